What follows belongs to an exercise in optimizing a design on an open flow for a short achievable clock period and few clock cycles per item; a production flow would make more cautious choices. Function was checked by simulation only, so behaviour that the tests miss may differ from the original. Runs are listed by start time; runs that overlapped did not see each other's results, and the first one shown may already differ from the original design. The series may have gaps, and a smaller design here may also do less where the tests do not look. No activity file was given, so power comes from the tool's default toggle rates.

==> design/flow/design.v <==
module selgen(
	input [7:0] ins,       
	input pend,
	output [100:0] sel);
	wire [1:0] op = ins[7:6];
	wire [7:0] xd = 8'b1 << ins[5:3];
	wire [7:0] yd = 8'b1 << ins[2:0];
	wire mv = ~pend & (op == 2'b00);
	wire ad = ~pend & (op == 2'b10);
	wire sb = ~pend & (op == 2'b11);
	assign sel[100] = pend;
	genvar i, j;
	generate
		for (i = 0; i < 8; i = i + 1) begin : d
			assign sel[i] = mv & yd[i];
			assign sel[8 + i] = ad & xd[i] & yd[i];
			for (j = 0; j < 8; j = j + 1) begin : p
				if (i < j)
					assign sel[16 + (i * (15 - i)) / 2 + j - i - 1] = ad & ((xd[i] & yd[j]) | (xd[j] & yd[i]));
				if (i != j)
					assign sel[44 + i * 7 + (j < i ? j : j - 1)] = sb & xd[i] & yd[j];
			end
		end
	endgenerate
endmodule
module bitmux(
	input [100:0] sel,
	input [100:0] dat,
	output out);
	assign out = |(sel & dat);
endmodule
module add16(
	input [15:0] a,
	input [15:0] b,
	input cin,
	output [15:0] s);
	wire [15:0] p0 = a ^ b;
	wire [15:0] g0 = a & b;
	wire [15:0] g1, p1, g2, p2, g3, p3, g4, p4;
	assign g1[0] = g0[0] | (p0[0] & cin);
	assign p1[0] = 1'b0;
	genvar n;
	generate
		for (n = 1; n < 16; n = n + 1) begin : l1
			assign g1[n] = g0[n] | (p0[n] & g0[n-1]);
			assign p1[n] = p0[n] & p0[n-1];
		end
	endgenerate
	wire [15:0] gg0 = {g0[15:1], g1[0]};
	wire [15:0] pp0 = {p0[15:1], 1'b0};
	generate
		for (n = 0; n < 16; n = n + 1) begin : k1
			if (n >= 1) begin
				assign g2[n] = gg0[n] | (pp0[n] & gg0[n-1]);
				assign p2[n] = pp0[n] & pp0[n-1];
			end else begin
				assign g2[n] = gg0[n];
				assign p2[n] = pp0[n];
			end
		end
		for (n = 0; n < 16; n = n + 1) begin : k2
			if (n >= 2) begin
				assign g3[n] = g2[n] | (p2[n] & g2[n-2]);
				assign p3[n] = p2[n] & p2[n-2];
			end else begin
				assign g3[n] = g2[n];
				assign p3[n] = p2[n];
			end
		end
		for (n = 0; n < 16; n = n + 1) begin : k3
			if (n >= 4) begin
				assign g4[n] = g3[n] | (p3[n] & g3[n-4]);
				assign p4[n] = p3[n] & p3[n-4];
			end else begin
				assign g4[n] = g3[n];
				assign p4[n] = p3[n];
			end
		end
	endgenerate
	wire [15:0] g5;
	generate
		for (n = 0; n < 16; n = n + 1) begin : k4
			if (n >= 8)
				assign g5[n] = g4[n] | (p4[n] & g4[n-8]);
			else
				assign g5[n] = g4[n];
		end
	endgenerate
	assign s = p0 ^ {g5[14:0], cin};
endmodule
module cute_processor(
	input [15:0] DIN,
	input Resetn, Clock, Run,
	output reg Done,
	output reg [15:0] BusWires);
	parameter mvi = 2'b01;
	reg [15:0] R [0:7];
	reg [15:0] S [0:7][0:7];    
	reg [15:0] D [0:7][0:7];    
	reg pend;           
	reg [2:0] px;       
	wire [1:0] op = DIN[14:13];
	wire [2:0] x = DIN[12:10];
	wire [100:0] sel, selw;
	selgen u_sel (.ins(DIN[14:7]), .pend(pend), .sel(sel));
	selgen u_selw (.ins(DIN[14:7]), .pend(pend), .sel(selw));
	wire [100:0] dat [0:15];
	genvar gi, gj, gb;
	generate
		for (gb = 0; gb < 16; gb = gb + 1) begin : cand
			assign dat[gb][100] = DIN[gb];
			for (gi = 0; gi < 8; gi = gi + 1) begin : d
				assign dat[gb][gi] = R[gi][gb];
				if (gb == 0)
					assign dat[gb][8 + gi] = 1'b0;
				else
					assign dat[gb][8 + gi] = R[gi][gb - 1];
				for (gj = 0; gj < 8; gj = gj + 1) begin : p
					if (gi < gj)
						assign dat[gb][16 + (gi * (15 - gi)) / 2 + gj - gi - 1] = S[gi][gj][gb];
					if (gi != gj)
						assign dat[gb][44 + gi * 7 + (gj < gi ? gj : gj - 1)] = D[gi][gj][gb];
				end
			end
		end
	endgenerate
	wire [15:0] res, resw;
	generate
		for (gb = 0; gb < 16; gb = gb + 1) begin : mux
			bitmux u_mux (.sel(sel), .dat(dat[gb]), .out(res[gb]));
			bitmux u_muxw (.sel(selw), .dat(dat[gb]), .out(resw[gb]));
		end
	endgenerate
	always @(*) begin
		Done = pend | (Run & (op != mvi));
		BusWires = res;
	end
	always @(posedge Clock, negedge Resetn)
		if (!Resetn)
			pend <= 1'b0;
		else
			pend <= ~pend & Run & (op == mvi);
	always @(posedge Clock)
		if (~pend)
			px <= x;
	wire wr = pend | (Run & (op != mvi));
	wire [2:0] wx = pend ? px : x;
	wire [7:0] wd = {8{wr}} & (8'b1 << wx);
	wire [15:0] T [0:7];    
	wire [15:0] U [0:7];    
	wire [15:0] V [0:7];    
	generate
		for (gb = 0; gb < 8; gb = gb + 1) begin : upd
			add16 u_t (.a(resw), .b(R[gb]), .cin(1'b0), .s(T[gb]));
			add16 u_u (.a(resw), .b(~R[gb]), .cin(1'b1), .s(U[gb]));
			add16 u_v (.a(R[gb]), .b(~resw), .cin(1'b1), .s(V[gb]));
		end
	endgenerate
	generate
		for (gi = 0; gi < 8; gi = gi + 1) begin : wr_r
			always @(posedge Clock)
				if (wd[gi])
					R[gi] <= resw;
			for (gj = 0; gj < 8; gj = gj + 1) begin : wr_p
				if (gi < gj)
					always @(posedge Clock)
						if (wd[gi] | wd[gj])
							S[gi][gj] <= wd[gi] ? T[gj] : T[gi];
				if (gi != gj)
					always @(posedge Clock)
						if (wd[gi] | wd[gj])
							D[gi][gj] <= wd[gi] ? U[gj] : V[gi];
			end
		end
	endgenerate
endmodule
==> design/flow/run.sh <==
#!/bin/bash
# synth_recipe.tcl (not shown) runs the flow's synth.tcl, then flattens the netlist and writes it again
# the make line also repeats each setting of config.mk as NAME=value (left out here)
make -C /OpenROAD-flow-scripts/flow DESIGN_CONFIG=/design/flow/config.mk WORK_HOME=/design/flow/orfs CLKGATE_MAP_FILE= SYNTH_SCRIPT=/design/flow/synth_recipe.tcl finish
==> design/flow/config.mk <==
export PLATFORM = sky130hd
export DESIGN_NAME = cute_processor
export DESIGN_NICKNAME = cute_processor
export VERILOG_FILES = /design/flow/design.v
export SDC_FILE = /design/flow/constraint.sdc
export NUM_CORES = 4
export LEC_CHECK = 0
export CAP_MARGIN = 20
export CORE_MARGIN = 2
export CORE_UTILIZATION = 40
export SETUP_SLACK_MARGIN = 2
export SLEW_MARGIN = 20
export SYNTH_HIERARCHICAL = 1
export SYNTH_MINIMUM_KEEP_SIZE = 0
==> design/flow/constraint.sdc <==
create_clock -name core_clock -period 6.0 [get_ports {Clock}]
set_input_delay 1.2000 -clock core_clock [delete_from_list [all_inputs] [get_ports {Clock}]]
set_output_delay 1.2000 -clock core_clock [all_outputs]
set_load 0.01 [all_outputs]
==> results.sh, run 1 <==
export IMPL_status="did not finish"
export IMPL_stop_stage="global routing (5_1_grt)"
export IMPL_error="[ERROR GRT-0232] Routing congestion too high. Check the congestion heatmap in the GUI."
export IMPL_synthTopCellsByArea="edfxtp_1, a21o_1, a221oi_2, a22o_1, ha_1"
export IMPL_async_flop_share_pct=0.0678
export IMPL_synth_seq_area_share_pct=45.7
export IMPL_syn_area_sq_um=96900
export IMPL_cts_buffers=172
export IMPL_yosys_area_top_type="edfxtp_1"
export IMPL_synth_edf_count=1472
export IMPL_ios=36
export IMPL_grt_use_total_pct=70.2
export IMPL_cts_max_path_buffers=3
export IMPL_clock_sinks=1476
export IMPL_grt_ovfl_total=1
export IMPL_dp_cells=14000
export IMPL_yosysWarnings=13
export IMPL_num_rows=180
export IMPL_port_buffers=35
export IMPL_yosysTopAreaCellShare_pct=45.6
export IMPL_initial_core_util_pct=40.3
export IMPL_ys_seq_elements=1476
export IMPL_synth_cells=8508
export IMPL_grt_max_degree=100
export IMPL_pre_cts_slack_ns=-1.53
export IMPL_synth_main_ff_cell="edfxtp_1"
export IMPL_h_tree_depth=4
export IMPL_die_w_um=496
export IMPL_hpwl_um=629000
export IMPL_ys_types=80
export IMPL_place_area_sq_um=128000
export IMPL_cts_root_buf="clkbuf_16"
export IMPL_synth_avg_cell_area_sq_um=11.4
export IMPL_die_height_um=496
export IMPL_gp_congestion=1.27
-- power by group through the flow --
stage                     clock [mW]  combinational [mW]  sequential (mW)
after detailed placement           0                25.3             14.6
after floorplan                    0                9.44             14.3
after global placement             0                25.0             14.6
after CTS                       10.9                26.4             14.4
-- Yosys stat by module, one instance, submodules excluded --
module,flip-flops and latches,cells,times used
add16,0,97,24
bitmux,0,61,32
cute_processor,1476,3848,1
selgen,0,190,2
-- timing repair --
| action | CTS |
|---|---|
| setup buffers | 123 |
| pin swaps | 224 |
| resized for setup | 762 |
| endpoints found under the setup margin | 1490 |
| hold buffers | 0 |
| gates cloned | 6 |
-- routing by layer --
layer | GRT overflow | track usage [%]
met5 | 0 | 39.5
met4 | 0 | 64.6
met3 | 0 | 59.6
met2 | 1 | 81.0
met1 | 0 | 72.7
-- through the flow --
| stage | hold slack (ns) | TNS (ns) |
|---|---|---|
| global placement | 0.610 | -1187.96 |
| CTS | 0.460 | 0 |
| floorplan | 0.581 | 0 |
| detailed placement | 0.619 | -1032.60 |
-- synthesized netlist by cell type, types with 52 or more instances --
cell      count
a22oi_1     378
nor2_1      268
buf_2       119
a221oi_1    184
clkbuf_1    161
inv_1       344
a21oi_1     268
o21ai_0      97
nor4_1       64
nand3_1      97
nand2_1     814
a31oi_1      52
a22o_1      608
a221oi_2    472
nor2b_1      61
ha_1        336
and2_1      142
a21o_1     1096
edfxtp_1   1472
and3_1       81
nand4_1     227
xnor2_1     216
xor2_1      102
nor3_1       52
-- logic make-up after synthesis --
group	share of synthesized area, %
and+or+nand+nor	11.1
DFF	45.7
muxes	0.485
AOI/OAI and AO/OA	31.4
other	0.00775
buffers and inverters	3.12
adders and majority gates	5.33
xor gates and xnor gates	2.87
-- how the worst max path moves through the flow --
stage / startpoint / endpoint / slack [ns] / depth (start not counted)
CTS: DIN[8] / BusWires[14] / 0.60 / 17
detailed placement: DIN[13] / D[12][14] / -1.53 / 26
global placement: DIN[13] / S[46][12] / -1.70 / 20
floorplan: DIN[11] / S[55][12] / 0.53 / 17
Testbench counts, summed over its fixed seeds: cycles 4,148, instructions 3,264.
==> run 2: changes to the inputs <==
==> design/flow/design.v (replaced) <==
module g_nor2(input a, b, output y); assign y = ~(a | b); endmodule
module g_nand4(input a, b, c, d, output y); assign y = ~(a & b & c & d); endmodule
module g_a22oi(input a, b, c, d, output y); assign y = ~((a & b) | (c & d)); endmodule
module g_a222oi(input a, b, c, d, e, f, output y); assign y = ~((a & b) | (c & d) | (e & f)); endmodule
module ydec(
	input [2:0] y,
	input busy,
	output [7:0] sel);
	assign sel = {8{~busy}} & (8'b1 << y);
endmodule
module busbit(
	input [7:0] sel,
	input [7:0] r,
	input sg, g, si, din,
	output out,
	output outw);
	wire n0, n1, n2, n3;
	g_a222oi u0 (.a(sel[0]), .b(r[0]), .c(sel[1]), .d(r[1]), .e(sg), .f(g), .y(n0));
	g_a222oi u1 (.a(sel[2]), .b(r[2]), .c(sel[3]), .d(r[3]), .e(si), .f(din), .y(n1));
	g_a22oi u2 (.a(sel[4]), .b(r[4]), .c(sel[5]), .d(r[5]), .y(n2));
	g_a22oi u3 (.a(sel[6]), .b(r[6]), .c(sel[7]), .d(r[7]), .y(n3));
	g_nand4 u4 (.a(n0), .b(n1), .c(n2), .d(n3), .y(out));
	g_nand4 u5 (.a(n0), .b(n1), .c(n2), .d(n3), .y(outw));
endmodule
module cute_processor(
	input [15:0] DIN,
	input Resetn, Clock, Run,
	output reg Done,
	output reg [15:0] BusWires);
	parameter mv = 2'b00, mvi = 2'b01;
	reg [15:0] R [0:7];
	reg [15:0] G;       
	reg sg;             
	reg si;             
	reg [2:0] px;       
	wire [1:0] op = DIN[14:13];
	wire [2:0] x = DIN[12:10];
	wire [2:0] y = DIN[9:7];
	wire busy = sg | si;
	wire idle = ~busy;
	wire acc = idle & Run;
	wire [7:0] sel;
	ydec u_ydec (.y(y), .busy(busy), .sel(sel));
	wire [15:0] bus, busw;    
	genvar b;
	generate
		for (b = 0; b < 16; b = b + 1) begin : bits
			busbit u_bit (.sel(sel),
				.r({R[7][b], R[6][b], R[5][b], R[4][b], R[3][b], R[2][b], R[1][b], R[0][b]}),
				.sg(sg), .g(G[b]), .si(si), .din(DIN[b]), .out(bus[b]), .outw(busw[b]));
		end
	endgenerate
	always @(*) begin
		Done = sg | si | (acc & (op == mv));
		BusWires = bus;
	end
	always @(posedge Clock, negedge Resetn)
		if (!Resetn) begin
			sg <= 1'b0;
			si <= 1'b0;
		end else begin
			sg <= acc & op[1];
			si <= acc & (op == mvi);
		end
	always @(posedge Clock)
		if (idle) begin
			px <= x;
			G <= op[0] ? R[x] - R[y] : R[x] + R[y];
		end
	integer k;
	always @(posedge Clock)
		for (k = 0; k < 8; k = k + 1)
			if ((busy & (px == k)) | (acc & (op == mv) & (x == k)))
				R[k] <= busw;
endmodule
--- a/design/flow/config.mk
+++ b/design/flow/config.mk
@@ -8,7 +8,7 @@
 export CAP_MARGIN = 20
 export CORE_MARGIN = 2
 export CORE_UTILIZATION = 40
-export SETUP_SLACK_MARGIN = 2
+export SETUP_SLACK_MARGIN = 3
 export SLEW_MARGIN = 20
 export SYNTH_HIERARCHICAL = 1
 export SYNTH_MINIMUM_KEEP_SIZE = 0
==> results.sh, run 2 <==
export IMPL_async_flop_share_pct=1.34
export IMPL_setup_viol=0
export IMPL_critPathKind="in2reg"
export IMPL_yosys_top_cells_count="edfxtp_1, nor2_1, mux2i_1"
export IMPL_status="finished clean"
export IMPL_tns_ns=0
export IMPL_worstSetupStartpointType="input port"
export IMPL_worst_hold_path_type="reg2reg"
export IMPL_grt_ovfl_total=0
export IMPL_antenna_left=0
export IMPL_min_from="R[4][12]"
export IMPL_grt_max_degree=29
export IMPL_maxUsedRoutingLayer="met5"
export IMPL_cts_tree="yes"
export IMPL_synth_cells=724
export IMPL_power_switching_mw=1.03
export IMPL_synth_avg_cell_area_sq_um=12.2
export IMPL_yosys_area_share_simple_pct=11.8
export IMPL_ys_types=73
export IMPL_synthToLayoutAreaGrowth_pct=41.2
export IMPL_worst_pin_slew_ns=1.12
export IMPL_grt_use_total_pct=29.3
export IMPL_worstPathArrival_ns=4.40
export IMPL_final_common_cell="edfxtp_1"
export IMPL_met2WireLength_um=16100
export IMPL_synth_main_ff_cell="edfxtp_1"
export IMPL_largest_register="R"
export IMPL_num_vias=8079
export IMPL_syn_area_sq_um=8860
export IMPL_die_w_um=153
export IMPL_dp_cells=1030
export IMPL_clockPowerShare_pct=31.8
export IMPL_synth_compound_area_share_pct=20.3
export IMPL_r2r_start="sg"
export IMPL_critPathCaptureType="register"
export IMPL_hold_violations=0
export IMPL_final_nets=976
export IMPL_yosys_area_top_type="edfxtp_1"
export IMPL_internal_power_mw=2.37
export IMPL_synth_edf_count=147
export IMPL_n_antenna_cell=0
export IMPL_switching_share_pct=30.2
export IMPL_grt_pass1_vias=8177
export IMPL_p_seq_share_pct=39.7
export IMPL_cts_max_path_buffers=2
export IMPL_ios=36
export IMPL_drv_cap=0
export IMPL_rsz0062_at_grt="yes"
export IMPL_initial_core_util_pct=40.7
export IMPL_synth_most_common_cell="edfxtp_1"
export IMPL_antenna_found_initial=1
export IMPL_num_rows=54
export IMPL_post_drt_via_cell_ratio=6.56
export IMPL_total_power_mw=3.40
export IMPL_h_tree_depth=4
export IMPL_layout_common_cells="edfxtp_1, buf_4, mux2i_1, nor2_1, buf_6"
export IMPL_dr_wl_met3_um=3570
export IMPL_yosysWarnings=8
export IMPL_top_regs="R (128), G (16), px (3)"
export IMPL_fin_crit_sh_pct=70.1
export IMPL_synth_adder_area_share_pct=2.63
export IMPL_clock_sinks=149
export IMPL_fp_coreArea_sq_um=21800
export IMPL_hpwl_um=20300
export IMPL_n_fill_cell=1697
export IMPL_grt_pass1_wl_um=50900
export IMPL_die_height_um=153
export IMPL_dr_pass1_iters=6
export IMPL_gp_congestion=0.979
export IMPL_synth_top_family_by_area="compound AO/OA/AOI/OAI gates"
export IMPL_synth_seq_area_share_pct=50.4
export IMPL_yosysTopAreaCellShare_pct=49.8
export IMPL_slew_headroom_pct=25.0
export IMPL_stdcell_count=1232
export IMPL_ys_seq_elements=149
export IMPL_holdBufCountCts=0
export IMPL_crit_path_start="DIN[9]"
export IMPL_synthTopCellsByArea="edfxtp_1, mux2i_1, a22oi_2, a222oi_1, mux4_2"
export IMPL_cts_buffers=17
export IMPL_wl_um=35500
export IMPL_slew_violations=0
export IMPL_power_leakage_nw=4.62
export IMPL_port_buffers=35
export IMPL_muxShareOfSynthArea_pct=8.97
export IMPL_drt_met1_wl_um=13600
export IMPL_wl_per_cell_um=28.8
export IMPL_clk_pin_slew_worst_paths_ns=0.07
export IMPL_drcViolationCount=0
export IMPL_crit_fanout=7
export IMPL_clk_latency_ns=0.44
export IMPL_vdd_drop_max_mv=0.173
export IMPL_largest_register_ffs=128
export IMPL_fmax_mhz=238
export IMPL_cp_required_ns=6.19
export IMPL_period_minus_slack_ns=4.21
export IMPL_synth_xor_area_share_pct=2.67
export IMPL_p_per_area_nw_per_um2=272
export IMPL_power_frac_comb_pct=28.5
export IMPL_die_area_sq_um=23300
export IMPL_clock_skew_ns=0.00992
export IMPL_cts_root_buf="clkbuf_16"
export IMPL_drtIter0Drc=1116
export IMPL_final_util_pct=57.5
export IMPL_drive_above_1_share_pct=42.0
run 2: changes by cell type after synthesis, sizes merged, moves of 210 or more:
cell	delta
edfxtp	-1325
a21o	-1117
nand2	-784
a221oi	-649
a22o	-606
a22oi	-337
inv	-332
ha	-319
a21oi	-258
nor2	-210
run 2: critical path, stage by stage:
cell      delay [ns]
buf_12          0.12
buf_12          0.13
or3_4           0.41
buf_12          0.17
o22ai_4         0.21
ha_4            0.18
nor2_2          0.04
xor2_1          0.14
ha_1            0.33
a21o_1          0.19
a21oi_2         0.17
o21bai_2        0.12
a2111o_1        0.46
a31o_2          0.25
a21o_1          0.16
xor2_1          0.14
run 2: worst paths after layout:
kind | cells after the start | endpoint | slack, ns
min in group asynchronous | 1 | si | 0.94
max in group asynchronous | 1 | sg | 4.91
setup / recovery | 16 | G[10] | 1.79
setup reg to reg | 23 | R[0][12] | 2.18
hold reg to reg | 3 | R[7][12] | 0.81
hold / removal | 3 | R[7][12] | 0.81
run 2: layer usage:
layer | vias to the layer above | GRT usage (%)
met2 | 553 | 46.7
met4 | 2 | 16.9
li1 | 3430 | -
met3 | 136 | 5.12
met1 | 3958 | 37.8
met5 | - | 0
run 2: stage by stage:
| step | hold WS, ns | setup WS [ns] | instance area (sq um) |
|---|---|---|---|
| final | 0.808 | 1.79 | 12500 |
| after global routing | 0.846 | 1.72 | 12500 |
| after CTS | 0.783 | 1.84 | 12000 |
| after detailed placement | 0.821 | 0.775 | 9780 |
| after global placement | 0.794 | 0.818 | 9770 |
| after floorplan | 0.704 | 1.73 | 9130 |
run 2: repair_timing:
action | in CTS | in global routing
setup endpoints to repair | 289 | 57
gates resized for setup | 173 | 79
pin swaps | 63 | 58
setup buffers | 129 | 32
cloned | 6 | 3
run 2: power groups by stage:
stage               clock [mW]  combinational, mW  sequential [mW]
floorplan                    0              0.457             1.34
global placement             0              0.653             1.37
detailed placement           0              0.666             1.37
CTS                       1.08              0.839             1.35
global route              1.12               1.03             1.36
finish                    1.08              0.971             1.35
run 2: kinds of logic (layout without fill, tap and decap cells):
| family | after synthesis | after routing |
|---|---|---|
| multiplexers | 64 | 64 |
| flip-flops | 149 | 149 |
| AO/OA/AOI/OAI | 217 | 217 |
| adder cells (fa/ha/maj) | 18 | 18 |
| AND/OR/NAND/NOR | 195 | 195 |
| buffers and inverters | 54 | 282 |
| XOR/XNOR | 27 | 27 |
run 2: final cells by class:
class,count,area [sq um],share of cell area (%)
clock buffer,19,433,3.46
clock inverter,13,146,1.17
timing repair buffer,231,2360,18.8
multi-input combinational,521,4670,37.3
inverter,19,81.3,0.650
sequential,149,4470,35.8
tap,280,350,2.80
run 2: modules after synthesis (local to each module, per instance), excerpt:
module / times used / cell area [sq um]
g_nand4: 32 / 6.26
g_a22oi: 32 / 12.5
g_a222oi: 32 / 10.0
cute_processor: 1 / 7860
ydec: 1 / 81.3
Testbench counts for the RTL of run 2, summed over its fixed seeds: cycles 5,717, instructions 3,264.
==> run 3: changes to the inputs <==
==> design/flow/design.v (replaced) <==
module g_nand4(input a, b, c, d, output y); assign y = ~(a & b & c & d); endmodule
module g_a22oi(input a, b, c, d, output y); assign y = ~((a & b) | (c & d)); endmodule
module g_a22o(input a, b, c, d, output y); assign y = (a & b) | (c & d); endmodule
module g_a221oi(input a, b, c, d, e, output y); assign y = ~((a & b) | (c & d) | e); endmodule
module rdec(
	input [2:0] n,
	input off,
	output [7:0] sel);
	assign sel = {8{~off}} & (8'b1 << n);
endmodule
module busbit(
	input [7:0] sel,
	input [7:0] r,
	input e,
	output out,
	output outw);
	wire n0, n1, n2, n3;
	g_a22oi u0 (.a(sel[0]), .b(r[0]), .c(sel[1]), .d(r[1]), .y(n0));
	g_a22oi u1 (.a(sel[2]), .b(r[2]), .c(sel[3]), .d(r[3]), .y(n1));
	g_a22oi u2 (.a(sel[4]), .b(r[4]), .c(sel[5]), .d(r[5]), .y(n2));
	g_a221oi u3 (.a(sel[6]), .b(r[6]), .c(sel[7]), .d(r[7]), .e(e), .y(n3));
	g_nand4 u4 (.a(n0), .b(n1), .c(n2), .d(n3), .y(out));
	g_nand4 u5 (.a(n0), .b(n1), .c(n2), .d(n3), .y(outw));
endmodule
module rbit(
	input [7:0] sel,
	input [7:0] r,
	output out);
	wire n0, n1, n2, n3;
	g_a22oi u0 (.a(sel[0]), .b(r[0]), .c(sel[1]), .d(r[1]), .y(n0));
	g_a22oi u1 (.a(sel[2]), .b(r[2]), .c(sel[3]), .d(r[3]), .y(n1));
	g_a22oi u2 (.a(sel[4]), .b(r[4]), .c(sel[5]), .d(r[5]), .y(n2));
	g_a22oi u3 (.a(sel[6]), .b(r[6]), .c(sel[7]), .d(r[7]), .y(n3));
	g_nand4 u4 (.a(n0), .b(n1), .c(n2), .d(n3), .y(out));
endmodule
module add16(
	input [15:0] a,
	input [15:0] b,
	output [15:0] s);
	wire [15:0] p0 = a ^ b;
	wire [15:0] g0 = a & b;
	wire [15:0] g1, p1, g2, p2, g3, p3, g4;
	genvar n;
	generate
		for (n = 0; n < 16; n = n + 1) begin : k
			if (n >= 1) begin
				assign g1[n] = g0[n] | (p0[n] & g0[n-1]);
				assign p1[n] = p0[n] & p0[n-1];
			end else begin
				assign g1[n] = g0[n];
				assign p1[n] = p0[n];
			end
			if (n >= 2) begin
				assign g2[n] = g1[n] | (p1[n] & g1[n-2]);
				assign p2[n] = p1[n] & p1[n-2];
			end else begin
				assign g2[n] = g1[n];
				assign p2[n] = p1[n];
			end
			if (n >= 4) begin
				assign g3[n] = g2[n] | (p2[n] & g2[n-4]);
				assign p3[n] = p2[n] & p2[n-4];
			end else begin
				assign g3[n] = g2[n];
				assign p3[n] = p2[n];
			end
			if (n >= 8)
				assign g4[n] = g3[n] | (p3[n] & g3[n-8]);
			else
				assign g4[n] = g3[n];
		end
	endgenerate
	assign s = p0 ^ {g4[14:0], 1'b0};
endmodule
module cute_processor(
	input [15:0] DIN,
	input Resetn, Clock, Run,
	output reg Done,
	output reg [15:0] BusWires);
	parameter mv = 2'b00, mvi = 2'b01;
	reg [15:0] R [0:7];
	reg [15:0] G;       
	reg sg;             
	reg si;             
	reg [2:0] px;       
	wire [1:0] op = DIN[14:13];
	wire [2:0] x = DIN[12:10];
	wire [2:0] y = DIN[9:7];
	wire busy = sg | si;
	wire idle = ~busy;
	wire acc = idle & Run;
	wire [7:0] sel_lo, sel_hi, selx;
	rdec u_ylo (.n(y), .off(busy), .sel(sel_lo));
	rdec u_yhi (.n(y), .off(busy), .sel(sel_hi));
	rdec u_x (.n(x), .off(1'b0), .sel(selx));
	wire [15:0] bus, busw;    
	wire [15:0] rx;           
	wire [15:0] e;
	genvar b;
	generate
		for (b = 0; b < 16; b = b + 1) begin : bits
			wire [7:0] rb = {R[7][b], R[6][b], R[5][b], R[4][b], R[3][b], R[2][b], R[1][b], R[0][b]};
			g_a22o u_e (.a(sg), .b(G[b]), .c(si), .d(DIN[b]), .y(e[b]));
			busbit u_bit (.sel(b < 8 ? sel_lo : sel_hi), .r(rb), .e(e[b]), .out(bus[b]), .outw(busw[b]));
			rbit u_rx (.sel(selx), .r(rb), .out(rx[b]));
		end
	endgenerate
	always @(*) begin
		Done = sg | si | (acc & (op == mv));
		BusWires = bus;
	end
	always @(posedge Clock, negedge Resetn)
		if (!Resetn) begin
			sg <= 1'b0;
			si <= 1'b0;
		end else begin
			sg <= acc & op[1];
			si <= acc & (op == mvi);
		end
	wire [15:0] sum, nsum;
	add16 u_add (.a(rx), .b(busw), .s(sum));
	add16 u_sub (.a(~rx), .b(busw), .s(nsum));
	always @(posedge Clock) begin
		px <= x;
		G <= op[0] ? ~nsum : sum;
	end
	integer k;
	always @(posedge Clock)
		for (k = 0; k < 8; k = k + 1)
			if ((busy & (px == k)) | (acc & (op == mv) & (x == k)))
				R[k] <= busw;
endmodule
==> results.sh, run 3 <==
export IMPL_status="finished clean"
export IMPL_synthTopCellsByArea="edfxtp_1, a22oi_2, dfxtp_1, ha_1, nand4_1"
export IMPL_die_height_um=150
export IMPL_largest_register="R"
export IMPL_num_rows=53
export IMPL_p_seq_share_pct=33.8
export IMPL_synth_seq_area_share_pct=50.0
export IMPL_vdd_drop_max_mv=0.240
export IMPL_synth_most_common_cell="edfxtp_1"
export IMPL_synth_edf_count=128
export IMPL_final_nets=940
export IMPL_antenna_found_initial=0
export IMPL_yosys_top_cells_count="edfxtp_1, a22oi_2, nand4_1"
export IMPL_min_from="R[7][9]"
export IMPL_initial_core_util_pct=40.6
export IMPL_die_area_sq_um=22500
export IMPL_grt_use_total_pct=27.1
export IMPL_synthToLayoutAreaGrowth_pct=48.3
export IMPL_regArea_sq_um=4280
export IMPL_drive_above_1_share_pct=54.8
export IMPL_r2r_end="G[15]"
export IMPL_multi_input_area_sq_um=5070
export IMPL_grt_pass1_vias=7260
export IMPL_n_antenna_cell=0
export IMPL_rsz0062_at_grt="yes"
export IMPL_internal_power_mw=2.65
export IMPL_grt_ovfl_total=0
export IMPL_async_flop_share_pct=1.34
export IMPL_largest_register_ffs=128
export IMPL_ys_types=53
export IMPL_n_fill_cell=1573
export IMPL_stdcell_area_sq_um=12700
export IMPL_ios=36
export IMPL_synth_cells=641
export IMPL_worstPathArrival_ns=2.58
export IMPL_cts_max_path_buffers=2
export IMPL_slew_violations=0
export IMPL_cts_tree="yes"
export IMPL_grt_pass1_wl_um=44500
export IMPL_port_buffers=35
export IMPL_fmax_mhz=264
export IMPL_ys_seq_elements=149
export IMPL_drcViolationCount=0
export IMPL_antenna_left=0
export IMPL_fin_crit_sh_pct=63.0
export IMPL_setup_viol=0
export IMPL_syn_area_sq_um=8540
export IMPL_r2r_start="si"
export IMPL_synth_avg_cell_area_sq_um=13.3
export IMPL_clock_skew_ns=0.00942
export IMPL_top_regs="R (128), G (16), px (3)"
export IMPL_power_leakage_nw=4.57
export IMPL_wl_um=30400
export IMPL_clk_pin_slew_worst_paths_ns=0.06
export IMPL_critPathKind="reg2out"
export IMPL_switching_share_pct=31.1
export IMPL_layout_common_cells="edfxtp_1, buf_4, a22oi_2, nand4_1, buf_6"
export IMPL_clock_sinks=149
export IMPL_worstSetupStartpointType="register"
export IMPL_p_per_area_nw_per_um2=304
export IMPL_crit_fanout=6
export IMPL_place_area_sq_um=9780
export IMPL_clockPowerShare_pct=30.5
export IMPL_grt_max_degree=17
export IMPL_gp_congestion=0.919
export IMPL_clk_latency_ns=0.44
export IMPL_synth_main_ff_cell="edfxtp_1"
export IMPL_dr_pass1_iters=5
export IMPL_slew_headroom_pct=44.5
export IMPL_yosysTopAreaCellShare_pct=45.0
export IMPL_r2r_cells=18
export IMPL_wl_per_cell_um=25.9
export IMPL_total_power_mw=3.85
export IMPL_die_w_um=150
export IMPL_tns_ns=0
export IMPL_hold_depth=3
export IMPL_critPathCaptureType="primary output"
export IMPL_num_vias=7314
export IMPL_cts_buffers=17
export IMPL_final_common_cell="edfxtp_1"
export IMPL_fp_coreArea_sq_um=21000
export IMPL_dp_cells=985
export IMPL_stdcell_count=1177
export IMPL_power_frac_comb_pct=35.8
export IMPL_period_minus_slack_ns=3.78
export IMPL_yosys_area_top_type="edfxtp_1"
export IMPL_drtIter0Drc=838
export IMPL_worst_pin_slew_ns=0.824
export IMPL_h_tree_depth=4
export IMPL_hpwl_um=17700
export IMPL_post_drt_via_cell_ratio=6.21
export IMPL_cp_required_ns=4.80
export IMPL_worst_hold_path_type="reg2reg"
export IMPL_regToRegSetupSlack_ns=2.35
export IMPL_cts_root_buf="clkbuf_16"
export IMPL_hold_violations=0
export IMPL_power_switching_mw=1.20
export IMPL_hold_end="R[1][9]"
export IMPL_yosysWarnings=8
export IMPL_drv_cap=0
[run 3: cell count changes in the layout (fill, tap and decap cells not counted), sizes merged, moves of 13 or more]
cell | before | now
a222oi | 32 | 0
a22o | 2 | 16
a22oi | 41 | 112
dfxtp | 0 | 19
edfxtp | 147 | 128
ha | 17 | 30
inv | 21 | 43
mux2i | 49 | 16
nand4 | 33 | 48
nor2 | 58 | 7
o22ai | 24 | 6
[run 3: per-module statistics from Yosys (local to each module, per instance), excerpt]
module / flip-flops and latches / copies in the design / cells / cell area (sq um)
rdec: 0 / 3 / 8 / 81.3
add16: 0 / 2 / 100 / 731
g_a221oi: 0 / 16 / 1 / 15.0
g_nand4: 0 / 48 / 1 / 6.26
cute_processor: 149 / 1 / 225 / 4750
g_a22o: 0 / 16 / 1 / 8.76
g_a22oi: 0 / 112 / 1 / 12.5
[run 3: how the worst max path moves through the flow]
stage,startpoint,to,slack [ns]
CTS,sg,BusWires[12],2.24
global route,si,BusWires[5],2.16
detailed placement,DIN[9],G[15],0.68
finish,si,BusWires[5],2.22
floorplan,DIN[12],G[14],2.10
global placement,DIN[8],G[15],0.79
[run 3: timing repair]
item,4_1_cts,5_1_grt
pin swaps,78,62
buffers inserted,132,23
setup endpoints to repair,289,32
gates resized for setup,244,54
gates cloned,5,0
hold buffers,0,0
[run 3: metal layers]
metal	share of wire [%]	wire, um	up-vias	track usage [%]
met2	47	14400	376	43.5
met5	0	0	-	0
met1	41	12500	3676	36.3
met4	3.5	1050	0	9.81
met3	8.1	2470	70	5.58
li1	-	-	3192	-
[run 3: power by group through the flow]
stage / clock network, mW / logic (mW) / registers [mW]
global route: 1.22 / 1.46 / 1.31
detailed placement: 0 / 0.919 / 1.33
CTS: 1.18 / 1.20 / 1.30
floorplan: 0 / 0.642 / 1.30
global placement: 0 / 0.904 / 1.33
finish: 1.17 / 1.38 / 1.30
[run 3: cell type report]
class	instances	share of cell area [%]
Clock inverter	13	1.63
Tap cell	275	2.72
Inverter	43	1.30
Sequential cell	149	33.8
Timing Repair Buffer	224	17.1
Clock buffer	19	3.42
Multi-Input combinational cell	454	40.0
[run 3: cells by family (layout without fill, tap and decap cells)]
kind of cell    after synthesis  after routing  share of synthesized area, %
mux                          16             16                          1.87
flops                       149            149                          50.0
other cells                   1              8                        0.0439
compound gates              221            221                          27.0
buf+inv                      45            299                          2.08
fa+ha+maj                    32             32                          4.86
simple gates                151            151                          11.5
xor+xnor                     26             26                          2.67
[run 3: metrics by stage]
stage / util (%) / hold WS [ns] / setup slack, ns
after floorplan: - / 0.640 / 2.10
after global placement: 46.5 / 0.891 / 0.794
after detailed placement: 46.5 / 0.891 / 0.677
after CTS: 58.0 / 0.758 / 2.24
after global routing: 60.2 / 0.835 / 2.16
final: 60.2 / 0.800 / 2.22
[run 3: critical path: stages (launching register included)]
cell and delay, ns:
dfrtp_4 0.49, nor2_4 0.21, clkinvlp_4 0.15, buf_12 0.15
buf_6 0.11, nor4b_4 0.30, buf_4 0.18, buf_6 0.10
buf_6 0.09, a22oi_2 0.07, nand4_1 0.13, buf_2 0.16
Testbench counts for the RTL of run 3, summed over its fixed seeds: cycles 5,717, instructions 3,264.
==> run 4: changes to the inputs <==
==> design/flow/design.v (replaced) <==
module g_nand4(input a, b, c, d, output y); assign y = ~(a & b & c & d); endmodule
module g_a22oi(input a, b, c, d, output y); assign y = ~((a & b) | (c & d)); endmodule
module g_a22o(input a, b, c, d, output y); assign y = (a & b) | (c & d); endmodule
module g_inv(input a, output y); assign y = ~a; endmodule
module g_and2(input a, b, output y); assign y = a & b; endmodule
module g_and4(input a, b, c, d, output y); assign y = a & b & c & d; endmodule
module g_nand2(input a, b, output y); assign y = ~(a & b); endmodule
module g_nor2(input a, b, output y); assign y = ~(a | b); endmodule
module g_xor2(input a, b, output y); assign y = a ^ b; endmodule
module g_a21oi(input a1, a2, b1, output y); assign y = ~((a1 & a2) | b1); endmodule
module g_o21ai(input a1, a2, b1, output y); assign y = ~((a1 | a2) & b1); endmodule
module g_a221oi(input a, b, c, d, e, output y); assign y = ~((a & b) | (c & d) | e); endmodule
module rdec(
	input [2:0] n,
	input on,
	output [7:0] sel);
	assign sel = {8{on}} & (8'b1 << n);
endmodule
module busbit(
	input [7:0] sel,
	input [7:0] r,
	input e,
	output out,
	output outw);
	wire n0, n1, n2, n3;
	g_a22oi u0 (.a(sel[0]), .b(r[0]), .c(sel[1]), .d(r[1]), .y(n0));
	g_a22oi u1 (.a(sel[2]), .b(r[2]), .c(sel[3]), .d(r[3]), .y(n1));
	g_a22oi u2 (.a(sel[4]), .b(r[4]), .c(sel[5]), .d(r[5]), .y(n2));
	g_a221oi u3 (.a(sel[6]), .b(r[6]), .c(sel[7]), .d(r[7]), .e(e), .y(n3));
	g_nand4 u4 (.a(n0), .b(n1), .c(n2), .d(n3), .y(out));
	g_nand4 u5 (.a(n0), .b(n1), .c(n2), .d(n3), .y(outw));
endmodule
module rbit(
	input [7:0] sel,
	input [7:0] r,
	output out,
	output outn);
	wire n0, n1, n2, n3;
	g_a22oi u0 (.a(sel[0]), .b(r[0]), .c(sel[1]), .d(r[1]), .y(n0));
	g_a22oi u1 (.a(sel[2]), .b(r[2]), .c(sel[3]), .d(r[3]), .y(n1));
	g_a22oi u2 (.a(sel[4]), .b(r[4]), .c(sel[5]), .d(r[5]), .y(n2));
	g_a22oi u3 (.a(sel[6]), .b(r[6]), .c(sel[7]), .d(r[7]), .y(n3));
	g_nand4 u4 (.a(n0), .b(n1), .c(n2), .d(n3), .y(out));
	g_and4 u5 (.a(n0), .b(n1), .c(n2), .d(n3), .y(outn));
endmodule
module add16(
	input [15:0] a,
	input [15:0] b,
	output [15:0] s);
	wire [15:0] p0, g0, g1n, p1n, g2, p2, g3n, p3n, g4;
	genvar n;
	generate
		for (n = 0; n < 16; n = n + 1) begin : k
			g_xor2 u_p (.a(a[n]), .b(b[n]), .y(p0[n]));
			g_and2 u_g (.a(a[n]), .b(b[n]), .y(g0[n]));
			if (n >= 1) begin : l1
				g_a21oi u_g1 (.a1(p0[n]), .a2(g0[n-1]), .b1(g0[n]), .y(g1n[n]));
				g_nand2 u_p1 (.a(p0[n]), .b(p0[n-1]), .y(p1n[n]));
			end else begin : l1p
				g_inv u_g1 (.a(g0[n]), .y(g1n[n]));
				g_inv u_p1 (.a(p0[n]), .y(p1n[n]));
			end
			if (n >= 2) begin : l2
				g_o21ai u_g2 (.a1(p1n[n]), .a2(g1n[n-2]), .b1(g1n[n]), .y(g2[n]));
				g_nor2 u_p2 (.a(p1n[n]), .b(p1n[n-2]), .y(p2[n]));
			end else begin : l2p
				g_inv u_g2 (.a(g1n[n]), .y(g2[n]));
				g_inv u_p2 (.a(p1n[n]), .y(p2[n]));
			end
			if (n >= 4) begin : l3
				g_a21oi u_g3 (.a1(p2[n]), .a2(g2[n-4]), .b1(g2[n]), .y(g3n[n]));
				g_nand2 u_p3 (.a(p2[n]), .b(p2[n-4]), .y(p3n[n]));
			end else begin : l3p
				g_inv u_g3 (.a(g2[n]), .y(g3n[n]));
				g_inv u_p3 (.a(p2[n]), .y(p3n[n]));
			end
			if (n >= 8) begin : l4
				g_o21ai u_g4 (.a1(p3n[n]), .a2(g3n[n-8]), .b1(g3n[n]), .y(g4[n]));
			end else begin : l4p
				g_inv u_g4 (.a(g3n[n]), .y(g4[n]));
			end
			if (n >= 1) begin : sm
				g_xor2 u_s (.a(p0[n]), .b(g4[n-1]), .y(s[n]));
			end else begin : s0
				assign s[n] = p0[n];
			end
		end
	endgenerate
endmodule
module cute_processor(
	input [15:0] DIN,
	input Resetn, Clock, Run,
	output reg Done,
	output reg [15:0] BusWires);
	parameter mv = 2'b00, mvi = 2'b01;
	reg [15:0] R [0:7];
	reg [15:0] G;       
	reg sg;             
	reg si;             
	reg [2:0] px;       
	reg idle;           
	wire [1:0] op = DIN[14:13];
	wire [2:0] x = DIN[12:10];
	wire [2:0] y = DIN[9:7];
	wire busy = ~idle;
	wire acc = idle & Run;
	wire [7:0] sel_lo, sel_hi, selx;
	rdec u_ylo (.n(y), .on(idle), .sel(sel_lo));
	rdec u_yhi (.n(y), .on(idle), .sel(sel_hi));
	rdec u_x (.n(x), .on(1'b1), .sel(selx));
	wire [15:0] bus, busw;    
	wire [15:0] rx, rxn;      
	wire [15:0] e;
	genvar b;
	generate
		for (b = 0; b < 16; b = b + 1) begin : bits
			wire [7:0] rb = {R[7][b], R[6][b], R[5][b], R[4][b], R[3][b], R[2][b], R[1][b], R[0][b]};
			g_a22o u_e (.a(sg), .b(G[b]), .c(si), .d(DIN[b]), .y(e[b]));
			busbit u_bit (.sel(b < 8 ? sel_lo : sel_hi), .r(rb), .e(e[b]), .out(bus[b]), .outw(busw[b]));
			rbit u_rx (.sel(selx), .r(rb), .out(rx[b]), .outn(rxn[b]));
		end
	endgenerate
	always @(*) begin
		Done = sg | si | (acc & (op == mv));
		BusWires = bus;
	end
	always @(posedge Clock, negedge Resetn)
		if (!Resetn) begin
			sg <= 1'b0;
			si <= 1'b0;
			idle <= 1'b1;
		end else begin
			sg <= acc & op[1];
			si <= acc & (op == mvi);
			idle <= ~(acc & (op != mv));
		end
	wire [15:0] sum, nsum;
	add16 u_add (.a(rx), .b(busw), .s(sum));
	add16 u_sub (.a(rxn), .b(busw), .s(nsum));
	always @(posedge Clock) begin
		px <= x;
		G <= op[0] ? ~nsum : sum;
	end
	integer k;
	always @(posedge Clock)
		for (k = 0; k < 8; k = k + 1)
			if ((busy & (px == k)) | (acc & (op == mv) & (x == k)))
				R[k] <= busw;
endmodule
==> results.sh, run 4 <==
export IMPL_hold_violations=0
export IMPL_n_fill_cell=1734
export IMPL_tns_ns=0
export IMPL_pre_cts_slack_ns=0.917
export IMPL_hold_depth=1
export IMPL_fmax_mhz=281
export IMPL_stdcell_count=1206
export IMPL_dr_pass1_iters=5
export IMPL_worst_pin_slew_ns=0.925
export IMPL_critPathCaptureType="primary output"
export IMPL_fp_coreArea_sq_um=22000
export IMPL_setup_viol=0
export IMPL_grt_pass1_vias=7714
export IMPL_slew_violations=0
export IMPL_async_flop_share_pct=2.00
export IMPL_cp_required_ns=4.80
export IMPL_yosysTopAreaCellShare_pct=42.8
export IMPL_die_area_sq_um=23700
export IMPL_syn_area_sq_um=8990
export IMPL_drcViolationCount=0
export IMPL_multi_input_area_sq_um=5640
export IMPL_largest_register="R"
export IMPL_ys_seq_elements=150
export IMPL_hpwl_um=18900
export IMPL_drv_cap=0
export IMPL_grt_use_total_pct=26.1
export IMPL_largest_register_ffs=128
export IMPL_yosys_top_cells_count="edfxtp_1, a22oi_2, xor2_1"
export IMPL_worstPathArrival_ns=2.36
export IMPL_num_rows=54
export IMPL_worstSetupStartpointType="input port"
export IMPL_final_util_pct=58.0
export IMPL_holdBufCountCts=0
export IMPL_clock_sinks=150
export IMPL_drive_above_1_share_pct=57.3
export IMPL_slew_headroom_pct=38.4
export IMPL_r2r_cells=16
export IMPL_final_nets=932
export IMPL_die_w_um=154
export IMPL_antenna_left=0
export IMPL_ios=36
export IMPL_cts_root_buf="clkbuf_16"
export IMPL_initial_core_util_pct=40.9
export IMPL_synth_most_common_cell="edfxtp_1"
export IMPL_yosys_area_top_type="edfxtp_1"
export IMPL_port_buffers=35
export IMPL_cts_tree="yes"
export IMPL_regArea_sq_um=4300
export IMPL_period_minus_slack_ns=3.56
export IMPL_ys_types=37
export IMPL_die_height_um=154
export IMPL_rsz0062_at_grt="yes"
export IMPL_status="finished clean"
export IMPL_synthToLayoutAreaGrowth_pct=41.6
export IMPL_dp_cells=1056
export IMPL_clock_skew_ns=0.00689
export IMPL_synth_seq_area_share_pct=47.8
export IMPL_clk_latency_ns=0.43
export IMPL_p_per_area_nw_per_um2=302
export IMPL_crit_fanout=6
export IMPL_synth_avg_cell_area_sq_um=12.5
export IMPL_grt_ovfl_total=0
export IMPL_worst_hold_path_type="reg2reg"
export IMPL_n_antenna_cell=0
export IMPL_synth_cells=721
export IMPL_power_leakage_nw=4.46
export IMPL_gp_congestion=0.969
export IMPL_wl_per_cell_um=25.6
export IMPL_yosysWarnings=8
export IMPL_wl_um=30800
export IMPL_drtIter0Drc=506
export IMPL_synthTopCellsByArea="edfxtp_1, a22oi_2, xor2_1, a21oi_2, dfxtp_1"
export IMPL_cts_buffers=17
export IMPL_grt_pass1_wl_um=46000
export IMPL_top_regs="R (128), G (16), px (3)"
export IMPL_num_vias=7448
export IMPL_synth_edf_count=128
export IMPL_post_drt_via_cell_ratio=6.18
export IMPL_layout_common_cells="edfxtp_1, a22oi_2, buf_4, nand4_1, a21oi_2"
export IMPL_h_tree_depth=4
export IMPL_fin_crit_sh_pct=59.3
export IMPL_grt_max_degree=23
export IMPL_clk_pin_slew_worst_paths_ns=0.06
export IMPL_critPathKind="in2out"
export IMPL_finalWorstSetupSlack_ns=2.44
export IMPL_synth_main_ff_cell="edfxtp_1"
export IMPL_vdd_drop_max_mv=0.211
export IMPL_antenna_found_initial=0
export IMPL_final_common_cell="edfxtp_1"
export IMPL_cts_max_path_buffers=2
## run 4: repair_timing
item | in CTS | in global routing
pin swaps | 97 | 33
cloned | 5 | 0
buffers inserted | 100 | 13
setup endpoints to repair | 161 | 32
gates resized for setup | 284 | 35
## run 4: power by group
part	switching, mW	internal (mW)	total (mW)
clock	0.439	0.740	1.18
combinational	0.797	0.568	1.36
sequential	0.0467	1.26	1.30
## run 4: worst max-delay path: stages
cell      delay (ns)
buf_12          0.11
and4b_4         0.26
buf_6           0.15
a221oi_4        0.29
nand4_1         0.17
buf_2           0.17
## run 4: final timing paths
check,start,end,slack (ns)
max,DIN[8],BusWires[3],2.44
min,idle,idle,0.68
max reg2reg,idle,G[15],2.71
min reg2reg,idle,idle,0.68
max in group asynchronous,Resetn,idle,4.84
min in group asynchronous,Resetn,si,0.94
## run 4: logic make-up after synthesis
kind of cell,Yosys count,share of synthesized area [%]
AO/OA/AOI/OAI,243,27.7
other,1,0.0417
multiplexers,16,1.78
flip-flops,150,47.8
XOR/XNOR,62,6.04
buffers and inverters,52,2.44
AND/OR/NAND/NOR,197,14.2
## run 4: through the flow
step	hold slack [ns]	instance area (sq um)	total power [mW]
finish	0.679	12700	3.85
detailed placement	0.634	10200	2.31
global route	0.718	12700	4.01
CTS	0.676	12400	3.76
floorplan	0.564	9360	2.03
global placement	0.613	10200	2.30
## run 4: modules after synthesis (local to each module, per instance), excerpt
module / flip-flops and latches / area, sq um / cells
cute_processor: 150 / 4750 / 213
g_xor2: 0 / 8.76 / 1
g_a22oi: 0 / 12.5 / 1
g_nand4: 0 / 6.26 / 1
rdec: 0 / 95.1 / 8
g_a221oi: 0 / 15.0 / 1
g_nand2: 0 / 3.75 / 1
g_a22o: 0 / 8.76 / 1
g_inv: 0 / 3.75 / 1
add16: 0 / 7.51 / 1
g_and2: 0 / 6.26 / 1
g_o21ai: 0 / 5.00 / 1
g_nor2: 0 / 3.75 / 1
g_a21oi: 0 / 8.76 / 1
## run 4: per-layer routing
metal	track usage, %	part of all wire, %
met1	32.6	41
met2	43.7	49
met3	5.27	6.2
met5	0	0
met4	12.1	4.3
## run 4: area by class of cell
class,instances,area share [%]
Tap cell,280,2.75
Clock inverter,12,1.56
Clock buffer,20,3.43
Inverter,47,1.39
Multi-Input combinational cell,526,44.3
Sequential cell,150,33.8
Timing Repair Buffer,171,12.8
Testbench counts for the RTL of run 4, summed over its fixed seeds: cycles 5,717, instructions 3,264.
==> run 5: changes to the inputs <==
--- a/design/flow/design.v
+++ b/design/flow/design.v
@@ -14,7 +14,24 @@
 	input [2:0] n,
 	input on,
 	output [7:0] sel);
-	assign sel = {8{on}} & (8'b1 << n);
+	wire [2:0] nn;
+	wire [3:0] lo_n;
+	wire [1:0] hi_n;
+	g_inv i0 (.a(n[0]), .y(nn[0]));
+	g_inv i1 (.a(n[1]), .y(nn[1]));
+	g_inv i2 (.a(n[2]), .y(nn[2]));
+	g_nand2 l0 (.a(nn[1]), .b(nn[0]), .y(lo_n[0]));
+	g_nand2 l1 (.a(nn[1]), .b(n[0]), .y(lo_n[1]));
+	g_nand2 l2 (.a(n[1]), .b(nn[0]), .y(lo_n[2]));
+	g_nand2 l3 (.a(n[1]), .b(n[0]), .y(lo_n[3]));
+	g_nand2 h0 (.a(nn[2]), .b(on), .y(hi_n[0]));
+	g_nand2 h1 (.a(n[2]), .b(on), .y(hi_n[1]));
+	genvar j;
+	generate
+		for (j = 0; j < 8; j = j + 1) begin : s
+			g_nor2 u (.a(lo_n[j % 4]), .b(hi_n[j / 4]), .y(sel[j]));
+		end
+	endgenerate
 endmodule
 module busbit(
 	input [7:0] sel,
==> results.sh, run 5 <==
export IMPL_status="finished clean"
export IMPL_die_area_sq_um=23400
export IMPL_grt_pass1_wl_um=45900
export IMPL_yosysTopAreaCellShare_pct=43.2
export IMPL_synth_cells=748
export IMPL_worstPathArrival_ns=2.26
export IMPL_async_flop_share_pct=2.00
export IMPL_post_drt_via_cell_ratio=5.90
export IMPL_fin_crit_sh_pct=57.6
export IMPL_crit_fanout=7
export IMPL_grt_busiest_layer="met2"
export IMPL_cts_buffers=17
export IMPL_initial_core_util_pct=40.8
export IMPL_stdcell_area_sq_um=12900
export IMPL_use_met1_pct=32.7
export IMPL_synth_most_common_cell="edfxtp_1"
export IMPL_critPathKind="in2out"
export IMPL_slew_headroom_pct=54.2
export IMPL_yosysWarnings=8
export IMPL_antenna_found_initial=0
export IMPL_die_height_um=153
export IMPL_wl_um=30200
export IMPL_synth_seq_area_share_pct=48.4
export IMPL_grt_pass1_vias=7632
export IMPL_worst_pin_slew_ns=0.687
export IMPL_yosys_area_top_type="edfxtp_1"
export IMPL_dp_cells=1066
export IMPL_cp_required_ns=4.80
export IMPL_grt_max_degree=19
export IMPL_fp_coreArea_sq_um=21800
export IMPL_grt_ovfl_total=0
export IMPL_synthToLayoutAreaGrowth_pct=45.0
export IMPL_pre_cts_slack_ns=1.10
export IMPL_port_buffers=35
export IMPL_synth_avg_cell_area_sq_um=11.9
export IMPL_final_nets=957
export IMPL_largest_register="R"
export IMPL_cts_root_buf="clkbuf_16"
export IMPL_synth_edf_count=128
export IMPL_wl_per_cell_um=24.5
export IMPL_period_minus_slack_ns=3.46
export IMPL_synthTopCellsByArea="edfxtp_1, a22oi_2, xor2_1, a21oi_2, dfxtp_1"
export IMPL_num_rows=54
export IMPL_vdd_drop_max_mv=0.222
export IMPL_layout_common_cells="edfxtp_1, a22oi_2, buf_4, nand4_1, inv_1"
export IMPL_tns_ns=0
export IMPL_holdBufCountCts=0
export IMPL_ys_types=32
export IMPL_n_antenna_cell=0
export IMPL_drtIter0Drc=470
export IMPL_stdcell_count=1231
export IMPL_cts_tree="yes"
export IMPL_largest_register_ffs=128
export IMPL_p_per_area_nw_per_um2=294
export IMPL_place_area_sq_um=10000
export IMPL_dr_pass1_iters=5
export IMPL_syn_area_sq_um=8890
export IMPL_final_common_cell="edfxtp_1"
export IMPL_grt_use_total_pct=25.8
export IMPL_synth_main_ff_cell="edfxtp_1"
export IMPL_hpwl_um=18700
export IMPL_met3_usage_pct=4.05
export IMPL_h_tree_depth=4
export IMPL_regArea_sq_um=4300
export IMPL_cts_max_path_buffers=2
export IMPL_slew_violations=0
export IMPL_met2_usage_pct=44.9
export IMPL_antenna_left=0
export IMPL_critPathCaptureType="primary output"
export IMPL_hold_slack_ns=0.693
export IMPL_yosys_top_cells_count="edfxtp_1, a22oi_2, xor2_1"
export IMPL_gp_congestion=0.953
export IMPL_clock_sinks=150
export IMPL_num_vias=7267
export IMPL_drive_above_1_share_pct=57.6
export IMPL_n_fill_cell=1677
export IMPL_multi_input_area_sq_um=5690
export IMPL_power_leakage_nw=4.50
export IMPL_clock_skew_ns=0.0132
export IMPL_die_w_um=153
export IMPL_setup_viol=0
export IMPL_worst_hold_path_type="reg2reg"
export IMPL_ios=36
export IMPL_drcViolationCount=0
export IMPL_clk_pin_slew_worst_paths_ns=0.07
export IMPL_worstSetupStartpointType="input port"
export IMPL_hold_violations=0
export IMPL_clk_latency_ns=0.43
export IMPL_rsz0062_at_grt="yes"
export IMPL_ys_seq_elements=150
export IMPL_top_regs="R (128), G (16), px (3)"
export IMPL_drv_cap=0
export IMPL_finalWorstSetupSlack_ns=2.54
export IMPL_fmax_mhz=289
## run 5: layout make-up
cell class / instances / share of cell area [%]
Multi-Input combinational cell: 538 / 44.1
Sequential cell: 150 / 33.4
Timing Repair Buffer: 175 / 13.4
Clock buffer: 19 / 3.51
Tap cell: 280 / 2.72
Inverter: 56 / 1.73
Clock inverter: 13 / 1.12
## run 5: logic make-up (layout without fill, tap and decap cells)
group	after synthesis	count (layout)	synth area share [%]
muxes	16	16	1.80
AOI/OAI and AO/OA	243	243	28.0
xor gates and xnor gates	62	62	6.11
DFF	150	150	48.4
buffers and inverters	61	263	2.84
other	1	2	0.0422
and+or+nand+nor	215	215	12.9
## run 5: per-stage QoR
| step | utilization [%] | power (mW) |
|---|---|---|
| finish | 59.1 | 3.79 |
| CTS | 57.3 | 3.66 |
| global placement | 46.0 | 2.26 |
| floorplan | - | 2.00 |
| global route | 59.1 | 3.94 |
| detailed placement | 46.0 | 2.27 |
## run 5: power by group
part           switching [mW]  internal (mW)
clock                   0.454          0.639
sequential             0.0482           1.26
combinational           0.808          0.582
total                    1.31           2.48
## run 5: final timing paths
kind | startpoint | endpoint | slack, ns | cells after the start
max | DIN[7] | BusWires[9] | 2.54 | 8
min | idle | idle | 0.69 | 1
max reg2reg | idle | G[15] | 2.75 | 18
min reg2reg | idle | idle | 0.69 | 1
max in group asynchronous | Resetn | idle | 4.84 | 1
min in group asynchronous | Resetn | si | 0.94 | 1
## run 5: modules after synthesis, one instance, submodules excluded, excerpt
module | area, sq um | cells
cute_processor | 4750 | 213
g_a221oi | 15.0 | 1
g_and4 | 8.76 | 1
g_a21oi | 8.76 | 1
g_xor2 | 8.76 | 1
g_a22o | 8.76 | 1
add16 | 7.51 | 1
g_nand2 | 3.75 | 1
g_inv | 3.75 | 1
g_nor2 | 3.75 | 1
## run 5: worst max-delay path, stage by stage
cell      delay [ns]
buf_12          0.12
inv_4           0.05
nand2_4         0.08
nor2_4          0.05
buf_12          0.15
a221oi_4        0.30
nand4_1         0.13
buf_2           0.17
## run 5: what timing repair did
item                                    CTS  global route
buffers inserted                        115            16
gates resized for setup                 283            55
endpoints found under the setup margin  185            31
gates cloned                              0             0
pin swaps                               146            47
## run 5: routing by layer
| metal | wire length [um] | part of all wire, % |
|---|---|---|
| met4 | 852 | 2.8 |
| met3 | 1480 | 4.9 |
| met2 | 15500 | 51 |
| met1 | 12300 | 41 |
| met5 | 0 | 0 |
Testbench counts for the RTL of run 5, summed over its fixed seeds: cycles 5,717, instructions 3,264.
==> run 6: changes to the inputs <==
--- a/design/flow/design.v
+++ b/design/flow/design.v
@@ -121,9 +121,11 @@
 	wire [2:0] y = DIN[9:7];
 	wire busy = ~idle;
 	wire acc = idle & Run;
-	wire [7:0] sel_lo, sel_hi, selx;
-	rdec u_ylo (.n(y), .on(idle), .sel(sel_lo));
-	rdec u_yhi (.n(y), .on(idle), .sel(sel_hi));
+	wire [7:0] sel0, sel1, sel2, sel3, selx;    
+	rdec u_y0 (.n(y), .on(idle), .sel(sel0));
+	rdec u_y1 (.n(y), .on(idle), .sel(sel1));
+	rdec u_y2 (.n(y), .on(idle), .sel(sel2));
+	rdec u_y3 (.n(y), .on(idle), .sel(sel3));
 	rdec u_x (.n(x), .on(1'b1), .sel(selx));
 	wire [15:0] bus, busw;    
 	wire [15:0] rx, rxn;      
@@ -133,7 +135,7 @@
 		for (b = 0; b < 16; b = b + 1) begin : bits
 			wire [7:0] rb = {R[7][b], R[6][b], R[5][b], R[4][b], R[3][b], R[2][b], R[1][b], R[0][b]};
 			g_a22o u_e (.a(sg), .b(G[b]), .c(si), .d(DIN[b]), .y(e[b]));
-			busbit u_bit (.sel(b < 8 ? sel_lo : sel_hi), .r(rb), .e(e[b]), .out(bus[b]), .outw(busw[b]));
+			busbit u_bit (.sel(b < 4 ? sel0 : b < 8 ? sel1 : b < 12 ? sel2 : sel3), .r(rb), .e(e[b]), .out(bus[b]), .outw(busw[b]));
 			rbit u_rx (.sel(selx), .r(rb), .out(rx[b]), .outn(rxn[b]));
 		end
 	endgenerate
==> results.sh, run 6 <==
export IMPL_status="finished clean"
export IMPL_crit_fanout=7
export IMPL_cts_buffers=17
export IMPL_grt_pass1_wl_um=47300
export IMPL_place_area_sq_um=10400
export IMPL_r2r_start="sg"
export IMPL_tns_ns=0
export IMPL_largest_register_ffs=128
export IMPL_ios=36
export IMPL_grt_max_degree=18
export IMPL_yosys_area_top_type="edfxtp_1"
export IMPL_drive_above_1_share_pct=58.9
export IMPL_period_minus_slack_ns=3.42
export IMPL_synth_seq_area_share_pct=47.7
export IMPL_hold_violations=0
export IMPL_p_seq_share_pct=33.9
export IMPL_grt_use_total_pct=26.7
export IMPL_setup_viol=0
export IMPL_largest_register="R"
export IMPL_dr_pass1_iters=5
export IMPL_drtIter0Drc=530
export IMPL_h_tree_depth=4
export IMPL_post_drt_via_cell_ratio=6.05
export IMPL_die_height_um=154
export IMPL_antenna_found_initial=0
export IMPL_cts_max_path_buffers=2
export IMPL_synth_edf_count=128
export IMPL_synth_avg_cell_area_sq_um=11.5
export IMPL_slew_headroom_pct=40.3
export IMPL_yosysTopAreaCellShare_pct=42.6
export IMPL_syn_area_sq_um=9020
export IMPL_total_power_mw=3.85
export IMPL_worstSetupStartpointType="input port"
export IMPL_finalWorstSetupSlack_ns=2.58
export IMPL_yosys_top_cells_count="edfxtp_1, a22oi_2, nand2_1"
export IMPL_wl_per_cell_um=25.1
export IMPL_grt_pass1_vias=7787
export IMPL_r2r_cells=14
export IMPL_die_area_sq_um=23800
export IMPL_fmax_mhz=292
export IMPL_worst_pin_slew_ns=0.895
export IMPL_cp_required_ns=4.80
export IMPL_num_rows=54
export IMPL_n_fill_cell=1700
export IMPL_wl_um=31300
export IMPL_critPathCaptureType="primary output"
export IMPL_regArea_sq_um=4300
export IMPL_gp_congestion=1.00
export IMPL_worst_hold_path_type="reg2reg"
export IMPL_crit_chain="buf_16 -> inv_8 -> nand2_4 -> buf_6 -> nor2_4 -> a22oi_2 -> nand4_1 -> buf_2"
export IMPL_power_leakage_nw=4.58
export IMPL_top_regs="R (128), G (16), px (3)"
export IMPL_synthToLayoutAreaGrowth_pct=45.1
export IMPL_hold_depth=2
export IMPL_clockPowerShare_pct=30.2
export IMPL_clk_pin_slew_worst_paths_ns=0.07
export IMPL_vdd_drop_max_mv=0.225
export IMPL_hpwl_um=19700
export IMPL_p_per_area_nw_per_um2=294
export IMPL_drv_cap=0
export IMPL_grt_ovfl_total=0
export IMPL_cts_root_buf="clkbuf_16"
export IMPL_final_util_pct=59.6
export IMPL_synth_main_ff_cell="edfxtp_1"
export IMPL_initial_core_util_pct=41.1
export IMPL_yosysWarnings=8
export IMPL_n_antenna_cell=0
export IMPL_layout_common_cells="edfxtp_1, a22oi_2, buf_4, nor2_4, nand4_1"
export IMPL_fin_crit_sh_pct=57.1
export IMPL_synthTopCellsByArea="edfxtp_1, a22oi_2, xor2_1, a21oi_2, dfxtp_1"
export IMPL_clock_skew_ns=0.00822
export IMPL_slew_violations=0
export IMPL_fp_coreArea_sq_um=22000
export IMPL_switching_share_pct=34.7
export IMPL_clock_sinks=150
export IMPL_power_switching_mw=1.34
export IMPL_final_nets=973
export IMPL_synth_most_common_cell="edfxtp_1"
export IMPL_ys_seq_elements=150
export IMPL_num_vias=7548
export IMPL_critical_path_slowest_cell="nor2_4"
export IMPL_pre_cts_slack_ns=1.03
export IMPL_r2r_end="G[14]"
export IMPL_clk_latency_ns=0.43
export IMPL_ys_types=32
export IMPL_die_w_um=154
export IMPL_multi_input_area_sq_um=5970
export IMPL_min_from="R[3][0]"
export IMPL_final_common_cell="edfxtp_1"
export IMPL_antenna_left=0
export IMPL_port_buffers=35
export IMPL_regToRegSetupSlack_ns=2.70
export IMPL_worstPathArrival_ns=2.22
export IMPL_power_frac_comb_pct=35.9
export IMPL_drcViolationCount=0
export IMPL_stdcell_area_sq_um=13100
export IMPL_slowest_delay_ns=0.22
export IMPL_internal_power_mw=2.51
export IMPL_hold_end="R[2][0]"
export IMPL_async_flop_share_pct=2.00
export IMPL_rsz0062_at_grt="yes"
export IMPL_cts_tree="yes"
export IMPL_synth_cells=782
export IMPL_critPathKind="in2out"
## run 6: logic make-up (layout without fill, tap and decap cells)
family	after synthesis	after routing	share of synthesized area (%)
xor gates and xnor gates	62	62	6.02
AOI/OAI and AO/OA	243	243	27.6
and+or+nand+nor	243	243	13.9
buffers and inverters	67	251	3.05
DFF	150	150	47.7
other	1	2	0.0416
muxes	16	16	1.78
## run 6: critical path, delay by kind of cell
kind / cells / cell delay, ns
simple gates: 3 / 0.40
compound gates: 1 / 0.13
buf+inv: 4 / 0.47
## run 6: cell type report
type	instances	share of cell area (%)
timing repair buffer	157	11.9
inverter	62	2.06
clock buffer	17	3.25
sequential	150	32.9
clock inverter	15	1.55
multi-input combinational	566	45.6
tap	280	2.68
## run 6: how the worst max path moves through the flow
| stage | cells past startpoint | slack (ns) | end | startpoint |
|---|---|---|---|---|
| after floorplan | 4 | 2.58 | R[4][0] | DIN[13] |
| after global placement | 13 | 1.10 | G[14] | DIN[7] |
| after detailed placement | 13 | 1.03 | G[14] | DIN[7] |
| after CTS | 9 | 2.61 | BusWires[13] | DIN[9] |
| after global routing | 18 | 2.53 | G[12] | DIN[7] |
| final | 8 | 2.58 | BusWires[2] | DIN[7] |
## run 6: metal layers
metal / global-route usage, % / routed length (um) / share of wire (%)
met5: 0 / 0 / 0
met4: 10.5 / 1040 / 3.3
met3: 3.70 / 1420 / 4.5
met2: 45.9 / 15400 / 49
met1: 34.2 / 13400 / 43
## run 6: timing repair
action,4_1_cts,5_1_grt
endpoints found under the setup margin,288,31
pin swaps,133,52
hold buffers,0,0
resized for setup,337,52
cloned,3,0
setup buffers,93,16
## run 6: stage by stage
| stage | instances | hold WS, ns |
|---|---|---|
| after floorplan | 783 | 0.545 |
| after global placement | 1101 | 0.665 |
| after detailed placement | 1102 | 0.695 |
| after CTS | 1230 | 0.722 |
| after global routing | 1247 | 0.767 |
| final | 1247 | 0.736 |
## run 6: power groups by stage
| stage | combinational, mW | sequential [mW] | clock, mW |
|---|---|---|---|
| after detailed placement | 1.02 | 1.33 | 0 |
| after global placement | 1.01 | 1.33 | 0 |
| after global routing | 1.47 | 1.31 | 1.22 |
| final | 1.38 | 1.31 | 1.16 |
| after CTS | 1.28 | 1.31 | 1.17 |
| after floorplan | 0.753 | 1.31 | 0 |
## run 6: Yosys stat by module, one instance, submodules excluded, a selection
module          flops+latches  times used  cell area, sq um
g_and2                      0          30              6.26
g_a221oi                    0          16              15.0
g_and4                      0          16              8.76
g_xor2                      0          62              8.76
g_o21ai                     0          40              5.00
g_nand2                     0          70              3.75
add16                       0           2              7.51
g_a22o                      0          16              8.76
g_a22oi                     0         112              12.5
cute_processor            150           1              4750
g_nor2                      0          62              3.75
g_nand4                     0          48              6.26
g_inv                       0          45              3.75
g_a21oi                     0          50              8.76
Testbench counts for the RTL of run 6, summed over its fixed seeds: cycles 5,717, instructions 3,264.
==> run 7: changes to the inputs <==
--- a/design/flow/design.v
+++ b/design/flow/design.v
@@ -1,6 +1,7 @@
 module g_nand4(input a, b, c, d, output y); assign y = ~(a & b & c & d); endmodule
 module g_a22oi(input a, b, c, d, output y); assign y = ~((a & b) | (c & d)); endmodule
 module g_a22o(input a, b, c, d, output y); assign y = (a & b) | (c & d); endmodule
+module g_nand3(input a, b, c, output y); assign y = ~(a & b & c); endmodule
 module g_inv(input a, output y); assign y = ~a; endmodule
 module g_and2(input a, b, output y); assign y = a & b; endmodule
 module g_and4(input a, b, c, d, output y); assign y = a & b & c & d; endmodule
@@ -15,35 +16,49 @@
 	input on,
 	output [7:0] sel);
 	wire [2:0] nn;
-	wire [3:0] lo_n;
-	wire [1:0] hi_n;
+	wire [7:0] sel_n;
+	wire [7:6] m_n;
 	g_inv i0 (.a(n[0]), .y(nn[0]));
 	g_inv i1 (.a(n[1]), .y(nn[1]));
 	g_inv i2 (.a(n[2]), .y(nn[2]));
-	g_nand2 l0 (.a(nn[1]), .b(nn[0]), .y(lo_n[0]));
-	g_nand2 l1 (.a(nn[1]), .b(n[0]), .y(lo_n[1]));
-	g_nand2 l2 (.a(n[1]), .b(nn[0]), .y(lo_n[2]));
-	g_nand2 l3 (.a(n[1]), .b(n[0]), .y(lo_n[3]));
-	g_nand2 h0 (.a(nn[2]), .b(on), .y(hi_n[0]));
-	g_nand2 h1 (.a(n[2]), .b(on), .y(hi_n[1]));
+	genvar j;
+	generate
+		for (j = 0; j < 6; j = j + 1) begin : s
+			g_nand4 d (.a(on), .b(j & 4 ? n[2] : nn[2]), .c(j & 2 ? n[1] : nn[1]), .d(j & 1 ? n[0] : nn[0]), .y(sel_n[j]));
+			g_inv u (.a(sel_n[j]), .y(sel[j]));
+		end
+		for (j = 6; j < 8; j = j + 1) begin : t
+			g_nand3 d (.a(n[2]), .b(n[1]), .c(j & 1 ? n[0] : nn[0]), .y(m_n[j]));
+			g_nand2 u (.a(on), .b(m_n[j]), .y(sel[j]));
+		end
+	endgenerate
+endmodule
+module xdec(
+	input [2:0] n,
+	output [7:0] sel);
+	wire [2:0] nn;
+	wire [7:0] sel_n;
+	g_inv i0 (.a(n[0]), .y(nn[0]));
+	g_inv i1 (.a(n[1]), .y(nn[1]));
+	g_inv i2 (.a(n[2]), .y(nn[2]));
 	genvar j;
 	generate
 		for (j = 0; j < 8; j = j + 1) begin : s
-			g_nor2 u (.a(lo_n[j % 4]), .b(hi_n[j / 4]), .y(sel[j]));
+			g_nand3 d (.a(j & 4 ? n[2] : nn[2]), .b(j & 2 ? n[1] : nn[1]), .c(j & 1 ? n[0] : nn[0]), .y(sel_n[j]));
+			g_inv u (.a(sel_n[j]), .y(sel[j]));
 		end
 	endgenerate
 endmodule
 module busbit(
 	input [7:0] sel,
 	input [7:0] r,
-	input e,
 	output out,
 	output outw);
 	wire n0, n1, n2, n3;
 	g_a22oi u0 (.a(sel[0]), .b(r[0]), .c(sel[1]), .d(r[1]), .y(n0));
 	g_a22oi u1 (.a(sel[2]), .b(r[2]), .c(sel[3]), .d(r[3]), .y(n1));
 	g_a22oi u2 (.a(sel[4]), .b(r[4]), .c(sel[5]), .d(r[5]), .y(n2));
-	g_a221oi u3 (.a(sel[6]), .b(r[6]), .c(sel[7]), .d(r[7]), .e(e), .y(n3));
+	g_a22oi u3 (.a(sel[6]), .b(r[6]), .c(sel[7]), .d(r[7]), .y(n3));
 	g_nand4 u4 (.a(n0), .b(n1), .c(n2), .d(n3), .y(out));
 	g_nand4 u5 (.a(n0), .b(n1), .c(n2), .d(n3), .y(outw));
 endmodule
@@ -126,16 +141,18 @@
 	rdec u_y1 (.n(y), .on(idle), .sel(sel1));
 	rdec u_y2 (.n(y), .on(idle), .sel(sel2));
 	rdec u_y3 (.n(y), .on(idle), .sel(sel3));
-	rdec u_x (.n(x), .on(1'b1), .sel(selx));
+	xdec u_x (.n(x), .sel(selx));
 	wire [15:0] bus, busw;    
 	wire [15:0] rx, rxn;      
-	wire [15:0] e;
 	genvar b;
 	generate
 		for (b = 0; b < 16; b = b + 1) begin : bits
 			wire [7:0] rb = {R[7][b], R[6][b], R[5][b], R[4][b], R[3][b], R[2][b], R[1][b], R[0][b]};
-			g_a22o u_e (.a(sg), .b(G[b]), .c(si), .d(DIN[b]), .y(e[b]));
-			busbit u_bit (.sel(b < 4 ? sel0 : b < 8 ? sel1 : b < 12 ? sel2 : sel3), .r(rb), .e(e[b]), .out(bus[b]), .outw(busw[b]));
+			wire [7:0] rbb;
+			g_a22o u_e6 (.a(idle), .b(R[6][b]), .c(sg), .d(G[b]), .y(rbb[6]));
+			g_a22o u_e7 (.a(idle), .b(R[7][b]), .c(si), .d(DIN[b]), .y(rbb[7]));
+			assign rbb[5:0] = rb[5:0];
+			busbit u_bit (.sel(b < 4 ? sel0 : b < 8 ? sel1 : b < 12 ? sel2 : sel3), .r(rbb), .out(bus[b]), .outw(busw[b]));
 			rbit u_rx (.sel(selx), .r(rb), .out(rx[b]), .outn(rxn[b]));
 		end
 	endgenerate
==> results.sh, run 7 <==
export IMPL_h_tree_depth=4
export IMPL_gp_congestion=0.926
export IMPL_internal_power_mw=2.58
export IMPL_critPathKind="in2reg"
export IMPL_hpwl_um=20200
export IMPL_drv_cap=0
export IMPL_worst_hold_path_type="reg2reg"
export IMPL_clk_pin_slew_worst_paths_ns=0.06
export IMPL_cts_max_path_buffers=2
export IMPL_finalWorstSetupSlack_ns=2.49
export IMPL_cp_required_ns=6.34
export IMPL_power_leakage_nw=4.84
export IMPL_post_drt_via_cell_ratio=6.07
export IMPL_synth_main_ff_cell="edfxtp_1"
export IMPL_clockPowerShare_pct=30.7
export IMPL_grt_pass1_wl_um=48700
export IMPL_status="finished clean"
export IMPL_fp_coreArea_sq_um=22600
export IMPL_n_fill_cell=1813
export IMPL_clk_latency_ns=0.43
export IMPL_wl_per_cell_um=25.2
export IMPL_fmax_mhz=285
export IMPL_stdcell_area_sq_um=13300
export IMPL_yosysWarnings=9
export IMPL_pre_cts_slack_ns=0.994
export IMPL_vdd_drop_max_mv=0.226
export IMPL_yosys_area_top_type="edfxtp_1"
export IMPL_holdBufCountCts=0
export IMPL_dr_pass1_iters=5
export IMPL_power_frac_comb_pct=36.1
export IMPL_drive_above_1_share_pct=58.6
export IMPL_wl_um=33300
export IMPL_synthToLayoutAreaGrowth_pct=43.6
export IMPL_ys_seq_elements=150
export IMPL_hold_violations=0
export IMPL_largest_register_ffs=128
export IMPL_p_per_area_nw_per_um2=294
export IMPL_final_nets=1041
export IMPL_grt_use_total_pct=27.6
export IMPL_p_seq_share_pct=33.1
export IMPL_synth_seq_area_share_pct=46.6
export IMPL_port_buffers=35
export IMPL_antenna_found_initial=0
export IMPL_cts_tree="yes"
export IMPL_initial_core_util_pct=40.8
export IMPL_synthTopCellsByArea="edfxtp_1, a22oi_2, xor2_1, nand4_1, a21oi_2"
export IMPL_rsz0062_at_grt="yes"
export IMPL_worst_pin_slew_ns=1.17
export IMPL_async_flop_share_pct=2.00
export IMPL_worstSetupStartpointType="input port"
export IMPL_yosysTopAreaCellShare_pct=41.6
export IMPL_grt_ovfl_total=0
export IMPL_syn_area_sq_um=9240
export IMPL_n_antenna_cell=0
export IMPL_ys_types=31
export IMPL_yosys_top_cells_count="a22oi_2, edfxtp_1, inv_1"
export IMPL_die_height_um=156
export IMPL_setup_viol=0
export IMPL_ios=36
export IMPL_fin_crit_sh_pct=58.4
export IMPL_cts_buffers=17
export IMPL_grt_max_degree=24
export IMPL_drtIter0Drc=577
export IMPL_clock_skew_ns=0.0113
export IMPL_die_area_sq_um=24300
export IMPL_power_switching_mw=1.32
export IMPL_crit_fanout=5
export IMPL_layout_common_cells="edfxtp_1, a22oi_2, buf_4, nand4_1, a21oi_2"
export IMPL_top_regs="R (128), G (16), px (3)"
export IMPL_tns_ns=0
export IMPL_antenna_left=0
export IMPL_num_vias=8015
export IMPL_synth_cells=807
export IMPL_period_minus_slack_ns=3.51
export IMPL_cts_root_buf="clkbuf_16"
export IMPL_largest_register="R"
export IMPL_drcViolationCount=0
export IMPL_slew_headroom_pct=22.1
export IMPL_die_w_um=156
export IMPL_synth_edf_count=128
export IMPL_worstPathArrival_ns=3.85
export IMPL_slew_violations=0
export IMPL_synth_avg_cell_area_sq_um=11.4
export IMPL_critPathCaptureType="register"
export IMPL_clock_sinks=150
export IMPL_num_rows=55
export IMPL_place_area_sq_um=10500
export IMPL_switching_share_pct=33.8
export IMPL_grt_pass1_vias=8030
run 7: cell types whose count changed after synthesis, sizes merged:
| cell | before | now |
|---|---|---|
| nor2 | 63 | 23 |
| a22oi | 112 | 128 |
| a221oi | 16 | 0 |
| conb | 1 | 0 |
| nand4 | 48 | 72 |
| a22o | 16 | 32 |
| inv | 62 | 94 |
| nand3 | 0 | 16 |
| nand2 | 73 | 51 |
run 7: Yosys stat by module (local to each module, per instance), a selection:
module	cells inside	cell area, sq um
g_nor2	1	3.75
g_and2	1	6.26
g_inv	1	3.75
g_nand2	1	3.75
g_o21ai	1	5.00
add16	1	7.51
g_a22o	1	8.76
g_nand3	1	5.00
cute_processor	212	4750
g_and4	1	8.76
g_a22oi	1	12.5
g_nand4	1	6.26
run 7: layer usage:
metal | GRT usage (%) | wire length, um
met5 | 0 | 0
met4 | 11.3 | 1370
met3 | 5.44 | 2330
met2 | 46.2 | 16000
met1 | 35.1 | 13600
run 7: worst max-delay path: stages:
cell        delay (ns)
buf_6             0.09
buf_6             0.11
buf_6             0.12
nand3_4           0.06
clkinvlp_4        0.14
buf_12            0.16
buf_16            0.14
a22oi_2           0.19
nand4_1           0.22
xor2_2            0.24
buf_4             0.17
a21oi_4           0.21
o21ai_4           0.08
a21oi_2           0.23
inv_2             0.08
xor2_1            0.17
inv_1             0.06
mux2i_1           0.17
run 7: repair_timing:
item,4_1_cts,5_1_grt
buffers inserted,117,21
hold endpoints to repair,0,0
cloned,5,1
endpoints found under the setup margin,241,48
gates resized for setup,333,55
pin swaps,135,65
run 7: metrics by stage:
stage / utilization (%) / cells / hold WS [ns] / power [mW]
6_report: 58.6 / 1320 / 0.792 / 3.90
5_1_grt: 58.6 / 1320 / 0.827 / 4.04
4_1_cts: 57.0 / 1298 / 0.768 / 3.81
3_5_place_dp: 46.4 / 1144 / 0.765 / 2.31
3_3_place_gp: 46.4 / 1143 / 0.762 / 2.31
2_1_floorplan: - / 807 / 0.793 / 2.02
run 7: worst paths after layout:
check	start	to	slack, ns	cells past startpoint
hold / removal	R[1][11]	R[2][11]	0.79	3
setup reg to reg	idle	G[10]	2.79	17
hold reg to reg	R[1][11]	R[2][11]	0.79	3
max in group asynchronous	Resetn	idle	4.84	1
min in group asynchronous	Resetn	si	0.95	1
setup / recovery	DIN[12]	G[5]	2.49	18
run 7: final cells by class:
cell class,instances,area (sq um),share of cell area (%)
clock inverter,14,223,1.68
timing repair buffer,201,1950,14.7
sequential,150,4300,32.4
tap,285,357,2.69
inverter,94,423,3.19
multi-input combinational,558,5580,42.1
clock buffer,18,429,3.24
run 7: kinds of logic after synthesis:
logic type | Yosys count | share of synthesized area (%)
flip-flops | 150 | 46.6
AND/OR/NAND/NOR | 221 | 13.5
buffers and inverters | 99 | 4.28
multiplexers | 16 | 1.73
XOR/XNOR | 62 | 5.88
AO/OA/AOI/OAI | 259 | 28.0
run 7: power by group through the flow:
| stage | Sequential (mW) | Clock, mW | Combinational, mW |
|---|---|---|---|
| after CTS | 1.29 | 1.20 | 1.32 |
| after global placement | 1.32 | 0 | 0.993 |
| final | 1.29 | 1.20 | 1.41 |
| after global routing | 1.30 | 1.25 | 1.50 |
| after floorplan | 1.30 | 0 | 0.718 |
| after detailed placement | 1.32 | 0 | 0.994 |
Testbench counts for the RTL of run 7, summed over its fixed seeds: cycles 5,717, instructions 3,264.
==> run 8: changes to the inputs <==
--- a/design/flow/design.v
+++ b/design/flow/design.v
@@ -141,7 +141,9 @@
 	rdec u_y1 (.n(y), .on(idle), .sel(sel1));
 	rdec u_y2 (.n(y), .on(idle), .sel(sel2));
 	rdec u_y3 (.n(y), .on(idle), .sel(sel3));
+	wire [7:0] selx_hi;
 	xdec u_x (.n(x), .sel(selx));
+	xdec u_xh (.n(x), .sel(selx_hi));
 	wire [15:0] bus, busw;    
 	wire [15:0] rx, rxn;      
 	genvar b;
@@ -153,7 +155,7 @@
 			g_a22o u_e7 (.a(idle), .b(R[7][b]), .c(si), .d(DIN[b]), .y(rbb[7]));
 			assign rbb[5:0] = rb[5:0];
 			busbit u_bit (.sel(b < 4 ? sel0 : b < 8 ? sel1 : b < 12 ? sel2 : sel3), .r(rbb), .out(bus[b]), .outw(busw[b]));
-			rbit u_rx (.sel(selx), .r(rb), .out(rx[b]), .outn(rxn[b]));
+			rbit u_rx (.sel(b < 8 ? selx : selx_hi), .r(rb), .out(rx[b]), .outn(rxn[b]));
 		end
 	endgenerate
 	always @(*) begin
==> results.sh, run 8 <==
export IMPL_worstSetupStartpointType="input port"
export IMPL_cts_root_buf="clkbuf_16"
export IMPL_post_drt_via_cell_ratio=5.65
export IMPL_final_nets=1057
export IMPL_num_rows=55
export IMPL_synthTopCellsByArea="edfxtp_1, a22oi_2, xor2_1, nand4_1, a21oi_2"
export IMPL_ys_types=31
export IMPL_clock_skew_ns=0.0151
export IMPL_status="finished clean"
export IMPL_synth_cells=826
export IMPL_yosys_area_share_simple_pct=13.8
export IMPL_critPathKind="in2out"
export IMPL_layout_common_cells="edfxtp_1, a22oi_2, buf_4, nand4_1, inv_2"
export IMPL_hpwl_um=19600
export IMPL_antenna_left=0
export IMPL_largest_register_ffs=128
export IMPL_die_area_sq_um=24500
export IMPL_ios=36
export IMPL_total_power_mw=3.79
export IMPL_wl_per_cell_um=22.4
export IMPL_grt_use_total_pct=24.9
export IMPL_hold_slack_ns=0.784
export IMPL_die_height_um=157
export IMPL_worstPathArrival_ns=2.20
export IMPL_crit_fanout=9
export IMPL_cp_common_cell="nand4_1"
export IMPL_cts_buffers=17
export IMPL_syn_area_sq_um=9320
export IMPL_drcViolationCount=0
export IMPL_critPathBufInv=4
export IMPL_synth_xor_area_share_pct=5.83
export IMPL_async_flop_share_pct=2.00
export IMPL_dr_pass1_iters=5
export IMPL_vdd_drop_max_mv=0.204
export IMPL_worst_hold_path_type="reg2reg"
export IMPL_power_leakage_nw=4.90
export IMPL_ys_seq_elements=150
export IMPL_yosys_top_cells_count="a22oi_2, edfxtp_1, inv_1"
export IMPL_hold_violations=0
export IMPL_clock_sinks=150
export IMPL_synthToLayoutAreaGrowth_pct=43.5
export IMPL_synth_seq_area_share_pct=46.2
export IMPL_finalWorstSetupSlack_ns=2.60
export IMPL_grt_pass1_wl_um=45100
export IMPL_initial_core_util_pct=40.9
export IMPL_critPathCaptureType="primary output"
export IMPL_crit_chain="buf_16 -> buf_6 -> nand4_1 -> inv_2 -> a22oi_2 -> nand4_1 -> buf_2"
export IMPL_slowest_delay_ns=0.21
export IMPL_clk_pin_slew_worst_paths_ns=0.06
export IMPL_cp_required_ns=4.80
export IMPL_dr_wl_met3_um=1490
export IMPL_cts_max_path_buffers=2
export IMPL_p_per_area_nw_per_um2=284
export IMPL_met2WireLength_um=15200
export IMPL_synth_avg_cell_area_sq_um=11.3
export IMPL_yosysWarnings=9
export IMPL_wl_um=30500
export IMPL_cts_tree="yes"
export IMPL_muxShareOfSynthArea_pct=1.72
export IMPL_synth_adder_area_share_pct=0
export IMPL_drtIter0Drc=562
export IMPL_drv_cap=0
export IMPL_slew_violations=0
export IMPL_tns_ns=0
export IMPL_grt_ovfl_total=0
export IMPL_slew_headroom_pct=43.1
export IMPL_critPathTopFamily="buffers and inverters"
export IMPL_drive_above_1_share_pct=58.0
export IMPL_maxUsedRoutingLayer="met4"
export IMPL_fin_crit_sh_pct=56.7
export IMPL_synth_top_family_by_area="compound AO/OA/AOI/OAI gates"
export IMPL_fmax_mhz=294
export IMPL_synth_compound_area_share_pct=27.8
export IMPL_setup_viol=0
export IMPL_grt_pass1_vias=7803
export IMPL_largest_register="R"
export IMPL_n_antenna_cell=0
export IMPL_top_regs="R (128), G (16), px (3)"
export IMPL_antenna_found_initial=0
export IMPL_die_w_um=157
export IMPL_drt_met1_wl_um=13100
export IMPL_gp_congestion=0.902
export IMPL_num_vias=7710
export IMPL_period_minus_slack_ns=3.40
export IMPL_yosys_area_top_type="edfxtp_1"
export IMPL_port_buffers=35
export IMPL_h_tree_depth=4
export IMPL_worst_pin_slew_ns=0.853
export IMPL_pre_cts_slack_ns=0.844
export IMPL_clk_latency_ns=0.44
export IMPL_grt_max_degree=36
export IMPL_yosysTopAreaCellShare_pct=41.3
export IMPL_synth_edf_count=128
export IMPL_fp_coreArea_sq_um=22800
export IMPL_critical_path_slowest_cell="a22oi_2"
export IMPL_rsz0062_at_grt="yes"
export IMPL_synth_main_ff_cell="edfxtp_1"
run 8: logic make-up after synthesis:
| family | Yosys count |
|---|---|
| compound gates | 259 |
| simple gates | 229 |
| flops | 150 |
| buf+inv | 110 |
| xor+xnor | 62 |
| mux | 16 |
run 8: worst register-to-register path, stage by stage (launching register included):
cell and delay, ns:
dfrtp_1 0.69, a22o_1 0.36, a22oi_2 0.24, buf_4 0.15, nand4_1 0.12, buf_6 0.17
xor2_2 0.24, buf_4 0.17, nand2_4 0.05, nor2_2 0.19, a21oi_4 0.10, o21ai_2 0.21
xor2_1 0.16, inv_1 0.05, mux2i_1 0.11
run 8: final timing paths:
path                       depth (start not counted)  startpoint          end  slack (ns)
max                                                7      DIN[8]  BusWires[8]        2.60
min                                                3     R[5][3]      R[0][3]        0.78
max reg2reg                                       14          sg        G[14]        2.92
min reg2reg                                        3     R[5][3]      R[0][3]        0.78
max in group asynchronous                          1      Resetn         idle        4.84
min in group asynchronous                          1      Resetn           sg        0.94
run 8: final cells by class:
type	count	area, sq um
Multi-Input combinational cell	566	5610
Fill cell	1860	9410
Tap cell	313	392
Timing Repair Buffer	198	1970
Sequential cell	150	4300
Clock buffer	21	460
Inverter	105	484
Clock inverter	11	149
run 8: per-stage QoR:
stage	instances	utilization, %	instance area [sq um]
floorplan	826	-	9680
global placement	1191	46.5	10600
detailed placement	1191	46.5	10600
CTS	1316	55.5	12700
finish	1364	58.7	13400
global route	1364	58.7	13400
run 8: power by group:
group	internal [mW]	switching (mW)	total, mW
logic	0.580	0.796	1.38
registers	1.25	0.0454	1.29
clock network	0.679	0.447	1.13
run 8: timing repair:
| action | 4_1_cts | 5_1_grt |
|---|---|---|
| cloned | 4 | 1 |
| hold buffers | 0 | 0 |
| gates resized for setup | 282 | 71 |
| buffers inserted | 89 | 47 |
| pin swaps | 147 | 98 |
| setup endpoints to repair | 217 | 31 |
run 8: modules after synthesis, one instance, submodules excluded, a selection:
module          times used  flip-flops and latches
add16                    2                       0
cute_processor           1                     150
g_a21oi                 50                       0
g_a22o                  32                       0
g_a22oi                128                       0
g_and2                  30                       0
g_and4                  16                       0
g_inv                   88                       0
g_nand2                 48                       0
g_nand3                 24                       0
g_nand4                 72                       0
g_nor2                  22                       0
g_o21ai                 40                       0
g_xor2                  62                       0
run 8: layer usage:
| layer | up-vias | track usage (%) |
|---|---|---|
| li1 | 3614 | - |
| met1 | 3786 | 31.9 |
| met2 | 250 | 42.8 |
| met3 | 60 | 4.82 |
| met4 | 0 | 7.30 |
| met5 | - | 0 |
Testbench counts for the RTL of run 8, summed over its fixed seeds: cycles 5,717, instructions 3,264.

separate check: timing with driven ports:
Ports are ideal in the flow. The routed layouts listed here were re-timed in OpenROAD. Step 1 sets driving cells, clkbuf_16 on the clock port and buf_2 on the other inputs (assumed; they add their load-dependent delay and slew). Step 2 adds t to the input delays and takes it off the output delays; t is the mean of the earliest and latest rising clock arrival at the registers after step 1. Input paths then give back, and output paths get back, about the clock's delay inside the block. Three values: ideal ports, drivers, drivers and shift; two values: the first two.
run	t, ns	setup slack, ns	hold WS [ns]	worst setup path at the end	slew at the worst register clock pin (ns)
run 2	0.474	1.794 / 1.644 / 1.193	0.808 / 0.808 / 0.808	input to register	0.07 / 0.07
run 3	0.481	2.219 / 2.172 / 1.743	0.800 / 0.800 / 0.800	input to register	0.06 / 0.06
run 4	0.471	2.443 / 2.289 / 1.950	0.679 / 0.679 / 0.679	input to register	0.06 / 0.06
run 5	0.471	2.543 / 2.480 / 2.124	0.693 / 0.693 / 0.693	input to register	0.07 / 0.07
run 6	0.474	2.576 / 2.393 / 2.012	0.736 / 0.736 / 0.736	input to register	0.07 / 0.07
run 7	0.474	2.494 / 2.445 / 2.035	0.792 / 0.792 / 0.792	input to register	0.07 / 0.07
run 8	0.475	2.600 / 2.431 / 2.173	0.784 / 0.784 / 0.784	input to register	0.07 / 0.07
After both steps every run listed still meets setup and hold. The setup slack of run 2, which loses most, moves by -0.150 ns with the drivers and by -0.601 ns with both steps.
